From an optimization exercise on the open Yosys and OpenROAD flow, aimed at small area; shortcuts taken in it are not production practice.
Where RTL was checked, it was by simulation tests only, not by an equivalence proof against the original.
Runs are listed by start time; runs that overlapped did not see each other's results, and the first one shown may already differ from the original design.
Some runs may be left out. An edit can pass the tests and still lose a function that they never use.
Function not checked in run 9: the RTL went through the layout flow alone.
The clock cells of runs 11 to 13 come from the design's own scripts or RTL, not from TritonCTS.
No driver is modelled on the clock port, so clock power and skew are understated where the tree is cut down; a real chip needs a root buffer or a tree.

==> flow/run.sh <==
#!/bin/bash
# synth_recipe.tcl (not shown) runs the flow's synth.tcl, then flattens the netlist and writes it again
# the make line also repeats each setting of config.mk as NAME=value (left out here)
make -C /OpenROAD-flow-scripts/flow DESIGN_CONFIG=/design/flow/config.mk WORK_HOME=/design/flow/orfs CLKGATE_MAP_FILE= SYNTH_SCRIPT=/design/flow/synth_recipe.tcl finish
==> flow/config.mk <==
export PLATFORM = sky130hd
export DESIGN_NAME = vga_sync_gen
export DESIGN_NICKNAME = vga_sync_gen
export VERILOG_FILES = /design/flow/design.v
export SDC_FILE = /design/flow/constraint.sdc
export NUM_CORES = 4
export LEC_CHECK = 0
export CAP_MARGIN = 20
export CORE_MARGIN = 2
export CORE_UTILIZATION = 40
export SLEW_MARGIN = 20
==> flow/constraint.sdc <==
create_clock -name core_clock -period 5.0 [get_ports {CLK}]
set_input_delay 1.0000 -clock core_clock [delete_from_list [all_inputs] [get_ports {CLK}]]
set_output_delay 1.0000 -clock core_clock [all_outputs]
set_load 0.01 [all_outputs]
==> flow/design.v <==
`timescale 1ns / 1ns
module vga_sync_gen
(
input wire          CLK,    
input wire          RST,    
output wire         GEN_ACTIVE,
output wire  [23:0] GEN_RGB,
output wire  [10:0] GEN_HCNT,
output wire         GEN_HSYNC,
output wire         GEN_HSYNCP,
output wire  [10:0] GEN_VCNT,
output wire         GEN_VSYNC,
output wire         GEN_VSYNCP,
input wire   [10:0] V_FRONT_PORCH,
input wire   [10:0] V_SYNC,
input wire   [10:0] V_BACK_PORCH,
input wire   [10:0] V_ACTIVE,
input wire          V_SYNC_POL,
input wire   [10:0] H_FRONT_PORCH,
input wire   [10:0] H_SYNC,
input wire   [10:0] H_BACK_PORCH,
input wire   [10:0] H_ACTIVE,
input wire          H_SYNC_POL
);
localparam  FSM_IDLE                = 0;
localparam  FSM_SYNC                = 30;
localparam  FSM_BACK_PORCH          = 40;
localparam  FSM_ACTIVE              = 50;
localparam  FSM_FRONT_PORCH         = 60;
reg   [7:0] fsm_h;
reg         fsm_tic;
reg         fsm_cv;
reg   [7:0] fsm_v;
reg  [10:0] cnt_h;
reg  [10:0] cnt_ha;
reg  [10:0] cnt_v;
reg  [10:0] cnt_va;
reg  [23:0] test_pattern;
reg         active_v;
reg         active_h;
reg         active_hv;
reg         sync_h;
reg         sync_hp;
reg         sync_v;
reg         sync_vp;
wire                             [7:0] test_y = cnt_ha[7:0];
always @(posedge CLK or posedge RST)
 if(RST)                                  test_pattern <= 24'h000000;
 else if(cnt_ha[3:0]==4'd0)               test_pattern <= 24'hFFFFFF;
 else if(cnt_va[3:0]==4'd0)               test_pattern <= 24'hFFFFFF;
 else if(cnt_va[5:4]==2'd0)               test_pattern <= {test_y,test_y,test_y};
 else if(cnt_va[5:4]==2'd1)               test_pattern <= {test_y,8'd0  ,8'd0  };
 else if(cnt_va[5:4]==2'd2)               test_pattern <= {8'd0  ,test_y,8'd0  };
 else if(cnt_va[5:4]==2'd3)               test_pattern <= {8'd0  ,8'd0  ,test_y};
always @(posedge CLK or posedge RST)
    if(RST)                                 fsm_h   <= FSM_IDLE;
    else case(fsm_h)                      
    FSM_IDLE:                               fsm_h   <= FSM_SYNC;
    FSM_SYNC:           if(cnt_h==1)        fsm_h   <= FSM_BACK_PORCH;
    FSM_BACK_PORCH:     if(cnt_h==1)        fsm_h   <= FSM_ACTIVE;
    FSM_ACTIVE:         if(cnt_h==1)        fsm_h   <= FSM_FRONT_PORCH;   
    FSM_FRONT_PORCH:    if(cnt_h==1)        fsm_h   <= FSM_SYNC;  
    endcase
always @(posedge CLK or posedge RST)
    if(RST)                                 fsm_tic <= 1'b0;
    else if(fsm_h == FSM_FRONT_PORCH)       fsm_tic <= cnt_h == 2;
    else                                    fsm_tic <= 1'b0;
always @(posedge CLK or posedge RST)
    if(RST)                                 fsm_cv <= 1'b0;
    else if(fsm_h == FSM_ACTIVE)            fsm_cv <= cnt_h == 1;
    else                                    fsm_cv <= 1'b0;
always @(posedge CLK or posedge RST)
    if(RST)                                 fsm_v  <= FSM_IDLE;
    else if(fsm_tic) case(fsm_v)                   
    FSM_IDLE:                               fsm_v  <= FSM_SYNC;
    FSM_SYNC:           if(cnt_v==1)        fsm_v  <= FSM_BACK_PORCH;
    FSM_BACK_PORCH:     if(cnt_v==1)        fsm_v  <= FSM_ACTIVE;
    FSM_ACTIVE:         if(cnt_v==1)        fsm_v  <= FSM_FRONT_PORCH;   
    FSM_FRONT_PORCH:    if(cnt_v==1)        fsm_v  <= FSM_SYNC;  
    endcase
always @(posedge CLK or posedge RST)
    if(RST)          cnt_h <= 1;
    else case(fsm_h)
    FSM_IDLE:           cnt_h <=              H_SYNC;
    FSM_SYNC:           cnt_h <= (cnt_h==1) ? H_BACK_PORCH      : (cnt_h - 1);
    FSM_BACK_PORCH:     cnt_h <= (cnt_h==1) ? H_ACTIVE          : (cnt_h - 1);
    FSM_ACTIVE:         cnt_h <= (cnt_h==1) ? H_FRONT_PORCH     : (cnt_h - 1);
    FSM_FRONT_PORCH:    cnt_h <= (cnt_h==1) ? H_SYNC            : (cnt_h - 1);
    endcase
always @(posedge CLK or posedge RST)
    if(RST)          cnt_v <= 1;
    else if(fsm_tic) case(fsm_v)
    FSM_IDLE:           cnt_v <=              V_SYNC;
    FSM_SYNC:           cnt_v <= (cnt_v==1) ? V_BACK_PORCH     : (cnt_v - 1);
    FSM_BACK_PORCH:     cnt_v <= (cnt_v==1) ? V_ACTIVE         : (cnt_v - 1);
    FSM_ACTIVE:         cnt_v <= (cnt_v==1) ? V_FRONT_PORCH    : (cnt_v - 1);
    FSM_FRONT_PORCH:    cnt_v <= (cnt_v==1) ? V_SYNC           : (cnt_v - 1);
    endcase
always @(posedge CLK or posedge RST)
    if(RST)                      sync_hp   <=        1'b0;
    else if(fsm_h == FSM_SYNC)   sync_hp   <=  H_SYNC_POL;
    else                         sync_hp   <= !H_SYNC_POL;
always @(posedge CLK or posedge RST)
    if(RST)                      sync_h    <=        1'b0;
    else if(fsm_h == FSM_SYNC)   sync_h    <=        1'b1;
    else                         sync_h    <=        1'b0;
always @(posedge CLK or posedge RST)
    if(RST)                      sync_vp   <=        1'b0;
    else if(fsm_v == FSM_SYNC)   sync_vp   <=  V_SYNC_POL;
    else                         sync_vp   <= !V_SYNC_POL;
always @(posedge CLK or posedge RST)
    if(RST)                      sync_v    <=        1'b0;
    else if(fsm_v == FSM_SYNC)   sync_v    <=        1'b1;
    else                         sync_v    <=        1'b0;
always @(posedge CLK or posedge RST)
    if(RST)                     active_h  <= 1'b0;
    else if(fsm_h != FSM_ACTIVE)active_h  <= 1'b0;
   else                         active_h  <= 1'b1;  
always @(posedge CLK or posedge RST)
    if(RST)                     active_v  <= 1'b0;
    else if(fsm_v != FSM_ACTIVE)active_v  <= 1'b0;
   else                         active_v  <= 1'b1;  
always @(posedge CLK or posedge RST)
    if(RST)                     active_hv <= 1'b0;
    else if(fsm_v != FSM_ACTIVE)active_hv <= 1'b0;
    else if(fsm_h != FSM_ACTIVE)active_hv <= 1'b0;
   else                         active_hv <= 1'b1;  
always @(posedge CLK or posedge RST)
    if(RST)                     cnt_ha    <= 11'd0;
    else if(active_h)           cnt_ha    <= cnt_ha + 11'd1;
    else                        cnt_ha    <= 11'd0;
always @(posedge CLK or posedge RST)
    if(RST)                     cnt_va    <= 11'd0;
    else if( active_v && fsm_cv)cnt_va    <= cnt_va + 11'd1;
    else if(!active_v)          cnt_va    <= 11'd0;
assign GEN_ACTIVE  = active_hv;
assign GEN_RGB     = test_pattern;
assign GEN_HCNT    = cnt_ha;
assign GEN_VCNT    = cnt_va;
assign GEN_HSYNC   = sync_h;
assign GEN_VSYNC   = sync_v;
assign GEN_HSYNCP  = sync_hp;
assign GEN_VSYNCP  = sync_vp;
endmodule
==> results of run 1 <==
-- worst min-delay path by stage --
| stage | startpoint | to | slack, ns | depth (start not counted) |
|---|---|---|---|---|
| floorplan | cnt_v[10] | cnt_v[10] | 0.46 | 2 |
| global placement | cnt_v[10] | cnt_v[10] | 0.51 | 2 |
| detailed placement | cnt_v[10] | cnt_v[10] | 0.50 | 2 |
| CTS | cnt_v[10] | cnt_v[10] | 0.52 | 2 |
| global route | cnt_v[8] | cnt_v[8] | 0.57 | 1 |
| finish | cnt_v[10] | cnt_v[10] | 0.53 | 2 |
-- placed cells by master, fill, tap and decap left out, types with 8 or more instances in the layout --
| cell type | netlist | routed |
|---|---|---|
| a22oi_1 | 28 | 28 |
| nand3_1 | 20 | 20 |
| o21ai_0 | 49 | 49 |
| ha_1 | 9 | 9 |
| clkdlybuf4s50_1 | 0 | 142 |
| and3_1 | 8 | 8 |
| nor2_1 | 42 | 42 |
| nor3_1 | 14 | 14 |
| nand2_1 | 51 | 51 |
| and2_1 | 16 | 16 |
| xnor2_1 | 18 | 18 |
| clkbuf_16 | 0 | 9 |
| a21oi_1 | 25 | 25 |
| inv_1 | 23 | 22 |
| dfrtp_1 | 85 | 85 |
-- area by class of cell --
| type | count | area, sq um |
|---|---|---|
| fill | 1102 | 5260 |
| multi-input combinational | 396 | 2460 |
| sequential | 87 | 2180 |
| timing repair buffer | 149 | 1470 |
| clock buffer | 10 | 239 |
| tap | 147 | 184 |
| inverter | 23 | 88.8 |
| clock inverter | 6 | 75.1 |
-- kinds of logic (layout without fill, tap and decap cells) --
logic type      after synthesis  count (layout)  share of synthesized area, %
fa+ha+maj                     9               9                          2.31
xor+xnor                     25              25                          4.49
buf+inv                      57             188                          4.90
compound gates              161             161                          21.9
simple gates                195             195                          20.5
mux                           6               6                          1.28
flops                        87              87                          44.7
-- metrics by stage --
stage          utilization, %  setup slack, ns  cell area, sq um  cells
3_3_place_gp             53.4             2.19              6380    802
4_1_cts                  56.0             2.04              6700    818
2_1_floorplan               -             1.75              4880    540
6_report                 56.0             2.01              6700    818
5_1_grt                  56.0             1.64              6700    818
3_5_place_dp             53.4             2.04              6380    802
-- registers in the layout, summed over array words and instances (netlist names), 5 cells and up --
register / count
test_pattern: 24
cnt_h: 11
cnt_ha: 11
cnt_v: 11
cnt_va: 11
fsm_h: 5
fsm_v: 5
-- worst max-delay path: stages (launching register included) --
cell and delay [ns]:
dfrtp_1 0.44, nor4_1 0.65, nand4_1 0.89, nand2_1 0.45, a32oi_1 0.15, a221o_1 0.30
-- routing by layer --
layer	track usage, %	share of wire [%]	routed length (um)
met5	0	0	0
met4	8.37	1.8	248
met3	3.44	4.4	599
met2	35.8	49	6620
met1	27.6	45	6150
==> run summary, run 1 <==
outcome timing/DRC/antenna clean; CTS Buffer Depth 2; port bufs 142; post-CTS resize count 0; Primary FF master, synth dfrtp_1; initial antenna violation count 0; Post-Syn Area 4880 sq um; fmax 335 MHz; drt wl/cell 16.6 um; synthesis-to-layout area growth 37.3%; Post-Route WL 13,600 um; Clock Tree Root clkbuf_16; vias in the first global route 4,514; cells on worst reg2reg path 5; synth unique cells 66; Yosys warning count 1; Clock transition at path regs 0.07 ns; Hold Vio Cnt, Final 0; Area contributors post-synth dfrtp_1 44%, o21ai_0 5.0%, a22oi_1 4.3%; synthesized flop and latch total 87; GR Overflow Total 0; headroom to the max-slew limit 34.7%; core footprint 12,000 sq um; hold_buf cts 0; first-pass GRT wire length 22,100 um; synth cell count leaders 85 x dfrtp_1, 51 x nand2_1, 49 x o21ai_0, 42 x nor2_1, 28 x a22oi_1; Post-DRT Antenna Nets 0; Reg2Reg Launch Point cnt_h[4]; hpwl dp 10,000 um; Nets 767; sequential cell area fraction in the yosys report 44.7%; final setup TNS 0 ns; Post-Syn Nets 641; largest area contributor in the netlist dfrtp_1; die width 114 um; Iteration-0 DRC Markers 252; Worst R2R End cnt_h[5]; largest net degree at the start of global routing 62; crit path from cnt_h[4]; Total Routing Usage GR 21.3%; unrepaired setup endpoints after global routing false; IO Pins 143; critical path capture point type register; First-pass DRT Iterations 5; Final GP Congestion 0.912; Max FO, Critical Path 23; Reg2Reg Setup Slack 2.01 ns; Critical Path RT 5.23 ns; Final Cycle Share 59.8%; CP Class reg2reg; synthesized area per cell 9.03 sq um; number of CTS-inserted buffers 9; Synth Instances 540; Max Slew Vio Count 0; worst setup path endpoint cnt_h[5]; diode count 0; share of cells above drive strength 1 5.37%; CTS tree yes; via count 4,570; Vias/cell 5.59; die area 13,100 sq um; Clock Sinks 87; Tightest Hold Check Type reg2reg; crit path time final 2.99 ns; count leader, synth dfrtp_1; FP Rows 40; Worst-Margin Slew 0.976 ns; count of final setup violators 0; arrival time at the worst endpoint 3.22 ns; setup bufs post-CTS 0; Post-synth EDFFs 0; H-tree levels 3; final worst clock skew 0.00843 ns; residual DRC count 0; max-cap violations 0; Initial Util 40.8%; Die Ht 114 um; crit start category register; area share of the largest cell type after synthesis 43.6%; Fin Hold WS 0.527 ns; later-pin clock latency in the skew report 0.35 ns; fraction of registers with async set/reset 100%
Power of run 1 is not shown: the default activity estimate is doubtful for this run.
==> run 2, diff against run 1 <==
==> flow/design.v (replaced) <==
`timescale 1ns / 1ns
module vga_sync_gen
(
input wire          CLK,
input wire          RST,
output wire         GEN_ACTIVE,
output wire  [23:0] GEN_RGB,
output wire  [10:0] GEN_HCNT,
output wire         GEN_HSYNC,
output wire         GEN_HSYNCP,
output wire  [10:0] GEN_VCNT,
output wire         GEN_VSYNC,
output wire         GEN_VSYNCP,
input wire   [10:0] V_FRONT_PORCH,
input wire   [10:0] V_SYNC,
input wire   [10:0] V_BACK_PORCH,
input wire   [10:0] V_ACTIVE,
input wire          V_SYNC_POL,
input wire   [10:0] H_FRONT_PORCH,
input wire   [10:0] H_SYNC,
input wire   [10:0] H_BACK_PORCH,
input wire   [10:0] H_ACTIVE,
input wire          H_SYNC_POL
);
localparam  FSM_IDLE                = 3'd0;
localparam  FSM_SYNC                = 3'd4;
localparam  FSM_BACK_PORCH          = 3'd5;
localparam  FSM_ACTIVE              = 3'd7;
localparam  FSM_FRONT_PORCH         = 3'd6;
reg   [2:0] fsm_h;
reg   [2:0] fsm_v;
reg  [10:0] cnt_h;
reg  [10:0] cnt_v;
reg         active_h;    
reg         active_h2;   
reg         active_v;    
reg         active_v2;   
reg         sync_h;
reg         sync_v;
reg         sync_hp;
reg         sync_vp;
reg  [10:0] xa;          
reg  [10:0] ya;          
wire        h_idle  = (fsm_h == FSM_IDLE);
wire        h_last  = (cnt_h == 11'd1);
wire        v_last  = (cnt_v == 11'd1);
wire        fsm_tic = (fsm_h == FSM_FRONT_PORCH) && h_last && !active_h;
wire        cv_d    = active_h2 && !active_h;
always @(posedge CLK or posedge RST)
    if(RST)                                 fsm_h   <= FSM_IDLE;
    else case(fsm_h)
    FSM_SYNC:           if(h_last)          fsm_h   <= FSM_BACK_PORCH;
    FSM_BACK_PORCH:     if(h_last)          fsm_h   <= FSM_ACTIVE;
    FSM_ACTIVE:         if(h_last)          fsm_h   <= FSM_FRONT_PORCH;
    FSM_FRONT_PORCH:    if(h_last)          fsm_h   <= FSM_SYNC;
    default:                                fsm_h   <= FSM_SYNC;
    endcase
always @(posedge CLK)
    case(fsm_h)
    FSM_SYNC:           cnt_h <= h_last ? H_BACK_PORCH  : (cnt_h - 11'd1);
    FSM_BACK_PORCH:     cnt_h <= h_last ? H_ACTIVE      : (cnt_h - 11'd1);
    FSM_ACTIVE:         cnt_h <= h_last ? H_FRONT_PORCH : (cnt_h - 11'd1);
    FSM_FRONT_PORCH:    cnt_h <= h_last ? H_SYNC        : (cnt_h - 11'd1);
    default:            cnt_h <= H_SYNC;
    endcase
always @(posedge CLK or posedge RST)
    if(RST)                                 fsm_v  <= FSM_IDLE;
    else if(fsm_tic) case(fsm_v)
    FSM_SYNC:           if(v_last)          fsm_v  <= FSM_BACK_PORCH;
    FSM_BACK_PORCH:     if(v_last)          fsm_v  <= FSM_ACTIVE;
    FSM_ACTIVE:         if(v_last)          fsm_v  <= FSM_FRONT_PORCH;
    FSM_FRONT_PORCH:    if(v_last)          fsm_v  <= FSM_SYNC;
    default:                                fsm_v  <= FSM_SYNC;
    endcase
always @(posedge CLK)
    if(fsm_tic) case(fsm_v)
    FSM_SYNC:           cnt_v <= v_last ? V_BACK_PORCH  : (cnt_v - 11'd1);
    FSM_BACK_PORCH:     cnt_v <= v_last ? V_ACTIVE      : (cnt_v - 11'd1);
    FSM_ACTIVE:         cnt_v <= v_last ? V_FRONT_PORCH : (cnt_v - 11'd1);
    FSM_FRONT_PORCH:    cnt_v <= v_last ? V_SYNC        : (cnt_v - 11'd1);
    default:            cnt_v <= V_SYNC;
    endcase
always @(posedge CLK or posedge RST)
    if(RST) begin
        active_h  <= 1'b0;
        active_h2 <= 1'b0;
        active_v  <= 1'b0;
        active_v2 <= 1'b0;
        sync_h    <= 1'b0;
        sync_v    <= 1'b0;
        sync_hp   <= 1'b0;
        sync_vp   <= 1'b0;
    end else begin
        active_h  <= (fsm_h == FSM_ACTIVE);
        active_h2 <= active_h;
        active_v  <= (fsm_v == FSM_ACTIVE);
        active_v2 <= active_v;
        sync_h    <= (fsm_h == FSM_SYNC);
        sync_v    <= (fsm_v == FSM_SYNC);
        sync_hp   <= (fsm_h == FSM_SYNC) ? H_SYNC_POL : !H_SYNC_POL;
        sync_vp   <= (fsm_v == FSM_SYNC) ? V_SYNC_POL : !V_SYNC_POL;
    end
wire [10:0] cnt_ha = active_h2 ? (xa + 11'd1) : 11'd0;
wire [10:0] cnt_va = !active_v2 ? 11'd0 : cv_d ? (ya + 11'd1) : ya;
always @(posedge CLK) begin
    xa <= cnt_ha;
    ya <= cnt_va;
end
wire  [7:0] test_y = xa[7:0];
wire        white  = (xa[3:0] == 4'd0) || (ya[3:0] == 4'd0);
reg  [23:0] test_pattern;
always @*
    if(h_idle)                    test_pattern = 24'h000000;
    else if(white)                test_pattern = 24'hFFFFFF;
    else case(ya[5:4])
    2'd0:                         test_pattern = {test_y,test_y,test_y};
    2'd1:                         test_pattern = {test_y,8'd0  ,8'd0  };
    2'd2:                         test_pattern = {8'd0  ,test_y,8'd0  };
    default:                      test_pattern = {8'd0  ,8'd0  ,test_y};
    endcase
assign GEN_ACTIVE  = active_h & active_v;
assign GEN_RGB     = test_pattern;
assign GEN_HCNT    = cnt_ha;
assign GEN_VCNT    = cnt_va;
assign GEN_HSYNC   = sync_h;
assign GEN_VSYNC   = sync_v;
assign GEN_HSYNCP  = sync_hp;
assign GEN_VSYNCP  = sync_vp;
endmodule
==> run summary, run 2 <==
first-pass GRT wire length 16,800 um (-24%); critical path capture point type primary output; outcome timing/DRC/antenna clean; met1 wire length 4650 um (-24%); synthesized area per cell 8.77 sq um (-3.0%); Critical Path RT 4.00 ns (-1.23 ns); final setup TNS 0 ns (unchanged); most common cell after layout, fill and taps aside clkdlybuf4s50_1; crit start category register; count leader, synth a21oi_1; IO Pins 143 (unchanged); Nets 678 (-12%); Clock transition at path regs 0.07 ns (about the same); Initial Util 40.7% (-0.048 points); Met2 Wirelength 5040 um (-24%); final worst clock skew 0.00904 ns (+0.000604 ns); die width 103 um (-9.7%); Vias/cell 5.34 (-4.5%); Clock Sinks 58 (-33%); port bufs 142 (unchanged); fraction of registers with async set/reset 24.1% (-76 points); vias in the first global route 3,547 (-21%); Hold Vio Cnt, Final 0 (unchanged); Post-Syn Nets 550 (-14%); residual DRC count 0 (unchanged); Yosys warning count 1 (unchanged); GR Overflow Total 0 (unchanged); crit path time final 3.40 ns (+0.407 ns); Total Routing Usage GR 20.0% (-1.4 points); Post-synth EDFFs 11 (+11); CP Class reg2out; area share of the largest cell type after synthesis 16.7% (-27 points); Tightest Hold Check Type reg2reg; H-tree levels 3 (unchanged); Crit-path slowest cell nor3_4; count of final setup violators 0 (unchanged); fmax 295 MHz (-12%); Reg2Reg Setup Slack 2.62 ns (+0.61 ns); Max FO, Critical Path 25 (+8.7%); hpwl dp 7690 um (-23%); Post-Route WL 10,500 um (-23%); worst path cell trace nor3_4 > a21oi_1 > clkdlybuf4s50_1; Die Ht 103 um (-9.7%); Synth Instances 450 (-17%); Post-Syn Area 3950 sq um (-19%); layout filler cell count 897 (-19%); Post-DRT Antenna Nets 0 (unchanged); largest net degree at the start of global routing 32 (-48%); initial antenna violation count 0 (unchanged); WL met3 658 um (+9.8%); die area 10,700 sq um (-18%); Max Slew Vio Count 0 (unchanged); Final Cycle Share 67.9% (+8.1 points); largest area contributor in the netlist dfxtp_1; CTS tree yes; area of the multi-input gates 2420 sq um (-1.4%); uppermost routed layer met4; Final GP Congestion 0.841 (-7.7%); setup bufs post-CTS 0 (unchanged); post-CTS resize count 0 (unchanged); most frequent cells in the layout 142 x clkdlybuf4s50_1, 39 x a21oi_1, 33 x nand2_1, 33 x dfxtp_1, 24 x nand2b_1; unrepaired setup endpoints after global routing false; later-pin clock latency in the skew report 0.33 ns (-0.02 ns); Iteration-0 DRC Markers 245 (-2.8%); Area contributors post-synth dfxtp_1 17%, dfrtp_1 8.9%, edfxtp_1 8.4%; First-pass DRT Iterations 5 (unchanged); FP Rows 36 (-10%); synth cell count leaders 39 x a21oi_1, 33 x dfxtp_1, 33 x nand2_1, 24 x nand2b_1, 23 x clkbuf_1; synthesized flop and latch total 58 (-33%); core footprint 9680 sq um (-19%); sequential cell area fraction in the yosys report 34.0% (-11 points); via count 3,822 (-16%); CTS Buffer Depth 2 (unchanged); drt wl/cell 14.6 um (-12%); synth unique cells 60 (-9.1%); Reg area 1340 sq um (-38%); Primary FF master, synth dfxtp_1; Worst-Margin Slew 0.803 ns (-0.173 ns); Clock Tree Root clkbuf_8; number of CTS-inserted buffers 9 (unchanged); arrival time at the worst endpoint 2.40 ns (-0.82 ns); max-cap violations 0 (unchanged); diode count 0 (unchanged); synthesis-to-layout area growth 42.9%; headroom to the max-slew limit 46.3% (+12 points); share of cells above drive strength 1 7.55% (+2.2 points); hold_buf cts 0 (unchanged); slowest cell delay on critical path 0.76 ns (-0.13 ns)
run 2: cell types whose count changed after synthesis, sizes merged, moves of 21 or more:
cell	before	now
nand2b	3	24
dfxtp	0	33
a22oi	28	3
dfrtp	85	14
nor2	42	19
o21ai	51	21
run 2: final cells by class:
type / count / share of cell area (%)
clock buffer: 10 / 2.26
clock inverter: 6 / 0.998
sequential: 58 / 23.8
timing repair buffer: 147 / 25.9
multi-input combinational: 345 / 43.0
inverter: 17 / 1.13
tap: 133 / 2.95
run 2: worst paths after layout:
check / start / to / cells past startpoint
max in group asynchronous: RST / active_h / 2
min reg2reg: active_v / active_v2 / 0
min: active_v / active_v2 / 0
max reg2reg: cnt_v[1] / cnt_v[2] / 6
min in group asynchronous: RST / active_v / 2
max: fsm_h[2] / GEN_RGB[13] / 3
run 2: critical path, delay by kind of cell (launching register included):
kind / cells / cell delay [ns]
flops: 1 / 0.68
compound gates: 1 / 0.10
simple gates: 1 / 0.76
buf+inv: 1 / 0.52
run 2: layer usage:
layer / track usage [%] / up-vias
met5: 0 / -
met4: 7.59 / 0
met3: 4.23 / 16
met2: 33.7 / 147
met1: 25.1 / 1755
li1: - / 1904
run 2: logic make-up (layout without fill, tap and decap cells):
kind of cell | after synthesis | in the layout | share of synthesized area [%]
adders and majority gates | 8 | 8 | 2.54
muxes | 27 | 27 | 9.93
other | 1 | 1 | 0.0951
DFF | 58 | 58 | 34.0
and+or+nand+nor | 179 | 179 | 25.9
buffers and inverters | 47 | 180 | 4.82
xor gates and xnor gates | 25 | 25 | 5.55
AOI/OAI and AO/OA | 105 | 105 | 17.2
run 2: through the flow:
stage	util [%]	hold WS, ns	setup slack (ns)	cells	area [sq um]
floorplan	-	0.347	2.44	450	3950
global placement	56.3	0.354	1.78	700	5450
detailed placement	56.3	0.358	1.65	700	5450
CTS	58.2	0.381	1.26	716	5630
global route	58.2	0.390	1.36	716	5640
finish	58.2	0.377	1.60	716	5640
Power of run 2 is not shown: the default activity estimate is doubtful for this run.
==> run 3, diff against run 2 <==
==> flow/flow/run.sh (new file) <==
#!/bin/bash
# Standard ORFS layout, with the port buffers made from the smallest buffer.
set -e
export BUFFER_PORTS_ARGS="-buffer_cell sky130_fd_sc_hd__buf_1"
bash standard.sh finish > standard.log 2>&1
==> flow/standard.sh (new file) <==
#!/bin/bash
# synth_recipe.tcl (not shown) runs the flow's synth.tcl, then flattens the netlist and writes it again
# the make line also repeats each setting of config.mk as NAME=value (left out here)
make -C /OpenROAD-flow-scripts/flow DESIGN_CONFIG=/design/flow/config.mk WORK_HOME=/design/flow/orfs CLKGATE_MAP_FILE= SYNTH_SCRIPT=/design/flow/synth_recipe.tcl "${@:-finish}"
removed: flow/run.sh
==> run summary, run 3 <==
Synth Instances 450 (unchanged); Crit-path slowest cell nor3_4; die area 10,700 sq um (unchanged); Yosys warning count 1 (unchanged); post-route cell area 4760 sq um (-16%); die width 103 um (unchanged); area share of the largest cell type after synthesis 16.7% (unchanged); share of cells above drive strength 1 6.70% (-0.85 points); synth cell count leaders 39 x a21oi_1, 33 x dfxtp_1, 33 x nand2_1, 24 x nand2b_1, 23 x clkbuf_1; crit path time final 3.10 ns (-0.298 ns); CP Class reg2out; Die Ht 103 um (unchanged); Clock Sinks 58 (unchanged); hold_buf cts 0 (unchanged); later-pin clock latency in the skew report 0.34 ns (about the same); post-CTS resize count 0 (unchanged); Initial Util 40.7% (unchanged); sequential cell area fraction in the yosys report 34.0% (unchanged); synthesized area per cell 8.77 sq um (unchanged); Post-Syn Nets 550 (unchanged); final core occ 49.2% (-9.1 points); critical path capture point type primary output; Final GP Congestion 0.848 (+0.81%); Hold Vio Cnt, Final 0 (unchanged); most frequent cells in the layout 142 x buf_1, 39 x a21oi_1, 33 x nand2_1, 33 x dfxtp_1, 24 x nand2b_1; core footprint 9680 sq um (unchanged); Vias/cell 5.27 (-1.2%); Post-synth EDFFs 11 (unchanged); via count 3,771 (-1.3%); IO Pins 143 (unchanged); FP Rows 36 (unchanged); fmax 323 MHz (+9.6%); Post-Syn Area 3950 sq um (unchanged); largest area contributor in the netlist dfxtp_1; final setup TNS 0 ns (unchanged); largest net degree at the start of global routing 32 (unchanged); diode count 0 (unchanged); Area contributors post-synth dfxtp_1 17%, dfrtp_1 8.9%, edfxtp_1 8.4%; synthesized flop and latch total 58 (unchanged); Tightest Hold Check Type reg2reg; GR Overflow Total 0 (unchanged); count of final setup violators 0 (unchanged); hpwl dp 7270 um (-5.5%); Worst-Margin Slew 0.822 ns (+0.0188 ns); slowest cell delay on critical path 0.81 ns (+0.05 ns); outcome timing/DRC/antenna clean; Max Slew Vio Count 0 (unchanged); port bufs 142 (unchanged); CTS tree yes; vias in the first global route 3,393 (-4.3%); count leader, synth a21oi_1; Clock transition at path regs 0.07 ns (about the same); first-pass GRT wire length 15,800 um (-6.1%); max-cap violations 0 (unchanged); final worst clock skew 0.0132 ns (+0.00414 ns); drt wl/cell 14.0 um (-3.9%); worst path cell trace nor3_4 > a21oi_1 > buf_1; Fin Hold WS 0.370 ns (-0.00654 ns); Nets 677 (-0.15%); setup bufs post-CTS 0 (unchanged); Critical Path RT 4.00 ns (about the same); H-tree levels 3 (unchanged); Final Cycle Share 61.9% (-6.0 points); initial antenna violation count 0 (unchanged); Max FO, Critical Path 24 (-4.0%); Clock Tree Root clkbuf_8; Iteration-0 DRC Markers 182 (-26%); Placement Cell Area 4550 sq um (-16%); residual DRC count 0 (unchanged); Total Routing Usage GR 18.7% (-1.2 points); synth unique cells 60 (unchanged); number of CTS-inserted buffers 9 (unchanged); fraction of registers with async set/reset 24.1% (unchanged); synthesis-to-layout area growth 20.7%; Post-DRT Antenna Nets 0 (unchanged); CTS Buffer Depth 2 (unchanged); First-pass DRT Iterations 4 (-1); crit start category register; Primary FF master, synth dfxtp_1; arrival time at the worst endpoint 2.10 ns (-0.30 ns); unrepaired setup endpoints after global routing false; headroom to the max-slew limit 45.2% (-1.1 points); Post-Route WL 10,000 um (-4.0%); most common cell after layout, fill and taps aside buf_1
==> run 3: cell counts after synthesis <==
Identical to the previous run, type by type.
==> run 3: worst max-delay path: cells and delay by family (launching register included) <==
family	cells	cell delay, ns
and+or+nand+nor	1	0.81
DFF	1	0.68
buffers and inverters	1	0.17
AOI/OAI and AO/OA	1	0.10
==> run 3: final cells by class <==
cell class / count / area, sq um
Clock inverter: 3 / 63.8
Timing Repair Buffer: 146 / 563
Fill cell: 962 / 4920
Tap cell: 133 / 166
Inverter: 17 / 63.8
Sequential cell: 58 / 1340
Clock buffer: 13 / 139
Multi-Input combinational cell: 345 / 2420
==> run 3: worst paths after layout <==
kind / startpoint / end / slack (ns) / cells after the start
max: fsm_h[1] / GEN_RGB[23] / 1.90 / 3
min: active_v / active_v2 / 0.37 / 0
max reg2reg: fsm_h[1] / cnt_v[9] / 2.53 / 4
min reg2reg: active_v / active_v2 / 0.37 / 0
max in group asynchronous: RST / fsm_h[2] / 3.94 / 2
min in group asynchronous: RST / sync_v / 0.68 / 2
==> run 3: cells by family (layout without fill, tap and decap cells) <==
logic type                 count (synthesis)  after routing  synth area share (%)
DFF                                       58             58                  34.0
muxes                                     27             27                  9.93
AOI/OAI and AO/OA                        105            105                  17.2
adders and majority gates                  8              8                  2.54
other                                      1              1                0.0951
xor gates and xnor gates                  25             25                  5.55
and+or+nand+nor                          179            179                  25.9
buffers and inverters                     47            179                  4.82
==> run 3: metal layers <==
layer  GRT usage (%)  vias to the layer above  routed length, um
met5               0                        -                  0
met4            5.16                        0                 44
met3            3.63                        7                520
met2            32.1                      123               4760
met1            24.2                     1749               4710
li1                -                     1892                  -
==> run 3: per-stage QoR <==
| step | cells | setup slack [ns] |
|---|---|---|
| 5_1_grt | 715 | 1.73 |
| 6_report | 715 | 1.90 |
| 3_3_place_gp | 699 | 2.07 |
| 2_1_floorplan | 450 | 2.44 |
| 3_5_place_dp | 699 | 1.96 |
| 4_1_cts | 715 | 1.60 |
Power of run 3 is not shown: the default activity estimate is doubtful for this run.
==> run 4, diff against run 3 <==
==> flow/design.v (replaced) <==
`timescale 1ns / 1ns
module vga_sync_gen
(
input wire          CLK,
input wire          RST,
output wire         GEN_ACTIVE,
output wire  [23:0] GEN_RGB,
output wire  [10:0] GEN_HCNT,
output wire         GEN_HSYNC,
output wire         GEN_HSYNCP,
output wire  [10:0] GEN_VCNT,
output wire         GEN_VSYNC,
output wire         GEN_VSYNCP,
input wire   [10:0] V_FRONT_PORCH,
input wire   [10:0] V_SYNC,
input wire   [10:0] V_BACK_PORCH,
input wire   [10:0] V_ACTIVE,
input wire          V_SYNC_POL,
input wire   [10:0] H_FRONT_PORCH,
input wire   [10:0] H_SYNC,
input wire   [10:0] H_BACK_PORCH,
input wire   [10:0] H_ACTIVE,
input wire          H_SYNC_POL
);
reg   [1:0] ph_h;
reg   [1:0] ph_v;
reg         h_run;       
reg         v_run;       
reg  [10:0] cnt_h;
reg  [10:0] cnt_v;
reg         active_h;    
reg         active_h2;   
reg         active_v;    
reg         active_v2;   
reg         sync_h;
reg         sync_v;
reg         sync_hp;
reg         sync_vp;
reg  [10:0] xa;          
reg  [10:0] ya;          
wire        h_sync  = h_run & (ph_h == 2'b01);
wire        h_bp    = h_run & (ph_h == 2'b11);
wire        h_act   = h_run & (ph_h == 2'b10);
wire        h_fp    = h_run & (ph_h == 2'b00);
wire        v_sync  = v_run & (ph_v == 2'b01);
wire        v_bp    = v_run & (ph_v == 2'b11);
wire        v_act   = v_run & (ph_v == 2'b10);
wire        v_fp    = v_run & (ph_v == 2'b00);
wire        h_last  = (cnt_h == 11'd1);
wire        v_last  = (cnt_v == 11'd1);
wire        h_next  = h_last | !h_run;           
wire        fsm_tic = h_fp & h_last & !active_h;
wire        v_next  = fsm_tic & (v_last | !v_run);
wire        cv_d    = active_h2 & !active_h;
always @(posedge CLK or posedge RST)
    if(RST) begin
        ph_h  <= 2'b00;
        h_run <= 1'b0;
    end else begin
        h_run <= 1'b1;
        if(h_next) ph_h <= {ph_h[0], !ph_h[1]};
    end
always @(posedge CLK or posedge RST)
    if(RST) begin
        ph_v  <= 2'b00;
        v_run <= 1'b0;
    end else if(v_next) begin
        v_run <= 1'b1;
        ph_v  <= {ph_v[0], !ph_v[1]};
    end
wire [10:0] h_dec = (cnt_h - 11'd1) & {11{h_run}};
always @(posedge CLK)
    cnt_h <= h_dec
           | ({11{(h_fp | !h_run) & h_last | !h_run}} & H_SYNC)
           | ({11{h_sync & h_last}} & H_BACK_PORCH)
           | ({11{h_bp   & h_last}} & H_ACTIVE)
           | ({11{h_act  & h_last}} & H_FRONT_PORCH);
wire [10:0] v_dec = (cnt_v - {10'd0, fsm_tic}) & {11{v_run}};
always @(posedge CLK)
    cnt_v <= v_dec
           | ({11{fsm_tic & !v_run}}   & V_SYNC)
           | ({11{fsm_tic & v_fp   & v_last}} & V_SYNC)
           | ({11{fsm_tic & v_sync & v_last}} & V_BACK_PORCH)
           | ({11{fsm_tic & v_bp   & v_last}} & V_ACTIVE)
           | ({11{fsm_tic & v_act  & v_last}} & V_FRONT_PORCH);
always @(posedge CLK or posedge RST)
    if(RST) begin
        active_h  <= 1'b0;
        active_h2 <= 1'b0;
        active_v  <= 1'b0;
        active_v2 <= 1'b0;
        sync_h    <= 1'b0;
        sync_v    <= 1'b0;
        sync_hp   <= 1'b0;
        sync_vp   <= 1'b0;
    end else begin
        active_h  <= h_act;
        active_h2 <= active_h;
        active_v  <= v_act;
        active_v2 <= active_v;
        sync_h    <= h_sync;
        sync_v    <= v_sync;
        sync_hp   <= h_sync ~^ H_SYNC_POL;
        sync_vp   <= v_sync ~^ V_SYNC_POL;
    end
wire [10:0] cnt_ha = (xa + 11'd1) & {11{active_h2}};
wire [10:0] cnt_va = (ya + {10'd0, cv_d}) & {11{active_v2}};
always @(posedge CLK) begin
    xa <= cnt_ha;
    ya <= cnt_va;
end
wire  [7:0] test_y = xa[7:0];
wire        white  = h_run & ((xa[3:0] == 4'd0) | (ya[3:0] == 4'd0));
wire        sel_r  = h_run & !ya[5];
wire        sel_g  = h_run & !ya[4];
wire        sel_b  = h_run & (ya[5] ~^ ya[4]);
assign GEN_ACTIVE  = active_h & active_v;
assign GEN_RGB     = {{8{white}} | ({8{sel_r}} & test_y),
                      {8{white}} | ({8{sel_g}} & test_y),
                      {8{white}} | ({8{sel_b}} & test_y)};
assign GEN_HCNT    = cnt_ha;
assign GEN_VCNT    = cnt_va;
assign GEN_HSYNC   = sync_h;
assign GEN_VSYNC   = sync_v;
assign GEN_HSYNCP  = sync_hp;
assign GEN_VSYNCP  = sync_vp;
endmodule
==> flow/flow/run.sh (replaced) <==
#!/bin/bash
# Layout flow: the standard ORFS flow (standard.sh) with three changes.
#  1. Synthesis is the standard flow's synthesis script with ABC's mapping step run from
#     flow/abc_area.script (area-oriented); registers and names are unchanged.
#  2. Port buffers are the smallest buffer, sky130_fd_sc_hd__buf_1.
#  3. The clock tree is built from sky130_fd_sc_hd__clkbuf_4 without dummy loads.
# Each tool's output goes to a log of its own in this folder (and ORFS's logs
# under orfs/logs).
set -euo pipefail
W=$(pwd)
export AREA_ABC_SCRIPT=$W/flow/abc_area.script
export FLOW_SYNTH_TCL=$W/synth_recipe.tcl
export BUFFER_PORTS_ARGS="-buffer_cell sky130_fd_sc_hd__buf_1"
export CTS_ARGS="-sink_clustering_enable -repair_clock_nets -buf_list sky130_fd_sc_hd__clkbuf_4 -root_buf sky130_fd_sc_hd__clkbuf_4 -dont_use_dummy_load"

sed "s#SYNTH_SCRIPT=[^ ]*#SYNTH_SCRIPT=$W/flow/area_synth.tcl#" standard.sh > area_synth.sh
bash area_synth.sh synth > synth.log 2>&1
bash standard.sh finish > standard.log 2>&1
==> flow/flow/abc_area.script (new file) <==
strash
dc2
dch -f
amap
topo
==> flow/flow/area_synth.tcl (new file) <==
# The standard flow's synthesis script (synth_recipe.tcl, unchanged) with ABC's technology
# mapping run from flow/abc_area.script instead of ORFS's speed script.
# Only the abc call changes: the flip-flops, their names and every other
# synthesis step stay as in the standard synthesis.
proc abc {args} {
  set i [lsearch -exact $args -script]
  if { $i >= 0 } {
    lset args [expr { $i + 1 }] $::env(AREA_ABC_SCRIPT)
  }
  yosys abc {*}$args
}
source $::env(FLOW_SYNTH_TCL)
==> run summary, run 4 <==
Hold Vio Cnt, Final 0 (unchanged); crit start category register; initial antenna violation count 0 (unchanged); final worst clock skew 0.0317 ns (+0.0186 ns); Worst-Margin Slew 0.717 ns (-0.105 ns); vias in the first global route 2,836 (-16%); most common cell after layout, fill and taps aside buf_1; Vias/cell 5.27 (-0.11%); number of CTS-inserted buffers 9 (unchanged); Max FO, Critical Path 7 (-71%); Primary FF master, synth dfxtp_1; Post-Route WL 7920 um (-21%); headroom to the max-slew limit 52.0% (+6.8 points); final setup TNS 0 ns (unchanged); Crit-path slowest cell dfrtp_1; worst path cell trace clkinv_1 > nor2_1 > ha_1 > ha_1 > and3_1 > and3_1 > nor2b_1 > a31oi_1 > nor3_1 > buf_1; hpwl dp 6240 um (-14%); critical path capture point type primary output; crit-path leading delay family simple AND/OR/NAND/NOR gates; Yosys warning count 1 (unchanged); Post-Syn Area 2980 sq um (-25%); later-pin clock latency in the skew report 0.38 ns (+0.04 ns); Synth Instances 366 (-19%); synthesized area per cell 8.14 sq um (-7.2%); Clock transition at path regs 0.08 ns (about the same); count of final setup violators 0 (unchanged); core footprint 7210 sq um (-26%); crit path time final 3.67 ns (+0.574 ns); FP Rows 31 (-14%); hold_buf cts 0 (unchanged); first-pass GRT wire length 13,100 um (-17%); via count 3,277 (-13%); Max Slew Vio Count 0 (unchanged); Clock Sinks 58 (unchanged); outcome timing/DRC/antenna clean; largest net degree at the start of global routing 25 (-22%); Post-synth EDFFs 0 (-11); Buffers & Inverters on Critical Path 2 (+1); First-pass DRT Iterations 4 (unchanged); H-tree levels 3 (unchanged); max-cap violations 0 (unchanged); Initial Util 41.3% (+0.54 points); diode count 0 (unchanged); synthesized flop and latch total 58 (unchanged); unrepaired setup endpoints after global routing false; Clock Tree Root clkbuf_4; synth unique cells 34 (-43%); most frequent cells in the layout 142 x buf_1, 50 x clkinv_1, 50 x o21ai_0, 44 x dfxtp_1, 34 x nand2_1; synthesis-to-layout area growth 26.0%; synth cell count leaders 50 x clkinv_1, 50 x o21ai_0, 44 x dfxtp_1, 34 x nand2_1; slowest cell delay on critical path 0.43 ns (-0.38 ns); setup bufs post-CTS 0 (unchanged); CP Class reg2out; Nets 626 (-7.5%); arrival time at the worst endpoint 2.67 ns (+0.57 ns); CTS tree yes; Iteration-0 DRC Markers 136 (-25%); die width 90.3 um (-13%); Final Cycle Share 73.4% (+11 points); Die Ht 90.3 um (-13%); fraction of registers with async set/reset 24.1% (unchanged); Total Routing Usage GR 19.6% (+0.86 points); port bufs 142 (unchanged); share of cells above drive strength 1 3.06% (-3.6 points); layout filler cell count 767 (-20%); Critical Path RT 4.00 ns (about the same); Area contributors post-synth dfxtp_1 30%, dfrtp_1 12%, o21ai_0 8.4%; drt wl/cell 12.7 um (-9.3%); Post-Syn Nets 467 (-15%); GR Overflow Total 0 (unchanged); sequential cell area fraction in the yosys report 41.3% (+7.3 points); Post-DRT Antenna Nets 0 (unchanged); residual DRC count 0 (unchanged); IO Pins 143 (unchanged); post-CTS resize count 0 (unchanged); Tightest Hold Check Type reg2reg; Final GP Congestion 0.813 (-4.0%); area share of the largest cell type after synthesis 29.6% (+13 points); CTS Buffer Depth 2 (unchanged); largest area contributor in the netlist dfxtp_1; die area 8150 sq um (-24%); fmax 272 MHz (-16%)
==> run 4: changes by cell type after synthesis, sizes merged, moves of 11 or more <==
cell / change
clkinv: +49
o21ai: +29
nand2b: -24
clkbuf: -23
a21oi: -19
and2: -19
a221o: +18
inv: -16
xnor2: -15
nand3: -12
dfxtp: +11
edfxtp: -11
mux2i: -11
==> run 4: logic make-up after synthesis <==
logic type / share of synthesized area [%]
and+or+nand+nor: 19.3
DFF: 41.3
adders and majority gates: 3.78
AOI/OAI and AO/OA: 29.2
other: 0.126
buffers and inverters: 6.30
==> run 4: worst paths after layout <==
| check | start | to | slack [ns] | cells after the start |
|---|---|---|---|---|
| worst max-delay path | active_h2 | GEN_VCNT[10] | 1.33 | 10 |
| worst min-delay path | active_v | active_v2 | 0.37 | 0 |
| worst max register to register | cnt_h[4] | cnt_v[7] | 1.62 | 16 |
| worst min register to register | active_v | active_v2 | 0.37 | 0 |
| max in group asynchronous | RST | ph_v[0] | 4.15 | 2 |
| min in group asynchronous | RST | sync_h | 0.54 | 2 |
==> run 4: routing by layer <==
metal	wire [um]	global-route usage, %	vias to the layer above	part of all wire (%)
li1	-	-	1689	-
met3	452	3.26	9	5.7
met1	3700	26.5	1475	47
met4	95	7.18	0	1.2
met2	3670	31.6	104	46
met5	0	0	-	0
==> run 4: area by class of cell <==
cell class | count | area [sq um] | share of cell area (%)
sequential | 58 | 1230 | 32.8
multi-input combinational | 258 | 1560 | 41.7
tap | 99 | 124 | 3.30
timing repair buffer | 148 | 578 | 15.4
clock buffer | 9 | 67.6 | 1.80
inverter | 50 | 188 | 5.00
==> run 4: metrics by stage <==
step                worst slack [ns]  cell area, sq um  instances  hold WS, ns  util, %
finish                          1.33              3750        622        0.369     52.0
global route                    1.03              3750        622        0.376     52.0
CTS                             1.28              3750        622        0.376     52.0
detailed placement              1.66              3680        613        0.382     51.1
global placement                1.75              3680        613        0.378     51.0
floorplan                       1.92              2980        366        0.347        -
Power of run 4 is not shown: the default activity estimate is doubtful for this run.
==> run 5, diff against run 4 <==
--- a/flow/design.v
+++ b/flow/design.v
@@ -25,7 +25,6 @@
 reg   [1:0] ph_h;
 reg   [1:0] ph_v;
 reg         h_run;       
-reg         v_run;       
 reg  [10:0] cnt_h;
 reg  [10:0] cnt_v;
 reg         active_h;    
@@ -38,19 +37,18 @@
 reg         sync_vp;
 reg  [10:0] xa;          
 reg  [10:0] ya;          
-wire        h_sync  = h_run & (ph_h == 2'b01);
-wire        h_bp    = h_run & (ph_h == 2'b11);
-wire        h_act   = h_run & (ph_h == 2'b10);
-wire        h_fp    = h_run & (ph_h == 2'b00);
-wire        v_sync  = v_run & (ph_v == 2'b01);
-wire        v_bp    = v_run & (ph_v == 2'b11);
-wire        v_act   = v_run & (ph_v == 2'b10);
-wire        v_fp    = v_run & (ph_v == 2'b00);
+wire        h_sync  = (ph_h == 2'b01);
+wire        h_bp    = (ph_h == 2'b11);
+wire        h_act   = (ph_h == 2'b10);
+wire        h_fp    = (ph_h == 2'b00);
+wire        v_sync  = (ph_v == 2'b01);
+wire        v_bp    = (ph_v == 2'b11);
+wire        v_act   = (ph_v == 2'b10);
+wire        v_fp    = (ph_v == 2'b00);
 wire        h_last  = (cnt_h == 11'd1);
 wire        v_last  = (cnt_v == 11'd1);
-wire        h_next  = h_last | !h_run;           
-wire        fsm_tic = h_fp & h_last & !active_h;
-wire        v_next  = fsm_tic & (v_last | !v_run);
+wire        fsm_tic = h_fp & h_last & !active_h & h_run;
+wire        v_next  = fsm_tic & v_last;
 wire        cv_d    = active_h2 & !active_h;
 always @(posedge CLK or posedge RST)
     if(RST) begin
@@ -58,27 +56,23 @@
         h_run <= 1'b0;
     end else begin
         h_run <= 1'b1;
-        if(h_next) ph_h <= {ph_h[0], !ph_h[1]};
+        if(h_last) ph_h <= {ph_h[0], !ph_h[1]};
     end
 always @(posedge CLK or posedge RST)
-    if(RST) begin
-        ph_v  <= 2'b00;
-        v_run <= 1'b0;
-    end else if(v_next) begin
-        v_run <= 1'b1;
-        ph_v  <= {ph_v[0], !ph_v[1]};
-    end
-wire [10:0] h_dec = (cnt_h - 11'd1) & {11{h_run}};
-always @(posedge CLK)
-    cnt_h <= h_dec
-           | ({11{(h_fp | !h_run) & h_last | !h_run}} & H_SYNC)
+    if(RST)             ph_v  <= 2'b00;
+    else if(v_next)     ph_v  <= {ph_v[0], !ph_v[1]};
+wire [10:0] h_dec = cnt_h - 11'd1;
+always @(posedge CLK or posedge RST)
+    if(RST) cnt_h <= 11'd1;
+    else cnt_h <= h_dec
+           | ({11{h_fp   & h_last}} & H_SYNC)
            | ({11{h_sync & h_last}} & H_BACK_PORCH)
            | ({11{h_bp   & h_last}} & H_ACTIVE)
            | ({11{h_act  & h_last}} & H_FRONT_PORCH);
-wire [10:0] v_dec = (cnt_v - {10'd0, fsm_tic}) & {11{v_run}};
-always @(posedge CLK)
-    cnt_v <= v_dec
-           | ({11{fsm_tic & !v_run}}   & V_SYNC)
+wire [10:0] v_dec = cnt_v - {10'd0, fsm_tic};
+always @(posedge CLK or posedge RST)
+    if(RST) cnt_v <= 11'd1;
+    else cnt_v <= v_dec
            | ({11{fsm_tic & v_fp   & v_last}} & V_SYNC)
            | ({11{fsm_tic & v_sync & v_last}} & V_BACK_PORCH)
            | ({11{fsm_tic & v_bp   & v_last}} & V_ACTIVE)
==> flow/flow/run.sh (replaced) <==
#!/bin/bash
# Layout flow: the standard ORFS flow (standard.sh) with these changes.
#  1. Synthesis is the standard flow's synthesis script (synth_recipe.tcl) with ABC's
#     mapping step tried with each area-oriented script flow/abc*.script,
#     keeping the smallest netlist (flow/area_synth.tcl), and without ORFS's
#     full/half-adder cell mapping, so ABC maps the adders too. The registers
#     and their names are those of the standard synthesis.
#  2. Port buffers are the smallest buffer, sky130_fd_sc_hd__buf_1.
#  3. The clock tree is built from small clock buffers, without dummy loads.
# Each tool's output goes to a log of its own in this folder (synth.log,
# standard.log) and to ORFS's logs under orfs/logs.
set -euo pipefail
W=$(pwd)
export AREA_ABC_SCRIPTS="$W/flow/abc1.script $W/flow/abc2.script $W/flow/abc3.script $W/flow/abc4.script"
export FLOW_SYNTH_TCL=$W/synth_recipe.tcl
export BUFFER_PORTS_ARGS="-buffer_cell sky130_fd_sc_hd__buf_1"
export CTS_ARGS="-sink_clustering_enable -repair_clock_nets -buf_list sky130_fd_sc_hd__clkbuf_8 -root_buf sky130_fd_sc_hd__clkbuf_8 -sink_clustering_size 64 -sink_clustering_max_diameter 400 -dont_use_dummy_load"

sed "s#SYNTH_SCRIPT=[^ ]*#SYNTH_SCRIPT=$W/flow/area_synth.tcl ADDER_MAP_FILE=#" standard.sh > area_synth.sh
bash area_synth.sh synth > synth.log 2>&1
bash standard.sh finish > standard.log 2>&1
==> flow/flow/abc1.script (new file) <==
strash
dc2
dch -f
amap
strash
dch -f
amap
topo
==> flow/flow/abc2.script (new file) <==
strash
&get -n
&deepsyn -T 30
&put
dch -f
amap
strash
dch -f
amap
topo
==> flow/flow/abc3.script (new file) <==
strash
balance
rewrite -z
refactor -z
rewrite -z
dch -f
amap
strash
dch -f
amap
topo
==> flow/flow/abc4.script (new file) <==
strash
dc2
dch -f
amap
strash
dc2
dch -f
amap
strash
dc2
dch -f
amap
strash
dc2
dch -f
amap
topo
==> flow/flow/area_synth.tcl (replaced) <==
# The standard flow's synthesis script (synth_recipe.tcl, unchanged) with ABC's technology
# mapping done by area-oriented scripts: abc is run once with each script in
# $AREA_ABC_SCRIPTS on the same netlist, and the smallest result is kept.
# Only the abc call changes: the flip-flops, their names and every other
# synthesis step stay as in the standard synthesis.
proc abc_area_of { } {
  set f $::env(OBJECTS_DIR)/abc_area_stat.txt
  set lib_args {}
  foreach l $::env(LIB_FILES) {
    lappend lib_args -liberty $l
  }
  yosys tee -q -o $f stat {*}$lib_args
  set fh [open $f r]
  set txt [read $fh]
  close $fh
  if { ![regexp {Chip area for module [^:]*: *([0-9.]+)} $txt -> area] } {
    error "no area in stat output"
  }
  return $area
}

proc abc {args} {
  set i [lsearch -exact $args -script]
  yosys design -save pre_abc
  set best_area ""
  foreach s $::env(AREA_ABC_SCRIPTS) {
    yosys design -load pre_abc
    lset args [expr { $i + 1 }] $s
    yosys abc {*}$args
    set area [abc_area_of]
    puts "AREA_ABC: $s -> $area"
    if { $best_area eq "" || $area < $best_area } {
      set best_area $area
      set best $s
      yosys design -save best_abc
    }
  }
  puts "AREA_ABC: kept $best ($best_area)"
  yosys design -load best_abc
}
source $::env(FLOW_SYNTH_TCL)
removed: flow/flow/abc_area.script
==> run summary, run 5 <==
outcome timing/DRC/antenna clean; Post-Syn Nets 399 (-15%); H-tree levels 3 (unchanged); Post-DRT Antenna Nets 0 (unchanged); first-pass GRT wire length 11,600 um (-11%); Synth Instances 307 (-16%); die width 86.0 um (-4.7%); area of the multi-input gates 1240 sq um (-21%); layout filler cell count 638 (-17%); Hold Vio Cnt, Final 0 (unchanged); most common cell after layout, fill and taps aside buf_1; port bufs 142 (unchanged); Reg area 1320 sq um (+7.1%); largest area contributor in the netlist dfrtp_1; Max FO, Critical Path 12 (+5); unrepaired setup endpoints after global routing false; Final GP Congestion 0.779 (-4.2%); vias in the first global route 2,629 (-7.3%); Die Ht 86.0 um (-4.7%); simple-gate area share of the yosys netlist 18.9% (-0.40 points); setup ws final 1.12 ns (-0.205 ns); mux contribution to synthesized area 0% (unchanged); fmax 258 MHz (-5.3%); Vias/cell 5.25 (-0.44%); Post-Route WL 7120 um (-10%); post-CTS resize count 0 (unchanged); Reg2Reg Setup Slack 1.12 ns (-0.50 ns); fraction of registers with async set/reset 61.4% (+37 points); Initial Util 41.9% (+0.61 points); First-pass DRT Iterations 5 (+1); hold depth 0 (unchanged); final setup TNS 0 ns (unchanged); die area 7400 sq um (-9.2%); xor and xnor area share after synthesis 0.326% (+0.33 points); residual DRC count 0 (unchanged); Compound-Gate Fraction of Synth Area 26.5% (-2.7 points); drt wl/cell 13.1 um (+3.1%); hold_buf cts 0 (unchanged); final core occ 54.5% (+2.5 points); Nets 559 (-11%); most frequent cells in the layout 142 x buf_1, 40 x nor2_1, 37 x clkinv_1, 33 x dfrtp_1, 32 x nand2_1; Total Routing Usage GR 19.7% (+0.15 points); largest net degree at the start of global routing 36 (+44%); CTS Buffer Depth 2 (unchanged); Tightest Hold Check Type reg2reg; Post-Syn Area 2690 sq um (-9.7%); Iteration-0 DRC Markers 105 (-23%); Critical Path RT 5.26 ns (+1.26 ns); Worst R2R End cnt_v[1]; count of final setup violators 0 (unchanged); IO Pins 143 (unchanged); arrival time at the worst endpoint 4.14 ns (+1.47 ns); Clock Sinks 57 (-1.7%); Yosys warning count 1 (unchanged); synthesized area per cell 8.76 sq um (+7.7%); synth unique cells 33 (-2.9%); share of cells above drive strength 1 4.09% (+1.0 points); sequential cell area fraction in the yosys report 49.0% (+7.7 points); Post-synth EDFFs 0 (unchanged); core footprint 6420 sq um (-11%); Area contributors post-synth dfrtp_1 31%, dfxtp_1 16%, o21ai_0 5.8%; Min-Delay Endpoint active_h2; Clock Tree Root clkbuf_8; Clock transition at path regs 0.06 ns (-0.02 ns); Reg2Reg Launch Point cnt_h[6]; synthesis-to-layout area growth 30.1%; cells on worst reg2reg path 11 (-5); CTS tree yes; Max Slew Vio Count 0 (unchanged); area share of the largest cell type after synthesis 30.7% (+1.1 points); Worst-Margin Slew 0.758 ns (+0.0416 ns); via count 2,843 (-13%); count leader, synth nor2_1; main combinational cell family by area after synthesis compound AO/OA/AOI/OAI gates; Final Cycle Share 77.5% (+4.1 points); hpwl dp 5510 um (-12%); Primary FF master, synth dfrtp_1; synthesized flop and latch total 57 (-1.7%); CP Class reg2reg; FP Rows 29 (-6.5%); min-delay src active_h; dpl ws 1.13 ns (-0.529 ns); GR Overflow Total 0 (unchanged); later-pin clock latency in the skew report 0.33 ns (-0.05 ns); critical path capture point type register; headroom to the max-slew limit 49.3% (-2.7 points); crit path time final 3.88 ns (+0.205 ns); final worst clock skew 0.0174 ns (-0.0143 ns); synth cell count leaders 40 x nor2_1, 37 x clkinv_1, 33 x dfrtp_1, 32 x nand2_1, 31 x o21ai_0; crit start category register; initial antenna violation count 0 (unchanged); diode count 0 (unchanged); adder-cell share of the synthesized area 0% (-3.8 points); setup bufs post-CTS 0 (unchanged); max-cap violations 0 (unchanged); number of CTS-inserted buffers 9 (unchanged)
==> run 5: logic make-up after synthesis <==
kind of cell / count (synthesis)
compound gates: 97
xor+xnor: 1
buf+inv: 37
flops: 57
other cells: 1
simple gates: 114
==> run 5: worst max-delay path by stage <==
stage                          end  cells after the start  startpoint  slack [ns]
after floorplan           cnt_v[3]                     10    cnt_h[6]        1.08
after CTS                 cnt_v[1]                     11    cnt_h[6]        1.11
final                     cnt_v[1]                     11    cnt_h[6]        1.12
after global routing      cnt_v[9]                     14    cnt_h[6]        0.72
after global placement    cnt_v[9]                     14    cnt_h[6]        1.38
after detailed placement  cnt_v[1]                     11    cnt_h[6]        1.13
==> run 5: cell type report <==
type / count / area share [%]
Clock buffer: 9 / 3.54
Inverter: 37 / 3.97
Multi-Input combinational cell: 213 / 35.3
Sequential cell: 57 / 37.7
Tap cell: 77 / 2.75
Timing Repair Buffer: 149 / 16.7
==> run 5: per-stage QoR <==
stage / area, sq um / hold slack, ns / instances
6_report: 3500 / 0.371 / 542
2_1_floorplan: 2690 / 0.347 / 307
3_3_place_gp: 3370 / 0.364 / 533
3_5_place_dp: 3380 / 0.369 / 533
4_1_cts: 3500 / 0.376 / 542
5_1_grt: 3500 / 0.386 / 542
==> run 5: metal layers <==
| layer | vias to the layer above | GRT usage, % | wire length [um] |
|---|---|---|---|
| li1 | 1465 | - | - |
| met1 | 1268 | 26.6 | 3320 |
| met2 | 101 | 31.2 | 3200 |
| met3 | 9 | 3.66 | 504 |
| met4 | 0 | 8.23 | 89 |
| met5 | - | 0 | 0 |
==> run 5: critical path: stages, from the launching register on <==
cell	delay (ns)
dfrtp_1	0.39
or4_1	0.56
nor4_1	0.41
clkinv_1	0.30
nor3_1	0.22
buf_4	0.23
nand3_1	0.14
nor3_1	0.30
clkinv_1	0.24
nor2_1	0.63
a221o_1	0.29
a221o_1	0.11
Power of run 5 is not shown: the default activity estimate is doubtful for this run.
==> run 6, diff against run 5 <==
--- a/flow/flow/run.sh
+++ b/flow/flow/run.sh
@@ -14,7 +14,7 @@
 export AREA_ABC_SCRIPTS="$W/flow/abc1.script $W/flow/abc2.script $W/flow/abc3.script $W/flow/abc4.script"
 export FLOW_SYNTH_TCL=$W/synth_recipe.tcl
 export BUFFER_PORTS_ARGS="-buffer_cell sky130_fd_sc_hd__buf_1"
-export CTS_ARGS="-sink_clustering_enable -repair_clock_nets -buf_list sky130_fd_sc_hd__clkbuf_8 -root_buf sky130_fd_sc_hd__clkbuf_8 -sink_clustering_size 64 -sink_clustering_max_diameter 400 -dont_use_dummy_load"
+export CTS_ARGS="-sink_clustering_enable -repair_clock_nets -buf_list sky130_fd_sc_hd__clkbuf_4 -root_buf sky130_fd_sc_hd__clkbuf_4 -sink_clustering_size 20 -dont_use_dummy_load"
 
 sed "s#SYNTH_SCRIPT=[^ ]*#SYNTH_SCRIPT=$W/flow/area_synth.tcl ADDER_MAP_FILE=#" standard.sh > area_synth.sh
 bash area_synth.sh synth > synth.log 2>&1
==> run summary, run 6 <==
outcome timing/DRC/antenna clean; later-pin clock latency in the skew report 0.37 ns (+0.04 ns); final setup TNS 0 ns (unchanged); share of cells above drive strength 1 4.09% (unchanged); met1 wire length 3260 um (-1.9%); Post-Route WL 7090 um (-0.35%); worst path cell trace or4_1 > nor4_1 > clkinv_1 > nor3_1 > buf_4 > nand3_1 > nor3_1 > clkinv_1 > nor2_1 > a221o_1 > a221o_1; uppermost routed layer met4; Vias/cell 5.26 (+0.28%); setup bufs post-CTS 0 (unchanged); Final Cycle Share 78.4% (+0.86 points); slowest cell delay on critical path 0.66 ns (+0.03 ns); max-cap violations 0 (unchanged); Total Routing Usage GR 19.8% (+0.020 points); critical path capture point type register; GR Overflow Total 0 (unchanged); headroom to the max-slew limit 46.6% (-2.6 points); CTS tree yes; H-tree levels 3 (unchanged); CTS Buffer Depth 2 (unchanged); fraction of registers with async set/reset 61.4% (unchanged); Clock Tree Root clkbuf_4; Worst-Margin Slew 0.797 ns (+0.0391 ns); Die Ht 86.0 um (unchanged); die width 86.0 um (unchanged); synth unique cells 33 (unchanged); Crit-path slowest cell nor2_1; Met2 Wirelength 3300 um (+2.9%); Max Slew Vio Count 0 (unchanged); Area contributors post-synth dfrtp_1 31%, dfxtp_1 16%, o21ai_0 5.8%; vias in the first global route 2,623 (-0.23%); unrepaired setup endpoints after global routing false; hold_buf cts 0 (unchanged); crit-path leading delay family simple AND/OR/NAND/NOR gates; Tightest Hold Check Type reg2reg; synthesized area per cell 8.76 sq um (unchanged); via count 2,851 (+0.28%); synthesis-to-layout area growth 28.0%; first-pass GRT wire length 11,600 um (about the same); die area 7400 sq um (unchanged); largest area contributor in the netlist dfrtp_1; Buffers & Inverters on Critical Path 3 (unchanged); Post-DRT Antenna Nets 0 (unchanged); Iteration-0 DRC Markers 111 (+5.7%); synth cell count leaders 40 x nor2_1, 37 x clkinv_1, 33 x dfrtp_1, 32 x nand2_1, 31 x o21ai_0; initial antenna violation count 0 (unchanged); number of CTS-inserted buffers 9 (unchanged); CP Class reg2reg; Hold Vio Cnt, Final 0 (unchanged); post-CTS resize count 0 (unchanged); Post-Syn Nets 399 (unchanged); WL met3 485 um (-3.8%); Clock Sinks 57 (unchanged); count leader, synth nor2_1; area share of the largest cell type after synthesis 30.7% (unchanged); crit start category register; Post-synth EDFFs 0 (unchanged); setup ws final 1.08 ns (-0.0429 ns); synthesized flop and latch total 57 (unchanged); most frequent cells in the layout 142 x buf_1, 40 x nor2_1, 37 x clkinv_1, 33 x dfrtp_1, 32 x nand2_1; residual DRC count 0 (unchanged); Post-Syn Area 2690 sq um (unchanged); Placement Cell Area 3380 sq um (unchanged); Critical Path RT 5.32 ns (+0.06 ns); dpl ws 1.13 ns (unchanged); final worst clock skew 0.0214 ns (+0.00396 ns); Nets 559 (unchanged); post-route cell area 3440 sq um (-1.6%); Max FO, Critical Path 12 (unchanged); Initial Util 41.9% (unchanged); Fin Hold WS 0.372 ns (+0.00121 ns); Yosys warning count 1 (unchanged); arrival time at the worst endpoint 4.24 ns (+0.10 ns); Primary FF master, synth dfrtp_1; most common cell after layout, fill and taps aside buf_1; core footprint 6420 sq um (unchanged); IO Pins 143 (unchanged); Synth Instances 307 (unchanged); Final GP Congestion 0.779 (unchanged); count of final setup violators 0 (unchanged); FP Rows 29 (unchanged); sequential cell area fraction in the yosys report 49.0% (unchanged); hpwl dp 5510 um (unchanged); First-pass DRT Iterations 6 (+1); port bufs 142 (unchanged); Clock transition at path regs 0.09 ns (+0.03 ns); largest net degree at the start of global routing 36 (unchanged); diode count 0 (unchanged); fmax 255 MHz (-1.1%); crit path time final 3.92 ns (+0.0429 ns); drt wl/cell 13.1 um (-0.35%)
-- run 6: changes by cell type in the layout (fill, tap and decap cells not counted) --
cell / before / now
clkbuf_8: 9 / 0
clkbuf_4: 0 / 9
-- run 6: kinds of logic (layout without fill, tap and decap cells) --
group                  Yosys count  count (layout)  share of synthesized area, %
AO/OA/AOI/OAI                   97              97                          26.5
flip-flops                      57              57                          49.0
AND/OR/NAND/NOR                114             114                          18.9
buffers and inverters           37             195                          5.16
XOR/XNOR                         1               1                         0.326
other                            1               1                         0.139
-- run 6: worst reg2reg max path: cells and delay by family, from the launching register on --
| family | cells | cell delay [ns] |
|---|---|---|
| simple gates | 6 | 2.31 |
| compound gates | 2 | 0.40 |
| buf+inv | 3 | 0.77 |
| flops | 1 | 0.40 |
-- run 6: worst paths after layout --
path,startpoint,endpoint,slack (ns),depth (start not counted)
setup / recovery,cnt_h[6],cnt_v[1],1.08,11
hold / removal,active_h,active_h2,0.37,0
hold reg to reg,active_h,active_h2,0.37,0
max in group asynchronous,RST,cnt_v[0],3.97,3
setup reg to reg,cnt_h[6],cnt_v[1],1.08,11
min in group asynchronous,RST,cnt_v[2],0.68,3
-- run 6: cell type report --
class	instances	area, sq um
clock buffers	9	67.6
repair buffers	149	586
flip-flops and latches	57	1320
well taps	77	96.3
fillers	647	2980
inverters	37	139
multi-input cells	213	1240
-- run 6: per-layer routing --
| metal | track usage, % | up-vias |
|---|---|---|
| met5 | 0 | - |
| met4 | 8.23 | 0 |
| met3 | 3.66 | 4 |
| met2 | 31.4 | 100 |
| met1 | 26.5 | 1280 |
| li1 | - | 1467 |
-- run 6: through the flow --
stage,utilization [%],instances
final,53.6,542
after global routing,53.6,542
after CTS,53.6,542
after detailed placement,52.6,533
after global placement,52.5,533
after floorplan,-,307
Power of run 6 is not shown: the default activity estimate is doubtful for this run.
==> run 7, diff against run 6 <==
--- a/flow/flow/run.sh
+++ b/flow/flow/run.sh
@@ -11,7 +11,7 @@
 # standard.log) and to ORFS's logs under orfs/logs.
 set -euo pipefail
 W=$(pwd)
-export AREA_ABC_SCRIPTS="$W/flow/abc1.script $W/flow/abc2.script $W/flow/abc3.script $W/flow/abc4.script"
+export AREA_ABC_SCRIPTS="$W/flow/abc1.script $W/flow/abc2.script $W/flow/abc3.script $W/flow/abc4.script $W/flow/abc5.script $W/flow/abc6.script"
 export FLOW_SYNTH_TCL=$W/synth_recipe.tcl
 export BUFFER_PORTS_ARGS="-buffer_cell sky130_fd_sc_hd__buf_1"
 export CTS_ARGS="-sink_clustering_enable -repair_clock_nets -buf_list sky130_fd_sc_hd__clkbuf_4 -root_buf sky130_fd_sc_hd__clkbuf_4 -sink_clustering_size 20 -dont_use_dummy_load"
==> flow/flow/abc5.script (new file) <==
strash
&get -n
&deepsyn -T 30 -S 1
&put
dch -f
amap
strash
dch -f
amap
topo
==> flow/flow/abc6.script (new file) <==
strash
&get -n
&deepsyn -T 30 -S 2
&put
dch -f
amap
strash
dch -f
amap
topo
--- a/flow/config.mk
+++ b/flow/config.mk
@@ -7,5 +7,5 @@
 export LEC_CHECK = 0
 export CAP_MARGIN = 20
 export CORE_MARGIN = 2
-export CORE_UTILIZATION = 40
+export CORE_UTILIZATION = 65
 export SLEW_MARGIN = 20
==> run summary, run 7 <==
count leader, synth nor2_1; Total Routing Usage GR 31.7% (+12 points); Worst-Margin Slew 0.816 ns (+0.0189 ns); Hold Vio Cnt, Final 0 (unchanged); Clock Sinks 57 (unchanged); Reg2Reg Setup Slack 1.18 ns (+0.10 ns); area of the multi-input gates 1230 sq um (-0.40%); worst setup path endpoint cnt_v[2]; area share of the largest cell type after synthesis 30.7% (unchanged); Post-Route WL 7000 um (-1.4%); Tightest Hold Check Type reg2reg; crit path from cnt_h[6]; most frequent cells in the layout 142 x buf_1, 40 x nor2_1, 37 x clkinv_1, 33 x dfrtp_1, 32 x nand2_1; Initial Util 67.3% (+25 points); later-pin clock latency in the skew report 0.39 ns (+0.02 ns); setup bufs post-CTS 0 (unchanged); largest area contributor in the netlist dfrtp_1; Post-Syn Area 2690 sq um (unchanged); hold_buf cts 0 (unchanged); Final GP Congestion 0.796 (+2.1%); Iteration-0 DRC Markers 206 (+86%); unrepaired setup endpoints after global routing false; layout filler cell count 283 (-56%); FP Rows 23 (-21%); die width 68.3 um (-21%); CTS Buffer Depth 2 (unchanged); synthesis-to-layout area growth 26.9%; crit start category register; core footprint 4000 sq um (-38%); residual DRC count 0 (unchanged); Yosys warning count 1 (unchanged); most common cell after layout, fill and taps aside buf_1; Vias/cell 5.91 (+12%); CTS tree yes; arrival time at the worst endpoint 4.12 ns (-0.12 ns); Max Slew Vio Count 0 (unchanged); GR Overflow Total 0 (unchanged); headroom to the max-slew limit 45.4% (-1.3 points); hpwl dp 5410 um (-1.7%); Primary FF master, synth dfrtp_1; CP Class reg2reg; Synth Instances 307 (unchanged); vias in the first global route 2,699 (+2.9%); final worst clock skew 0.0317 ns (+0.0104 ns); Nets 560 (+0.18%); Post-DRT Antenna Nets 0 (unchanged); fraction of registers with async set/reset 61.4% (unchanged); Critical Path RT 5.29 ns (-0.03 ns); post-CTS resize count 0 (unchanged); IO Pins 143 (unchanged); synthesized area per cell 8.76 sq um (unchanged); hold depth 0 (unchanged); Worst R2R End cnt_v[2]; max-cap violations 0 (unchanged); drt wl/cell 13.6 um (+3.6%); largest net degree at the start of global routing 36 (unchanged); final core occ 85.3% (+32 points); sequential cell area fraction in the yosys report 49.0% (unchanged); synth cell count leaders 40 x nor2_1, 37 x clkinv_1, 33 x dfrtp_1, 32 x nand2_1, 31 x o21ai_0; Final Cycle Share 76.4% (-2.0 points); H-tree levels 3 (unchanged); Reg2Reg Launch Point cnt_h[6]; Reg area 1320 sq um (unchanged); count of final setup violators 0 (unchanged); crit path time final 3.82 ns (-0.0985 ns); fmax 262 MHz (+2.6%); Clock transition at path regs 0.10 ns (about the same); First-pass DRT Iterations 7 (+1); cells on worst reg2reg path 10 (-1); via count 3,047 (+6.9%); synth unique cells 33 (unchanged); diode count 0 (unchanged); Clock Tree Root clkbuf_4; Area contributors post-synth dfrtp_1 31%, dfxtp_1 16%, o21ai_0 5.8%; Die Ht 68.3 um (-21%); Post-synth EDFFs 0 (unchanged); Post-Syn Nets 399 (unchanged); port bufs 142 (unchanged); outcome timing/DRC/antenna clean; synthesized flop and latch total 57 (unchanged); first-pass GRT wire length 10,900 um (-5.8%); initial antenna violation count 0 (unchanged); final setup TNS 0 ns (unchanged); setup ws final 1.18 ns (+0.0985 ns); share of cells above drive strength 1 4.08% (-0.0088 points); die area 4670 sq um (-37%); number of CTS-inserted buffers 9 (unchanged); critical path capture point type register; dpl ws 1.28 ns (+0.149 ns); Max FO, Critical Path 11 (-1); Fin Hold WS 0.369 ns (-0.00282 ns)
-- run 7: cell types whose count changed in the layout (fill, tap and decap cells not counted), sizes merged --
cell  before  now
buf      149  150
-- run 7: final cells by class --
cell class | instances | share of cell area, %
Timing Repair Buffer | 150 | 17.4
Clock buffer | 9 | 1.98
Multi-Input combinational cell | 213 | 36.1
Tap cell | 50 | 1.83
Sequential cell | 57 | 38.6
Inverter | 37 | 4.07
-- run 7: stage by stage --
stage | std cells | area [sq um]
global route | 516 | 3410
CTS | 516 | 3410
detailed placement | 507 | 3350
floorplan | 307 | 2690
finish | 516 | 3410
global placement | 507 | 3350
-- run 7: worst min path at each step --
stage / start / to / slack [ns]
6_report: active_v / active_v2 / 0.37
3_5_place_dp: active_h / active_h2 / 0.37
2_1_floorplan: active_v / active_v2 / 0.35
3_3_place_gp: active_v / active_v2 / 0.36
5_1_grt: active_h / active_h2 / 0.37
4_1_cts: active_v / active_v2 / 0.37
-- run 7: kinds of logic (layout without fill, tap and decap cells) --
| logic type | Yosys count | after routing | share of synthesized area, % |
|---|---|---|---|
| AND/OR/NAND/NOR | 114 | 114 | 18.9 |
| AO/OA/AOI/OAI | 97 | 97 | 26.5 |
| buffers and inverters | 37 | 196 | 5.16 |
| other | 1 | 1 | 0.139 |
| XOR/XNOR | 1 | 1 | 0.326 |
| flip-flops | 57 | 57 | 49.0 |
-- run 7: layer usage --
| layer | up-vias | part of all wire (%) | global-route usage (%) |
|---|---|---|---|
| li1 | 1473 | - | - |
| met1 | 1387 | 38 | 35.0 |
| met2 | 164 | 51 | 54.6 |
| met3 | 23 | 8.7 | 10.2 |
| met4 | 0 | 2.0 | 15.8 |
| met5 | - | 0 | 0 |
-- run 7: critical path, cell delays in order (launching register included) --
cell      delay, ns
dfrtp_1        0.41
or4_1          0.56
nor4_1         0.44
clkinv_1       0.31
nor3_1         0.26
nand3_1        0.16
nor3_1         0.30
clkinv_1       0.24
nor2_1         0.67
a221o_1        0.28
a221o_1        0.11
Power of run 7 is not shown: the default activity estimate is doubtful for this run.
==> run 8, diff against run 7 <==
--- a/flow/config.mk
+++ b/flow/config.mk
@@ -7,5 +7,5 @@
 export LEC_CHECK = 0
 export CAP_MARGIN = 20
 export CORE_MARGIN = 2
-export CORE_UTILIZATION = 65
+export CORE_UTILIZATION = 40
 export SLEW_MARGIN = 20
==> run summary, run 8 <==
hold_buf cts 0 (unchanged); crit start category register; Tightest Hold Check Type reg2reg; First-pass DRT Iterations 6 (-1); die area 7400 sq um (+58%); Post-Syn Nets 399 (unchanged); hold depth 0 (unchanged); setup ws final 1.08 ns (-0.0985 ns); Synth Instances 307 (unchanged); CTS tree yes; most frequent cells in the layout 142 x buf_1, 40 x nor2_1, 37 x clkinv_1, 33 x dfrtp_1, 32 x nand2_1; setup bufs post-CTS 0 (unchanged); post-route cell area 3440 sq um (+0.92%); largest net degree at the start of global routing 36 (unchanged); unrepaired setup endpoints after global routing false; residual DRC count 0 (unchanged); arrival time at the worst endpoint 4.24 ns (+0.12 ns); Area contributors post-synth dfrtp_1 31%, dfxtp_1 16%, o21ai_0 5.8%; dpl ws 1.13 ns (-0.149 ns); synthesized flop and latch total 57 (unchanged); post-CTS resize count 0 (unchanged); die width 86.0 um (+26%); crit path time final 3.92 ns (+0.0985 ns); later-pin clock latency in the skew report 0.37 ns (-0.02 ns); Iteration-0 DRC Markers 111 (-46%); number of CTS-inserted buffers 9 (unchanged); Vias/cell 5.26 (-11%); Reg2Reg Setup Slack 1.08 ns (-0.10 ns); synthesis-to-layout area growth 28.0%; Post-Syn Area 2690 sq um (unchanged); diode count 0 (unchanged); core footprint 6420 sq um (+61%); Worst-Margin Slew 0.797 ns (-0.0189 ns); first-pass GRT wire length 11,600 um (+6.1%); M1 GR Usage 26.5% (-8.5 points); Clock transition at path regs 0.09 ns (about the same); vias in the first global route 2,623 (-2.8%); CTS Buffer Depth 2 (unchanged); Initial Util 41.9% (-25 points); count of final setup violators 0 (unchanged); layout filler cell count 647 (+130%); FP Rows 29 (+26%); Placement Cell Area 3380 sq um (+0.93%); drt wl/cell 13.1 um (-3.5%); Total Routing Usage GR 19.8% (-12 points); area share of the largest cell type after synthesis 30.7% (unchanged); CP Class reg2reg; headroom to the max-slew limit 46.6% (+1.3 points); Nets 559 (-0.18%); Die Ht 86.0 um (+26%); IO Pins 143 (unchanged); Reg2Reg Launch Point cnt_h[6]; Final Cycle Share 78.4% (+2.0 points); GR Util met3 3.66% (-6.5 points); Hold Vio Cnt, Final 0 (unchanged); share of cells above drive strength 1 4.09% (+0.0088 points); cells on worst reg2reg path 11 (+1); crit-path leading delay family simple AND/OR/NAND/NOR gates; max-cap violations 0 (unchanged); Post-DRT Antenna Nets 0 (unchanged); synth unique cells 33 (unchanged); Yosys warning count 1 (unchanged); final worst clock skew 0.0214 ns (-0.0104 ns); fmax 255 MHz (-2.5%); Max FO, Critical Path 12 (+1); min-delay src active_h; Primary FF master, synth dfrtp_1; GR Overflow Total 0 (unchanged); via count 2,851 (-6.4%); Final GP Congestion 0.779 (-2.1%); Clock Tree Root clkbuf_4; synthesized area per cell 8.76 sq um (unchanged); critical path capture point type register; outcome timing/DRC/antenna clean; sequential cell area fraction in the yosys report 49.0% (unchanged); Critical Path RT 5.32 ns (+0.03 ns); count leader, synth nor2_1; Post-Route WL 7090 um (+1.4%); slowest cell delay on critical path 0.66 ns (about the same); Post-synth EDFFs 0 (unchanged); Clock Sinks 57 (unchanged); GRT busiest layer met2; most common cell after layout, fill and taps aside buf_1; Worst R2R End cnt_v[1]; hpwl dp 5510 um (+1.7%); initial antenna violation count 0 (unchanged); Min-Delay Endpoint active_h2; final setup TNS 0 ns (unchanged); met2 GRT Util 31.4% (-23 points); fraction of registers with async set/reset 61.4% (unchanged); H-tree levels 3 (unchanged); Crit-path slowest cell nor2_1; port bufs 142 (unchanged); worst path cell trace or4_1 > nor4_1 > clkinv_1 > nor3_1 > buf_4 > nand3_1 > nor3_1 > clkinv_1 > nor2_1 > a221o_1 > a221o_1; largest area contributor in the netlist dfrtp_1; synth cell count leaders 40 x nor2_1, 37 x clkinv_1, 33 x dfrtp_1, 32 x nand2_1, 31 x o21ai_0; Max Slew Vio Count 0 (unchanged); Buffers & Inverters on Critical Path 3 (+1)
run 8: cell counts after synthesis:
No cell type changed its count.
run 8: per-stage QoR:
step	util, %	std cells	hold WS [ns]
4_1_cts	53.6	542	0.375
6_report	53.6	542	0.372
2_1_floorplan	-	307	0.347
5_1_grt	53.6	542	0.386
3_5_place_dp	52.6	533	0.369
3_3_place_gp	52.5	533	0.364
run 8: worst max-delay path by stage:
| stage | from | slack, ns | cells after the start | end |
|---|---|---|---|---|
| after floorplan | cnt_h[6] | 1.08 | 10 | cnt_v[3] |
| after global placement | cnt_h[6] | 1.38 | 14 | cnt_v[9] |
| after detailed placement | cnt_h[6] | 1.13 | 11 | cnt_v[1] |
| after CTS | cnt_h[6] | 1.11 | 11 | cnt_v[1] |
| after global routing | cnt_h[6] | 0.71 | 14 | cnt_v[9] |
| final | cnt_h[6] | 1.08 | 11 | cnt_v[1] |
run 8: routing by layer:
| layer | up-vias | wire, um |
|---|---|---|
| met2 | 100 | 3300 |
| met4 | 0 | 55 |
| met3 | 4 | 485 |
| li1 | 1467 | - |
| met1 | 1280 | 3260 |
| met5 | - | 0 |
run 8: worst reg2reg max path, stage by stage (launching register included):
cell and delay (ns):
dfrtp_1 0.40, or4_1 0.57, nor4_1 0.41, clkinv_1 0.30
nor3_1 0.22, buf_4 0.23, nand3_1 0.15, nor3_1 0.30
clkinv_1 0.24, nor2_1 0.66, a221o_1 0.29, a221o_1 0.11
run 8: logic make-up after synthesis:
| family | synth area share [%] |
|---|---|
| DFF | 49.0 |
| xor gates and xnor gates | 0.326 |
| AOI/OAI and AO/OA | 26.5 |
| other | 0.139 |
| buffers and inverters | 5.16 |
| and+or+nand+nor | 18.9 |
run 8: area by class of cell:
cell class / count / area, sq um / share of cell area, %
Clock buffer: 9 / 67.6 / 1.96
Inverter: 37 / 139 / 4.03
Multi-Input combinational cell: 213 / 1240 / 35.9
Sequential cell: 57 / 1320 / 38.3
Tap cell: 77 / 96.3 / 2.80
Timing Repair Buffer: 149 / 586 / 17.0
Power of run 8 is not shown: the default activity estimate is doubtful for this run.
==> run 9, diff against run 8 <==
--- a/flow/design.v
+++ b/flow/design.v
@@ -61,7 +61,13 @@
 always @(posedge CLK or posedge RST)
     if(RST)             ph_v  <= 2'b00;
     else if(v_next)     ph_v  <= {ph_v[0], !ph_v[1]};
-wire [10:0] h_dec = cnt_h - 11'd1;
+wire [10:0] h_bz;
+assign h_bz[0] = 1'b1;
+genvar gi;
+generate for (gi = 1; gi < 11; gi = gi + 1) begin : g_hbz
+    assign h_bz[gi] = h_bz[gi-1] & !cnt_h[gi-1];
+end endgenerate
+wire [10:0] h_dec = cnt_h ^ h_bz;
 always @(posedge CLK or posedge RST)
     if(RST) cnt_h <= 11'd1;
     else cnt_h <= h_dec
@@ -69,7 +75,12 @@
            | ({11{h_sync & h_last}} & H_BACK_PORCH)
            | ({11{h_bp   & h_last}} & H_ACTIVE)
            | ({11{h_act  & h_last}} & H_FRONT_PORCH);
-wire [10:0] v_dec = cnt_v - {10'd0, fsm_tic};
+wire [10:0] v_bz;
+assign v_bz[0] = fsm_tic;
+generate for (gi = 1; gi < 11; gi = gi + 1) begin : g_vbz
+    assign v_bz[gi] = v_bz[gi-1] & !cnt_v[gi-1];
+end endgenerate
+wire [10:0] v_dec = cnt_v ^ v_bz;
 always @(posedge CLK or posedge RST)
     if(RST) cnt_v <= 11'd1;
     else cnt_v <= v_dec
@@ -97,8 +108,16 @@
         sync_hp   <= h_sync ~^ H_SYNC_POL;
         sync_vp   <= v_sync ~^ V_SYNC_POL;
     end
-wire [10:0] cnt_ha = (xa + 11'd1) & {11{active_h2}};
-wire [10:0] cnt_va = (ya + {10'd0, cv_d}) & {11{active_v2}};
+wire [10:0] xc;
+wire [10:0] yc;
+assign xc[0] = 1'b1;
+assign yc[0] = cv_d;
+generate for (gi = 1; gi < 11; gi = gi + 1) begin : g_inc
+    assign xc[gi] = xc[gi-1] & xa[gi-1];
+    assign yc[gi] = yc[gi-1] & ya[gi-1];
+end endgenerate
+wire [10:0] cnt_ha = (xa ^ xc) & {11{active_h2}};
+wire [10:0] cnt_va = (ya ^ yc) & {11{active_v2}};
 always @(posedge CLK) begin
     xa <= cnt_ha;
     ya <= cnt_va;
--- a/flow/config.mk
+++ b/flow/config.mk
@@ -8,4 +8,5 @@
 export CAP_MARGIN = 20
 export CORE_MARGIN = 2
 export CORE_UTILIZATION = 40
+export GPL_TIMING_DRIVEN = 0
 export SLEW_MARGIN = 20
==> run summary, run 9 <==
arrival time at the worst endpoint 4.97 ns (+0.73 ns); First-pass DRT Iterations 5 (-1); vias in the first global route 2,732 (+4.2%); synth unique cells 31 (-6.1%); IO Pins 143 (unchanged); Final GP Congestion 0.806 (+3.5%); Tightest Hold Check Type reg2reg; die width 86.9 um (+1.0%); share of cells above drive strength 1 3.97% (-0.12 points); Hold Vio Cnt, Final 0 (unchanged); largest area contributor in the netlist dfrtp_1; area share of the largest cell type after synthesis 30.0% (-0.66 points); initial antenna violation count 0 (unchanged); hpwl dp 5440 um (-1.1%); Post-DRT Antenna Nets 0 (unchanged); headroom to the max-slew limit 31.9% (-15 points); critical path capture point type register; Final Cycle Share 93.2% (+15 points); Primary FF master, synth dfrtp_1; max-cap violations 0 (unchanged); first-pass GRT wire length 11,900 um (+2.1%); Min-Delay Endpoint active_v2; diode count 0 (unchanged); GR Overflow Total 0 (unchanged); unrepaired setup endpoints after global routing false; H-tree levels 3 (unchanged); Post-Route WL 6940 um (-2.1%); residual DRC count 0 (unchanged); synthesized area per cell 8.41 sq um (-4.1%); count leader, synth clkinv_1; Fin Hold WS 0.388 ns (+0.0158 ns); port bufs 142 (unchanged); fraction of registers with async set/reset 61.4% (unchanged); most common cell after layout, fill and taps aside buf_1; crit start category register; Iteration-0 DRC Markers 131 (+18%); crit path from cnt_h[0]; Reg2Reg Launch Point cnt_h[0]; later-pin clock latency in the skew report 0.38 ns (about the same); Area contributors post-synth dfrtp_1 30%, dfxtp_1 16%, o21ai_0 6.6%; Placement Cell Area 3420 sq um (+1.3%); via count 2,963 (+3.9%); largest net degree at the start of global routing 36 (unchanged); outcome timing/DRC/antenna clean; Nets 573 (+2.5%); post-CTS resize count 0 (unchanged); Worst-Margin Slew 1.02 ns (+0.218 ns); Max FO, Critical Path 11 (-1); Post-Syn Area 2750 sq um (+2.2%); Max Slew Vio Count 0 (unchanged); core footprint 6720 sq um (+4.6%); Yosys warning count 1 (unchanged); sequential cell area fraction in the yosys report 48.0% (-1.0 points); die area 7550 sq um (+2.1%); setup bufs post-CTS 0 (unchanged); Initial Util 40.9% (-0.97 points); Die Ht 86.9 um (+1.0%); Post-Syn Nets 419 (+5.0%); hold depth 0 (unchanged); Clock Tree Root clkbuf_4; drt wl/cell 12.4 um (-5.1%); Clock transition at path regs 0.09 ns (about the same); post-route cell area 3510 sq um (+1.8%); fmax 214 MHz (-16%); synthesized flop and latch total 57 (unchanged); CTS tree yes; min-delay src active_v; Reg2Reg Setup Slack 0.34 ns (-0.74 ns); most frequent cells in the layout 142 x buf_1, 40 x clkinv_1, 39 x nor2_1, 35 x nand2_1, 35 x o21ai_0; cells on worst reg2reg path 13 (+2); Worst R2R End cnt_v[9]; number of CTS-inserted buffers 9 (unchanged); CTS Buffer Depth 2 (unchanged); Critical Path RT 5.31 ns (about the same); crit path time final 4.66 ns (+0.743 ns); Clock Sinks 57 (unchanged); Total Routing Usage GR 19.6% (-0.15 points); Synth Instances 327 (+6.5%); synth cell count leaders 41 x clkinv_1, 39 x nor2_1, 36 x o21ai_0, 35 x nand2_1, 33 x dfrtp_1; final worst clock skew 0.0251 ns (+0.00375 ns); Post-synth EDFFs 0 (unchanged); count of final setup violators 0 (unchanged); Vias/cell 5.30 (+0.77%); hold_buf cts 0 (unchanged); FP Rows 30 (+3.4%); synthesis-to-layout area growth 27.6%; CP Class reg2reg
run 9: area by class of cell:
cell class              instances  area [sq um]
fillers                       686          3210
clock buffers                   9          67.6
inverters                      41           155
flip-flops and latches         57          1320
repair buffers                143           541
well taps                      80           100
multi-input cells             229          1330
run 9: how the worst max path moves through the flow:
| stage | cells after the start | slack [ns] | end |
|---|---|---|---|
| after floorplan | 12 | 0.55 | cnt_v[9] |
| after global placement | 12 | -0.84 | cnt_v[9] |
| after detailed placement | 13 | 0.20 | cnt_v[9] |
| after CTS | 13 | 0.20 | cnt_v[9] |
| after global routing | 13 | 0.08 | cnt_v[9] |
| final | 13 | 0.34 | cnt_v[9] |
run 9: cells by family after synthesis:
group	after synthesis	synth area share, %
AND/OR/NAND/NOR	128	21.4
buffers and inverters	41	5.60
flip-flops	57	48.0
other	1	0.136
AO/OA/AOI/OAI	100	24.9
run 9: layer usage:
metal  routed length, um  global-route usage [%]
met3                 456                    5.50
met1                3150                    25.0
met5                   0                       0
met4                  65                    5.26
met2                3270                    32.6
run 9: metrics by stage:
step	worst slack, ns	util (%)	setup TNS [ns]	cells
after floorplan	0.549	-	0	327
after global placement	-0.837	50.3	-7.71	549
after detailed placement	0.196	50.9	0	550
after CTS	0.195	51.9	0	559
after global routing	0.0778	52.2	0	559
final	0.338	52.2	0	559
run 9: worst max-delay path, stage by stage (launching register included):
cell	delay, ns
dfstp_2	0.55
or4b_1	0.50
or4_1	0.41
or4_1	0.56
nor3_2	0.50
buf_4	0.25
nand3_1	0.15
nor4_1	0.39
clkinv_1	0.36
nor3_4	0.51
a222oi_1	0.21
nand2_1	0.11
nor2_1	0.04
o21ai_0	0.07
Power of run 9 is not shown: the default activity estimate is doubtful for this run.
==> run 10, diff against run 9 <==
--- a/flow/design.v
+++ b/flow/design.v
@@ -61,13 +61,7 @@
 always @(posedge CLK or posedge RST)
     if(RST)             ph_v  <= 2'b00;
     else if(v_next)     ph_v  <= {ph_v[0], !ph_v[1]};
-wire [10:0] h_bz;
-assign h_bz[0] = 1'b1;
-genvar gi;
-generate for (gi = 1; gi < 11; gi = gi + 1) begin : g_hbz
-    assign h_bz[gi] = h_bz[gi-1] & !cnt_h[gi-1];
-end endgenerate
-wire [10:0] h_dec = cnt_h ^ h_bz;
+wire [10:0] h_dec = cnt_h - 11'd1;
 always @(posedge CLK or posedge RST)
     if(RST) cnt_h <= 11'd1;
     else cnt_h <= h_dec
@@ -75,12 +69,7 @@
            | ({11{h_sync & h_last}} & H_BACK_PORCH)
            | ({11{h_bp   & h_last}} & H_ACTIVE)
            | ({11{h_act  & h_last}} & H_FRONT_PORCH);
-wire [10:0] v_bz;
-assign v_bz[0] = fsm_tic;
-generate for (gi = 1; gi < 11; gi = gi + 1) begin : g_vbz
-    assign v_bz[gi] = v_bz[gi-1] & !cnt_v[gi-1];
-end endgenerate
-wire [10:0] v_dec = cnt_v ^ v_bz;
+wire [10:0] v_dec = cnt_v - {10'd0, fsm_tic};
 always @(posedge CLK or posedge RST)
     if(RST) cnt_v <= 11'd1;
     else cnt_v <= v_dec
@@ -108,16 +97,8 @@
         sync_hp   <= h_sync ~^ H_SYNC_POL;
         sync_vp   <= v_sync ~^ V_SYNC_POL;
     end
-wire [10:0] xc;
-wire [10:0] yc;
-assign xc[0] = 1'b1;
-assign yc[0] = cv_d;
-generate for (gi = 1; gi < 11; gi = gi + 1) begin : g_inc
-    assign xc[gi] = xc[gi-1] & xa[gi-1];
-    assign yc[gi] = yc[gi-1] & ya[gi-1];
-end endgenerate
-wire [10:0] cnt_ha = (xa ^ xc) & {11{active_h2}};
-wire [10:0] cnt_va = (ya ^ yc) & {11{active_v2}};
+wire [10:0] cnt_ha = (xa + 11'd1) & {11{active_h2}};
+wire [10:0] cnt_va = (ya + {10'd0, cv_d}) & {11{active_v2}};
 always @(posedge CLK) begin
     xa <= cnt_ha;
     ya <= cnt_va;
--- a/flow/flow/run.sh
+++ b/flow/flow/run.sh
@@ -11,7 +11,7 @@
 # standard.log) and to ORFS's logs under orfs/logs.
 set -euo pipefail
 W=$(pwd)
-export AREA_ABC_SCRIPTS="$W/flow/abc1.script $W/flow/abc2.script $W/flow/abc3.script $W/flow/abc4.script $W/flow/abc5.script $W/flow/abc6.script"
+export AREA_ABC_SCRIPTS="$W/flow/abc1.script $W/flow/abc2.script $W/flow/abc3.script $W/flow/abc4.script"
 export FLOW_SYNTH_TCL=$W/synth_recipe.tcl
 export BUFFER_PORTS_ARGS="-buffer_cell sky130_fd_sc_hd__buf_1"
 export CTS_ARGS="-sink_clustering_enable -repair_clock_nets -buf_list sky130_fd_sc_hd__clkbuf_4 -root_buf sky130_fd_sc_hd__clkbuf_4 -sink_clustering_size 20 -dont_use_dummy_load"
removed: flow/flow/abc5.script
removed: flow/flow/abc6.script
==> run summary, run 10 <==
largest area contributor in the netlist dfrtp_1; Total Routing Usage GR 19.8% (+0.20 points); initial antenna violation count 0 (unchanged); placed cells 527 (-4.2%); Area contributors post-synth dfrtp_1 31%, dfxtp_1 16%, o21ai_0 5.8%; CTS Buffer Depth 2 (unchanged); synth cell count leaders 40 x nor2_1, 37 x clkinv_1, 33 x dfrtp_1, 32 x nand2_1, 31 x o21ai_0; synthesized flop and latch total 57 (unchanged); synthesis-to-layout area growth 27.2%; drt wl/cell 13.3 um (+7.1%); Critical Path RT 5.31 ns (about the same); First-pass DRT Iterations 5 (unchanged); share of cells above drive strength 1 3.92% (-0.045 points); Crit-path slowest cell nor3_2; Die Ht 86.0 um (-1.0%); Iteration-0 DRC Markers 103 (-21%); sequential cell area fraction in the yosys report 49.0% (+1.0 points); hold_buf cts 0 (unchanged); FP Rows 29 (-3.3%); later-pin clock latency in the skew report 0.40 ns (+0.02 ns); Clock Sinks 57 (unchanged); synthesized area per cell 8.76 sq um (+4.2%); slowest cell delay on critical path 0.68 ns (+0.12 ns); critical path capture point type register; vias in the first global route 2,675 (-2.1%); hpwl dp 5530 um (+1.6%); Post-DRT Antenna Nets 0 (unchanged); Fin Hold WS 0.371 ns (-0.0168 ns); Yosys warning count 1 (unchanged); Buffers & Inverters on Critical Path 2 (unchanged); Max Slew Vio Count 0 (unchanged); Max FO, Critical Path 12 (+1); area share of the largest cell type after synthesis 30.7% (+0.66 points); Non-Filler Instances 536 (-4.1%); Initial Util 41.9% (+0.97 points); outcome timing/DRC/antenna clean; fmax 227 MHz (+5.9%); Post-Syn Area 2690 sq um (-2.1%); Hold Vio Cnt, Final 0 (unchanged); Tightest Hold Check Type reg2reg; Clock Tree Root clkbuf_4; most common cell after layout, fill and taps aside buf_1; final worst clock skew 0.0355 ns (+0.0104 ns); post-CTS resize count 0 (unchanged); Nets 553 (-3.5%); arrival time at the worst endpoint 4.71 ns (-0.26 ns); first-pass GRT wire length 11,700 um (-1.3%); Primary FF master, synth dfrtp_1; GRT busiest layer met2; Synth Instances 307 (-6.1%); final setup TNS 0 ns (unchanged); CP Class reg2reg; unrepaired setup endpoints after global routing false; max-cap violations 0 (unchanged); Post-Syn Nets 399 (-4.8%); core footprint 6420 sq um (-4.4%); crit start category register; Clock transition at path regs 0.09 ns (about the same); residual DRC count 0 (unchanged); die area 7400 sq um (-2.0%); Final Cycle Share 88.1% (-5.2 points); Vias/cell 5.39 (+1.8%); setup bufs post-CTS 0 (unchanged); Reg2Reg Setup Slack 0.60 ns (+0.26 ns); Final GP Congestion 0.790 (-2.1%); largest net degree at the start of global routing 36 (unchanged); M1 GR Usage 24.9% (-0.18 points); Post-Route WL 7130 um (+2.7%); met2 GRT Util 33.5% (+0.86 points); H-tree levels 3 (unchanged); synth unique cells 33 (+6.5%); via count 2,891 (-2.4%); GR Util met3 4.14% (-1.4 points); die width 86.0 um (-1.0%); fraction of registers with async set/reset 61.4% (unchanged); number of CTS-inserted buffers 9 (unchanged); count of final setup violators 0 (unchanged); diode count 0 (unchanged); Post-synth EDFFs 0 (unchanged); most frequent cells in the layout 142 x buf_1, 40 x nor2_1, 36 x clkinv_1, 33 x dfrtp_1, 32 x nand2_1; port bufs 142 (unchanged); crit path time final 4.40 ns (-0.258 ns); crit-path leading delay family simple AND/OR/NAND/NOR gates; GR Overflow Total 0 (unchanged); CTS tree yes; worst path cell trace or4_1 > nor4_1 > clkinv_1 > nor3_2 > nand3_1 > nor3_1 > clkinv_1 > nor2_1 > a221o_1 > a221o_1; count leader, synth nor2_1; headroom to the max-slew limit 32.8% (+0.88 points); IO Pins 143 (unchanged); layout filler cell count 656 (-4.4%); Worst-Margin Slew 1.00 ns (-0.0131 ns)
run 10: cell types whose count changed in the layout (fill, tap and decap cells not counted), sizes merged, moves of 5 or more:
cell and delta:
a221o +6, a22oi -10, nand3 -5, o21ai -5, a22o +6
run 10: cell type report:
type                       count  area, sq um  share of cell area, %
inverter                      37          140                   4.10
clock buffer                   9         67.6                   1.98
sequential                    57         1320                   38.6
multi-input combinational    213         1260                   36.8
tap                           77         96.3                   2.82
timing repair buffer         143          541                   15.8
run 10: cells by family after synthesis:
logic type / count (synthesis) / share of synthesized area, %
buffers and inverters: 37 / 5.16
XOR/XNOR: 1 / 0.326
AND/OR/NAND/NOR: 114 / 18.9
AO/OA/AOI/OAI: 97 / 26.5
other: 1 / 0.139
flip-flops: 57 / 49.0
run 10: final timing paths:
check | to | cells after the start | startpoint
setup / recovery | cnt_v[1] | 10 | cnt_h[6]
setup reg to reg | cnt_v[1] | 10 | cnt_h[6]
min in group asynchronous | sync_h | 2 | RST
hold reg to reg | active_h2 | 0 | active_h
max in group asynchronous | cnt_v[10] | 2 | RST
hold / removal | active_h2 | 0 | active_h
run 10: metal layers:
| metal | routed length (um) | vias to the layer above |
|---|---|---|
| li1 | - | 1458 |
| met1 | 3140 | 1325 |
| met2 | 3430 | 99 |
| met3 | 471 | 9 |
| met4 | 95 | 0 |
| met5 | 0 | - |
run 10: worst register-to-register path, cell delays in order (launching register included):
cell	delay, ns
dfrtp_1	0.41
or4_1	0.58
nor4_1	0.38
clkinv_1	0.31
nor3_2	0.68
nand3_1	0.28
nor3_1	0.33
clkinv_1	0.28
nor2_1	0.67
a221o_1	0.30
a221o_1	0.12
run 10: metrics by stage:
stage | util [%] | instance area (sq um) | setup slack, ns
after floorplan | - | 2690 | 1.08
after global placement | 51.7 | 3320 | -0.242
after detailed placement | 52.2 | 3350 | 0.509
after CTS | 53.3 | 3420 | 0.462
after global routing | 53.3 | 3420 | 0.0748
final | 53.3 | 3420 | 0.596
Power of run 10 is not shown: the default activity estimate is doubtful for this run.
==> run 11, diff against run 10 <==
--- a/flow/flow/run.sh
+++ b/flow/flow/run.sh
@@ -6,7 +6,10 @@
 #     full/half-adder cell mapping, so ABC maps the adders too. The registers
 #     and their names are those of the standard synthesis.
 #  2. Port buffers are the smallest buffer, sky130_fd_sc_hd__buf_1.
-#  3. The clock tree is built from small clock buffers, without dummy loads.
+#  3. The clock reaches the registers through a two-level buffer tree built
+#     by flow/clock_tree.tcl (run before CTS in place of TritonCTS): four
+#     leaf clock buffers, each at the centre of a quarter of the registers,
+#     and one root buffer on the CLK port.
 # Each tool's output goes to a log of its own in this folder (synth.log,
 # standard.log) and to ORFS's logs under orfs/logs.
 set -euo pipefail
@@ -14,7 +17,10 @@
 export AREA_ABC_SCRIPTS="$W/flow/abc1.script $W/flow/abc2.script $W/flow/abc3.script $W/flow/abc4.script"
 export FLOW_SYNTH_TCL=$W/synth_recipe.tcl
 export BUFFER_PORTS_ARGS="-buffer_cell sky130_fd_sc_hd__buf_1"
-export CTS_ARGS="-sink_clustering_enable -repair_clock_nets -buf_list sky130_fd_sc_hd__clkbuf_4 -root_buf sky130_fd_sc_hd__clkbuf_4 -sink_clustering_size 20 -dont_use_dummy_load"
+export PRE_CTS_TCL=$W/flow/clock_tree.tcl
+export CLOCK_LEAVES=4
+export CLOCK_LEAF_CELL=sky130_fd_sc_hd__clkbuf_8
+export CLOCK_ROOT_CELL=sky130_fd_sc_hd__clkbuf_2
 
 sed "s#SYNTH_SCRIPT=[^ ]*#SYNTH_SCRIPT=$W/flow/area_synth.tcl ADDER_MAP_FILE=#" standard.sh > area_synth.sh
 bash area_synth.sh synth > synth.log 2>&1
==> flow/flow/clock_tree.tcl (new file) <==
# PRE_CTS hook: clock distribution for this small design, in place of
# TritonCTS's buffer tree (clock_tree_synthesis is redefined below, so
# cts.tcl's call builds this instead). The register clock pins are split by
# recursive median bisection (alternating x and y) into $CLOCK_LEAVES groups;
# each group is driven by one leaf clock buffer at the group's centre, and one
# root clock buffer on the CLK port drives the leaf buffers. Every register
# sees the same path: CLK port, root buffer, one leaf buffer.
proc clock_bisect { pins depth axis } {
  if { $depth == 0 || [llength $pins] < 2 } {
    return [list $pins]
  }
  set idx [expr { $axis + 1 }]
  set sorted [lsort -real -index $idx $pins]
  set half [expr { [llength $sorted] / 2 }]
  set a [lrange $sorted 0 [expr { $half - 1 }]]
  set b [lrange $sorted $half end]
  set next [expr { 1 - $axis }]
  return [concat [clock_bisect $a [expr { $depth - 1 }] $next] \
    [clock_bisect $b [expr { $depth - 1 }] $next]]
}

proc clock_tree_synthesis { args } {
  set dbu [[ord::get_db_block] getDbUnitsPerMicron]
  set pins {}
  foreach pin [get_pins -of_objects [get_nets CLK] -filter "direction == input"] {
    set box [[[sta::sta_to_db_pin $pin] getInst] getBBox]
    set x [expr { ([$box xMin] + [$box xMax]) / 2.0 / $dbu }]
    set y [expr { ([$box yMin] + [$box yMax]) / 2.0 / $dbu }]
    lappend pins [list $pin $x $y]
  }
  set depth [expr { int(round(log($::env(CLOCK_LEAVES)) / log(2))) }]
  set groups [clock_bisect $pins $depth 0]
  set leaf_locs {}
  set k 0
  foreach group $groups {
    set sx 0.0
    set sy 0.0
    set gpins {}
    foreach p $group {
      lassign $p pin x y
      lappend gpins $pin
      set sx [expr { $sx + $x }]
      set sy [expr { $sy + $y }]
    }
    set n [llength $group]
    set loc [list [expr { $sx / $n }] [expr { $sy / $n }]]
    lappend leaf_locs $loc
    puts "clock_tree: leaf $k drives $n clock pins from $loc"
    insert_buffer -buffer_cell $::env(CLOCK_LEAF_CELL) -net CLK -load_pins $gpins \
      -location $loc -buffer_name clkbuf_leaf_$k -net_name clk_leaf_$k
    incr k
  }
  set sx 0.0
  set sy 0.0
  foreach loc $leaf_locs {
    set sx [expr { $sx + [lindex $loc 0] }]
    set sy [expr { $sy + [lindex $loc 1] }]
  }
  set loc [list [expr { $sx / $k }] [expr { $sy / $k }]]
  puts "clock_tree: root drives $k leaf buffers from $loc"
  insert_buffer -buffer_cell $::env(CLOCK_ROOT_CELL) -net CLK \
    -location $loc -buffer_name clkbuf_root -net_name clk_root
  set_propagated_clock [all_clocks]
}
==> run summary, run 11 <==
setup bufs post-CTS 0 (unchanged); GR Overflow Total 0 (unchanged); arrival time at the worst endpoint 4.78 ns (+0.07 ns); CP Class reg2reg; diode count 0 (unchanged); synth unique cells 33 (unchanged); Area contributors post-synth dfrtp_1 31%, dfxtp_1 16%, o21ai_0 5.8%; area share of the largest cell type after synthesis 30.7% (unchanged); crit path time final 4.43 ns (+0.0277 ns); headroom to the max-slew limit 33.4% (+0.69 points); layout filler cell count 654 (-0.30%); IO Pins 143 (unchanged); final setup TNS 0 ns (unchanged); synth cell count leaders 40 x nor2_1, 37 x clkinv_1, 33 x dfrtp_1, 32 x nand2_1, 31 x o21ai_0; synthesized flop and latch total 57 (unchanged); crit start category register; fmax 226 MHz (-0.62%); Reg2Reg Launch Point cnt_h[6]; sequential cell area fraction in the yosys report 49.0% (unchanged); most frequent cells in the layout 142 x buf_1, 40 x nor2_1, 36 x clkinv_1, 33 x dfrtp_1, 32 x nand2_1; post-CTS resize count 0 (unchanged); cells on worst reg2reg path 10 (unchanged); Worst-Margin Slew 0.992 ns (-0.0103 ns); Final GP Congestion 0.790 (unchanged); residual DRC count 0 (unchanged); count leader, synth nor2_1; largest net degree at the start of global routing 36 (unchanged); Tightest Hold Check Type reg2reg; Post-synth EDFFs 0 (unchanged); drt wl/cell 13.3 um (about the same); vias in the first global route 2,598 (-2.9%); Max Slew Vio Count 0 (unchanged); Reg2Reg Setup Slack 0.57 ns (-0.03 ns); unrepaired setup endpoints after global routing false; Yosys warning count 1 (unchanged); synthesis-to-layout area growth 26.9%; First-pass DRT Iterations 5 (unchanged); via count 2,851 (-1.4%); core footprint 6420 sq um (unchanged); Worst R2R End cnt_v[1]; Critical Path RT 5.35 ns (+0.04 ns); outcome timing/DRC/antenna clean; die area 7400 sq um (unchanged); initial antenna violation count 0 (unchanged); max-cap violations 0 (unchanged); port bufs 142 (unchanged); hold_buf cts 0 (unchanged); Max FO, Critical Path 12 (unchanged); Post-Syn Nets 399 (unchanged); Iteration-0 DRC Markers 122 (+18%); min-delay src active_h; Synth Instances 307 (unchanged); synthesized area per cell 8.76 sq um (unchanged); Total Routing Usage GR 18.4% (-1.4 points); share of cells above drive strength 1 3.08% (-0.84 points); Post-Syn Area 2690 sq um (unchanged); most common cell after layout, fill and taps aside buf_1; critical path capture point type register; Hold Vio Cnt, Final 0 (unchanged); Post-Route WL 7080 um (-0.69%); fraction of registers with async set/reset 61.4% (unchanged); first-pass GRT wire length 11,600 um (-0.71%); Initial Util 41.9% (unchanged); later-pin clock latency in the skew report 0.41 ns (about the same); Clock transition at path regs 0.09 ns (about the same); final worst clock skew 0.00855 ns (-0.0270 ns); FP Rows 29 (unchanged); hold depth 0 (unchanged); Nets 549 (-0.72%); Primary FF master, synth dfrtp_1; Post-DRT Antenna Nets 0 (unchanged); hpwl dp 5530 um (unchanged); Final Cycle Share 88.6% (+0.55 points); Vias/cell 5.36 (-0.64%); largest area contributor in the netlist dfrtp_1; die width 86.0 um (unchanged); count of final setup violators 0 (unchanged); Die Ht 86.0 um (unchanged); Min-Delay Endpoint active_h2
run 11: cell counts after synthesis:
Identical to the previous run, type by type.
run 11: how the worst max path moves through the flow:
stage,start,to,slack [ns],depth (start not counted)
6_report,cnt_h[6],cnt_v[1],0.57,10
3_3_place_gp,cnt_h[6],cnt_v[3],-0.24,10
2_1_floorplan,cnt_h[6],cnt_v[3],1.08,10
4_1_cts,cnt_h[6],cnt_v[1],0.47,10
5_1_grt,cnt_h[6],cnt_v[9],0.08,13
3_5_place_dp,cnt_h[6],cnt_v[1],0.51,10
run 11: layout make-up, without the clock buffers:
| type | count | area (sq um) | area share [%] |
|---|---|---|---|
| inverter | 37 | 140 | 4.11 |
| multi-input combinational | 213 | 1260 | 36.8 |
| sequential | 57 | 1320 | 38.6 |
| tap | 77 | 96.3 | 2.82 |
| timing repair buffer | 143 | 541 | 15.8 |
run 11: metal layers:
metal / vias up / track usage [%] / wire [um]
li1: 1444 / - / -
met1: 1298 / 25.2 / 3100
met2: 101 / 32.7 / 3420
met3: 8 / 1.73 / 470
met4: 0 / 2.16 / 91
met5: - / 0 / 0
run 11: stage by stage:
stage / cell area [sq um] / worst slack [ns] / utilization [%] / cells / hold slack (ns)
finish: 3410 / 0.568 / 53.1 / 532 / 0.388
global route: 3410 / 0.0816 / 53.1 / 532 / 0.401
CTS: 3410 / 0.474 / 53.1 / 532 / 0.387
detailed placement: 3350 / 0.509 / 52.2 / 527 / 0.365
global placement: 3320 / -0.242 / 51.7 / 526 / 0.364
floorplan: 2690 / 1.08 / - / 307 / 0.347
run 11: kinds of logic after synthesis:
group	synth area share, %
AO/OA/AOI/OAI	26.5
buffers and inverters	5.16
XOR/XNOR	0.326
other	0.139
AND/OR/NAND/NOR	18.9
flip-flops	49.0
run 11: worst max-delay path, cell delays in order, from the launching register on:
cell and delay [ns]:
dfrtp_1 0.42, or4_1 0.57, nor4_1 0.38, clkinv_1 0.31
nor3_2 0.70, nand3_1 0.28, nor3_1 0.33, clkinv_1 0.28
nor2_1 0.69, a221o_1 0.30, a221o_1 0.12
Power of run 11 is not shown: the default activity estimate is doubtful for this run.
==> run 12, diff against run 11 <==
--- a/flow/config.mk
+++ b/flow/config.mk
@@ -5,8 +5,8 @@
 export SDC_FILE = /design/flow/constraint.sdc
 export NUM_CORES = 4
 export LEC_CHECK = 0
-export CAP_MARGIN = 20
+export CAP_MARGIN = 0
 export CORE_MARGIN = 2
 export CORE_UTILIZATION = 40
 export GPL_TIMING_DRIVEN = 0
-export SLEW_MARGIN = 20
+export SLEW_MARGIN = 0
==> run summary, run 12 <==
Post-DRT Antenna Nets 0 (unchanged); Max Slew Vio Count 0 (unchanged); Crit. path cell count 10 (unchanged); Final Cycle Share 86.6% (-2.0 points); residual DRC count 0 (unchanged); crit-path leading delay family simple AND/OR/NAND/NOR gates; Clock transition at path regs 0.09 ns (about the same); hold depth 0 (unchanged); Fin Hold WS 0.383 ns (-0.00460 ns); sequential cell area fraction in the yosys report 49.0% (unchanged); Synth Instances 307 (unchanged); GR Overflow Total 0 (unchanged); max-cap violations 0 (unchanged); most frequent cells in the layout 142 x buf_1, 40 x nor2_1, 36 x clkinv_1, 33 x dfrtp_1, 32 x nand2_1; arrival time at the worst endpoint 4.67 ns (-0.11 ns); die width 86.0 um (unchanged); Area contributors post-synth dfrtp_1 31%, dfxtp_1 16%, o21ai_0 5.8%; Max FO, Critical Path 12 (unchanged); count of final setup violators 0 (unchanged); final setup TNS 0 ns (unchanged); slowest cell delay on critical path 0.69 ns (about the same); min-delay src active_v; critical path capture point type register; vias in the first global route 2,565 (-1.3%); Initial Util 41.9% (unchanged); final worst clock skew 0.00805 ns (-0.000497 ns); Total Routing Usage GR 17.9% (-0.52 points); diode count 0 (unchanged); synthesis-to-layout area growth 26.7%; Post-Syn Nets 399 (unchanged); Buffers & Inverters on Critical Path 2 (unchanged); synth unique cells 33 (unchanged); largest net degree at the start of global routing 36 (unchanged); initial antenna violation count 0 (unchanged); Vias/cell 5.33 (-0.60%); most common cell after layout, fill and taps aside buf_1; CP Class reg2reg; Primary FF master, synth dfrtp_1; core footprint 6420 sq um (unchanged); fraction of registers with async set/reset 61.4% (unchanged); Worst R2R End cnt_v[1]; outcome timing/DRC/antenna clean; Post-Syn Area 2690 sq um (unchanged); Post-Route WL 7010 um (-1.0%); drt wl/cell 13.2 um (-1.0%); Worst-Margin Slew 1.15 ns (+0.155 ns); Crit-path slowest cell nor2_1; final core occ 53.0% (-0.097 points); Min-Delay Endpoint active_v2; IO Pins 143 (unchanged); largest area contributor in the netlist dfrtp_1; Nets 549 (unchanged); later-pin clock latency in the skew report 0.40 ns (about the same); area share of the largest cell type after synthesis 30.7% (unchanged); First-pass DRT Iterations 4 (-1); Die Ht 86.0 um (unchanged); Final GP Congestion 0.790 (unchanged); Non-Filler Instances 532 (unchanged); hold_buf cts 0 (unchanged); crit start category register; share of cells above drive strength 1 2.86% (-0.22 points); Iteration-0 DRC Markers 123 (+0.82%); cells on worst reg2reg path 10 (unchanged); via count 2,834 (-0.60%); synthesized area per cell 8.76 sq um (unchanged); Reg2Reg Setup Slack 0.67 ns (+0.10 ns); synth cell count leaders 40 x nor2_1, 37 x clkinv_1, 33 x dfrtp_1, 32 x nand2_1, 31 x o21ai_0; unrepaired setup endpoints after global routing false; hpwl dp 5400 um (-2.3%); Post-synth EDFFs 0 (unchanged); FP Rows 29 (unchanged); Reg2Reg Launch Point cnt_h[6]; synthesized flop and latch total 57 (unchanged); fmax 231 MHz (+2.4%); Yosys warning count 1 (unchanged); headroom to the max-slew limit 23.0% (-10 points); setup bufs post-CTS 0 (unchanged); count leader, synth nor2_1; layout filler cell count 648 (-0.92%); die area 7400 sq um (unchanged); first-pass GRT wire length 11,300 um (-3.0%); crit path time final 4.33 ns (-0.102 ns); Hold Vio Cnt, Final 0 (unchanged); worst path cell trace or4_1 > nor4_1 > clkinv_1 > nor3_2 > nand3_1 > nor3_1 > clkinv_1 > nor2_1 > a221o_1 > a221o_1; placed cells 526 (-0.19%); Tightest Hold Check Type reg2reg; Critical Path RT 5.34 ns (about the same); port bufs 142 (unchanged)
-- run 12: cell types whose count changed in the layout (fill, tap and decap cells not counted) --
cell	before	now
clkinv_2	1	0
inv_2	0	1
nor3_1	14	15
nor3_2	5	4
-- run 12: cell families after synthesis --
logic type      Yosys count  synth area share [%]
simple gates            114                  18.9
compound gates           97                  26.5
flops                    57                  49.0
buf+inv                  37                  5.16
xor+xnor                  1                 0.326
other cells               1                 0.139
-- run 12: how the worst max path moves through the flow --
stage | startpoint | end | slack, ns
2_1_floorplan | cnt_h[6] | cnt_v[3] | 1.08
3_3_place_gp | cnt_h[6] | cnt_v[3] | -0.24
3_5_place_dp | cnt_h[6] | cnt_v[6] | -0.28
4_1_cts | cnt_h[6] | cnt_v[8] | 0.20
5_1_grt | cnt_h[6] | cnt_v[5] | 0.28
6_report | cnt_h[6] | cnt_v[1] | 0.67
-- run 12: final cells by class, without the clock buffers --
type / count / area [sq um] / share of cell area [%]
sequential: 57 / 1320 / 38.7
multi-input combinational: 213 / 1250 / 36.8
timing repair buffer: 143 / 541 / 15.9
inverter: 37 / 139 / 4.08
tap: 77 / 96.3 / 2.83
-- run 12: repair_timing --
item / in CTS / in global routing
setup endpoints to repair: 11 / 10
gates resized for setup: 1 / 1
hold endpoints to repair: 0 / 0
-- run 12: through the flow --
| stage | setup WS (ns) | area, sq um |
|---|---|---|
| 5_1_grt | 0.278 | 3410 |
| 6_report | 0.670 | 3410 |
| 3_5_place_dp | -0.277 | 3320 |
| 3_3_place_gp | -0.242 | 3320 |
| 2_1_floorplan | 1.08 | 2690 |
| 4_1_cts | 0.199 | 3380 |
-- run 12: routing by layer --
layer  vias to the layer above  track usage (%)  share of wire, %
met4                         0             2.16               1.3
met3                         9             1.54               6.6
met2                       100             32.5                47
li1                       1443                -                 -
met5                         -                0                 0
met1                      1282             23.9                45
Power of run 12 is not shown: the default activity estimate is doubtful for this run.
==> run 13, diff against run 12 <==
--- a/flow/config.mk
+++ b/flow/config.mk
@@ -7,6 +7,6 @@
 export LEC_CHECK = 0
 export CAP_MARGIN = 0
 export CORE_MARGIN = 2
-export CORE_UTILIZATION = 40
+export CORE_UTILIZATION = 60
 export GPL_TIMING_DRIVEN = 0
 export SLEW_MARGIN = 0
==> run summary, run 13 <==
hold_buf cts 0 (unchanged); Vias/cell 5.63 (+5.6%); share of cells above drive strength 1 2.63% (-0.23 points); headroom to the max-slew limit 20.8% (-2.2 points); First-pass DRT Iterations 5 (+1); synthesized area per cell 8.76 sq um (unchanged); Nets 551 (+0.36%); residual DRC count 0 (unchanged); Area contributors post-synth dfrtp_1 31%, dfxtp_1 16%, o21ai_0 5.8%; Min-Delay Endpoint active_v2; cells on worst reg2reg path 11 (+1); Final Cycle Share 87.1% (+0.50 points); Final GP Congestion 0.826 (+4.6%); Yosys warning count 1 (unchanged); Iteration-0 DRC Markers 180 (+46%); initial antenna violation count 0 (unchanged); Synth Instances 307 (unchanged); Reg2Reg Launch Point cnt_h[6]; sequential cell area fraction in the yosys report 49.0% (unchanged); Post-synth EDFFs 0 (unchanged); Max FO, Critical Path 12 (unchanged); final setup TNS 0 ns (unchanged); count leader, synth nor2_1; hpwl dp 4990 um (-7.6%); setup bufs post-CTS 0 (unchanged); core footprint 4320 sq um (-33%); die width 71.0 um (-17%); most common cell after layout, fill and taps aside buf_1; Total Routing Usage GR 25.6% (+7.6 points); IO Pins 143 (unchanged); port bufs 142 (unchanged); FP Rows 24 (-17%); GR Overflow Total 0 (unchanged); fmax 230 MHz (-0.58%); crit path time final 4.36 ns (+0.0252 ns); Die Ht 71.0 um (-17%); Primary FF master, synth dfrtp_1; Post-Syn Nets 399 (unchanged); min-delay src active_v; synthesis-to-layout area growth 26.6% (about the same); final worst clock skew 0.0106 ns (+0.00259 ns); max-cap violations 0 (unchanged); Tightest Hold Check Type reg2reg; Worst-Margin Slew 1.18 ns (+0.0324 ns); synth cell count leaders 40 x nor2_1, 37 x clkinv_1, 33 x dfrtp_1, 32 x nand2_1, 31 x o21ai_0; vias in the first global route 2,618 (+2.1%); most frequent cells in the layout 142 x buf_1, 40 x nor2_1, 37 x clkinv_1, 33 x dfrtp_1, 32 x nand2_1; unrepaired setup endpoints after global routing false; later-pin clock latency in the skew report 0.39 ns (about the same); synth unique cells 33 (unchanged); largest area contributor in the netlist dfrtp_1; arrival time at the worst endpoint 4.67 ns (about the same); via count 2,864 (+1.1%); Post-Syn Area 2690 sq um (unchanged); outcome timing/DRC/antenna clean; hold depth 0 (unchanged); largest net degree at the start of global routing 36 (unchanged); post-route cell area 3400 sq um (about the same); CP Class reg2reg; area share of the largest cell type after synthesis 30.7% (unchanged); Reg2Reg Setup Slack 0.64 ns (-0.03 ns); die area 5040 sq um (-32%); Max Slew Vio Count 0 (unchanged); Worst R2R End cnt_v[3]; first-pass GRT wire length 10,900 um (-3.1%); Critical Path RT 5.31 ns (-0.03 ns); drt wl/cell 13.1 um (-0.27%); Placement Cell Area 3290 sq um (-0.94%); Post-DRT Antenna Nets 0 (unchanged); Clock transition at path regs 0.10 ns (about the same); critical path capture point type register; Hold Vio Cnt, Final 0 (unchanged); synthesized flop and latch total 57 (unchanged); diode count 0 (unchanged); Initial Util 62.2% (+20 points); fraction of registers with async set/reset 61.4% (unchanged); crit start category register; count of final setup violators 0 (unchanged); Post-Route WL 6690 um (-4.6%)
run 13: metrics by stage:
step | utilization [%] | hold WS [ns] | setup slack [ns] | std cells
2_1_floorplan | - | 0.347 | 1.08 | 307
6_report | 78.7 | 0.390 | 0.645 | 509
3_3_place_gp | 76.0 | 0.360 | -0.0242 | 501
5_1_grt | 78.7 | 0.404 | 0.206 | 509
4_1_cts | 77.5 | 0.385 | 0.280 | 506
3_5_place_dp | 76.0 | 0.360 | -0.158 | 501
run 13: layout make-up, without the clock buffers:
type	instances	area, sq um
multi-input cells	213	1250
well taps	52	65.1
inverters	37	139
flip-flops and latches	57	1320
repair buffers	145	573
fillers	349	920
run 13: how the worst max path moves through the flow:
stage / start / endpoint / cells after the start
after floorplan: cnt_h[6] / cnt_v[3] / 10
after global placement: cnt_h[6] / cnt_v[3] / 10
after detailed placement: cnt_h[6] / cnt_v[3] / 10
after CTS: cnt_h[6] / cnt_v[3] / 10
after global routing: cnt_h[6] / cnt_v[3] / 11
final: cnt_h[6] / cnt_v[3] / 11
run 13: worst max-delay path, cell delays in order, from the launching register on:
cell	delay [ns]
dfrtp_1	0.40
or4_1	0.55
nor4_1	0.39
clkinv_1	0.33
nor3_4	0.48
nand3_1	0.22
nor3_1	0.38
clkinv_1	0.29
nor3_1	0.69
buf_2	0.31
a22oi_1	0.11
o2111ai_1	0.12
run 13: kinds of logic after synthesis:
| kind of cell | synth area share, % |
|---|---|
| xor+xnor | 0.326 |
| simple gates | 18.9 |
| compound gates | 26.5 |
| buf+inv | 5.16 |
| other cells | 0.139 |
| flops | 49.0 |
run 13: layer usage:
| layer | track usage (%) | routed length, um | up-vias |
|---|---|---|---|
| met5 | 0 | 0 | - |
| met4 | 5.24 | 84 | 0 |
| met3 | 2.14 | 472 | 9 |
| met2 | 46.7 | 3350 | 125 |
| met1 | 33.3 | 2780 | 1279 |
| li1 | - | - | 1451 |
run 13: timing repair:
action | 4_1_cts | 5_1_grt
gates cloned | 0 | 0
hold endpoints to repair | 0 | 0
setup endpoints to repair | 11 | 11
gates resized for setup | 1 | 2
Power of run 13 is not shown: the default activity estimate is doubtful for this run.

static timing again, ports no longer ideal:
The results above use ideal ports. As a check the final layouts listed here were re-extracted and re-timed, cells and wires unchanged. Step 1 assumes that a clkbuf_16 drives the clock port and a buf_2 every other input. Step 2 moves the port delays by t, midway between the first and last clock arrival at a register: inputs arrive t later, outputs are due t later. That takes back most of the time a late clock gives input paths. Three values: no drivers, after step 1, after step 2; two values: the first two.
| run | t, ns | setup slack, ns | worst hold slack (ns) | slew at the worst register clock pin (ns) |
|---|---|---|---|---|
| run 1 | 0.384 | 2.012 / 2.012 / 2.012 | 0.527 / 0.527 / 0.527 | 0.07 / 0.07 |
| run 2 | 0.356 | 1.605 / 1.578 / 1.935 | 0.377 / 0.377 / 0.377 | 0.07 / 0.07 |
| run 3 | 0.359 | 1.903 / 1.875 / 2.235 | 0.370 / 0.370 / 0.370 | 0.07 / 0.07 |
| run 4 | 0.393 | 1.329 / 1.300 / 1.622 | 0.369 / 0.369 / 0.369 | 0.10 / 0.10 |
| run 5 | 0.347 | 1.123 / 1.123 / 1.123 | 0.371 / 0.371 / 0.371 | 0.07 / 0.07 |
| run 6 | 0.393 | 1.080 / 1.080 / 1.080 | 0.372 / 0.372 / 0.372 | 0.09 / 0.09 |
| run 7 | 0.396 | 1.179 / 1.179 / 1.179 | 0.369 / 0.369 / 0.369 | 0.10 / 0.10 |
| run 8 | 0.393 | 1.080 / 1.080 / 1.080 | 0.372 / 0.372 / 0.372 | 0.09 / 0.09 |
| run 9 | 0.401 | 0.338 / 0.338 / 0.338 | 0.388 / 0.388 / 0.388 | 0.11 / 0.11 |
| run 10 | 0.410 | 0.596 / 0.596 / 0.596 | 0.371 / 0.371 / 0.371 | 0.11 / 0.11 |
| run 11 | 0.429 | 0.568 / 0.568 / 0.568 | 0.388 / 0.388 / 0.388 | 0.09 / 0.09 |
| run 12 | 0.427 | 0.670 / 0.670 / 0.670 | 0.383 / 0.383 / 0.383 | 0.09 / 0.09 |
| run 13 | 0.411 | 0.645 / 0.645 / 0.645 | 0.390 / 0.390 / 0.390 | 0.10 / 0.10 |
After both steps setup and hold are still met in every run listed.
